Source: an optimization exercise on an open RTL-to-GDS flow (aim: small area). Production flows keep margins and buffers that such runs may drop.
The RTL was checked by simulation tests, not by an equivalence proof against the original design.
Runs are listed by start time; runs that overlapped did not see each other's results, and the first one shown may already differ from the original design.
Some runs may be left out. An edit can pass the tests and still lose a function that they never use.
No driver is modelled on the clock port, so clocking that relies on it looks cheaper here than on a real chip.
Power and IR drop assume default switching activity.

File: design.v
`timescale 1ns / 1ps
module BCDCounterx10(
    input clk,
    input cr,
    input ce,
    input clr,
    input en,
    output up_signal,
    output reg [3:0] bcd10
    );
    assign up_signal=(bcd10==9)?1'b1:1'b0;
    always@(posedge clk or negedge cr)
        if(!cr)
            bcd10 <= 0;
        else if(clr)
            bcd10 <= 0;
        else if(ce&en)
            if(bcd10!=9)
                bcd10<=bcd10+1'b1;
            else
                bcd10<=0;
        else
            bcd10<=bcd10;
endmodule
`timescale 1ns / 1ps
module BCDCounterx6(
    input clk,
    input cr,
    input ce,
    input clr,
    input en,
    output up_signal,
    output reg [3:0] bcd6
    );
    assign up_signal=(bcd6==5)?1'b1:1'b0;
    always@(posedge clk or negedge cr)
        if(!cr)
            bcd6 <= 4'b0000;
            else if(clr)
                bcd6 <= 4'b0000;
            else if(ce&en)
                if(bcd6!=5)
                    bcd6<=bcd6+1'b1;
                else
                    bcd6<=0;
            else
                bcd6<=bcd6;
endmodule
`timescale 1ns / 1ps
module counter60(
    input clk,
    input cr,
    input ce,
    input clr,
    input en,
    output up_siganl,
    output [7:0] data
    );
    wire bcd_up_l,bcd_up_h;
    assign up_siganl=bcd_up_l&bcd_up_h;
    BCDCounterx10 c10(clk,cr,ce,clr,en,bcd_up_l,data[3:0]);
    BCDCounterx6 c6(clk,cr,ce,clr,bcd_up_l&en,bcd_up_h,data[7:4]);
endmodule
`timescale 1ns / 1ps
module counter24(
    input clk,
    input cr,
    input ce,
    input en,
    output [7:0]data
    );
    reg [3:0] bcd_hr,bcd_lr;
    assign data[7:4] = bcd_hr;
    assign data[3:0] = bcd_lr;
    always@(posedge clk or negedge cr)
        if(!cr)
            begin
            bcd_hr<=0;
            bcd_lr<=0;
            end
        else if(ce&en)
            if((bcd_hr==2)&(bcd_lr==3))
                begin
                bcd_hr<=0;
                bcd_lr<=0;
                end
            else if(bcd_lr==9)
                begin
                bcd_hr<=bcd_hr+1'b1;
                bcd_lr<=0;
                end
            else
                bcd_lr<=bcd_lr+1'b1;
endmodule
`timescale 1ns / 1ps
module ClkDivider(
    input clk_50m,
    input cr,
    output reg clk_1hz,
    output reg clk_2hz,
    output reg clk_1k,
    output tick_1hz,
    output tick_1k
    );
    reg [32:0] count1k;
    reg [32:0] count1hz;
    reg [32:0] count2hz;
    assign tick_1hz = (count1hz==32'd249) & ~clk_1hz;
    assign tick_1k  = (count1k==16'd24) & ~clk_1k;
always@(posedge clk_50m or negedge cr)
    if(!cr)
    begin 
        count1k <= 0;
        clk_1k <= 1'b0;
    end
    else
    begin
		  if(count1k==16'd24)
        begin
            count1k<=0;
            clk_1k<=~clk_1k;
        end
        else
            count1k<=count1k+1'b1;
    end
always@(posedge clk_50m or negedge cr)
    if(!cr)
    begin 
        count1hz <= 0;
        clk_1hz <= 1'b0;
    end
    else
    begin
        if(count1hz==32'd249)
        begin
            count1hz<=0;
            clk_1hz<=~clk_1hz;
        end
        else
            count1hz<=count1hz+1'b1;
    end  
always@(posedge clk_50m or negedge cr)
    if(!cr)
    begin 
        count2hz <= 0;
        clk_2hz <= 1'b0;
    end
    else
    begin
        if(count2hz==32'd124)
        begin
            count2hz<=0;
            clk_2hz<=~clk_2hz;
        end
        else
            count2hz<=count2hz+1'b1;
    end  
endmodule
`timescale 1ns / 1ps
module ClockAndSet(
    input clk,
    input ce,
    input cr,
    input [1:0] clock_set_select,
    input set_confirm,
    output [7:0] hour,minute,second
    );
    wire minute_en,hour_en,up_minute,up_second,second_set;
    assign minute_en =up_second&(clock_set_select!=2'b01)|(set_confirm&(clock_set_select==2'b10));
    assign hour_en=(up_minute&up_second&(clock_set_select!=2'b10))|(set_confirm&(clock_set_select==2'b11));
    assign second_set=~((clock_set_select==2'b01)&&set_confirm);
    counter60 csecond(clk,cr,ce,~second_set,1'b1,up_second,second);
    counter60 cminute(clk,cr,ce,1'b0,minute_en,up_minute,minute);
    counter24 chour(clk,cr,ce,hour_en,hour);
endmodule
`timescale 1ns / 1ps
module AlarmSet(
    input clk,
    input ce,
    input cr,
    input en,
    input [1:0] alarm_set_select,
    input set_confirm,
    output [7:0] hour,
    output [7:0] minute
    );
    wire minute_en,hour_en,up_tmp;
    assign minute_en=en&(set_confirm&(alarm_set_select==2'b01));
    assign hour_en=en&(set_confirm&(alarm_set_select==2'b10));
    counter60 aminute(clk,cr,ce,1'b0,minute_en,up_tmp,minute);
    counter24 ahour(clk,cr,ce,hour_en,hour);
endmodule
`timescale 1ns / 1ps
module ClockAlarm(
    input clk,
    input tick_1hz,
    input clk_2hz,
    input cr,
    input en,
    input [1:0] alarm_set_select,
    input set_confirm,
    input [7:0] clock_hour,clock_minute,
    output [7:0] alarm_hour,alarm_minute,
    output alarm
    );
    wire eq;
    assign eq=(clock_hour==alarm_hour)&(clock_minute==alarm_minute);
    assign alarm=clk_2hz&eq;
    AlarmSet calarm(clk,tick_1hz,cr,en,alarm_set_select,set_confirm,alarm_hour,alarm_minute);
endmodule
`timescale 1ns / 1ps
module HourAlarm(
    input [7:0] hour,minute,second,
    input clk,
    input ce,
    input clk_1hz,
    input cr,
    input en,
    input day_set,
    output hour_alarm
    );
    wire modify,borr,mid_night;
    wire [7:0] hour_tmp,hour_out_tmp;
    reg [7:0] last;
    reg blink_en;
    assign modify=(hour[7:4]>1)||((hour[7:4]==1))&&(hour[3:0]>2);
    assign borr=(hour[3:0]<2)?1:0;
    assign hour_tmp[3:0]=borr?(hour[3:0]+4'b1010-4'b0010):(hour[3:0]-4'b0010);
    assign hour_tmp[7:4]=borr?(hour[7:4]-4'b0010):(hour[7:4]-4'b0001);
    assign mid_night= (hour==8'h00);
    assign hour_out_tmp=(mid_night&day_set)?8'h12:((modify&day_set)?hour_tmp:hour);
    assign hour_alarm=en&clk_1hz&blink_en;
    always@(posedge clk or negedge cr)
    if(!cr)
        begin
        last<=0;
        blink_en<=0;
        end
    else if(ce)
    begin
    if(en)
        if({minute,second}==16'h0000 && hour_out_tmp!=8'h00)
            begin
            last<=hour_out_tmp[3:0]+hour_out_tmp[7:4]*10-1;
            blink_en<=1;
            end
        else if(last==0)
            blink_en<=0;
        else last<=last-1'b1;
    else last<=last;
    end
endmodule
`timescale 1ns / 1ps
module Day24or12(
    input [7:0] hour,
    input day_set,
    output pm_or_am,
    output [7:0] hour_out
    );
    wire modify,borr,mid_night,noon;
    wire [7:0] hour_tmp,hour_out_tmp;
    assign noon=(hour==8'h12);
    assign modify=(hour[7:4]>1)||((hour[7:4]==1))&&(hour[3:0]>2);
    assign borr=(hour[3:0]<2)?1:0;
    assign hour_tmp[3:0]=borr?(hour[3:0]+4'b1010-4'b0010):(hour[3:0]-4'b0010);
    assign hour_tmp[7:4]=borr?(hour[7:4]-4'b0010):(hour[7:4]-4'b0001);
    assign mid_night= (hour==8'h00);
    assign hour_out_tmp=(modify&day_set)?hour_tmp:hour;
    assign hour_out=(mid_night&day_set)?8'h12:hour_out_tmp;
    assign pm_or_am=(modify|noon)&day_set;
endmodule
`timescale 1ns / 1ps
module Mix6to1(
    input [3:0] select,
    input [3:0] bcd0,
    input [3:0] bcd1,
    input [3:0] bcd2,
    input [3:0] bcd3,
    input [3:0] bcd4,
    input [3:0] bcd5,
    output reg [3:0] bcd
    );
always@(select,bcd0,bcd1,bcd2,bcd3,bcd4,bcd5)
case(select)
4'b0000:bcd<=bcd0;
4'b0001:bcd<=bcd1;
4'b0010:bcd<=bcd2;
4'b0011:bcd<=bcd3;
4'b0100:bcd<=bcd4;
4'b0101:bcd<=bcd5;
default:bcd<=4'b0000;
endcase
endmodule
`timescale 1ns / 1ps
module PoseDecode(
    input [3:0] bcd_pos,
    output reg [7:0] pos
    );
    always@(bcd_pos)
    case(bcd_pos)
	 4'b0000:pos <= 8'b1111_1110;
    4'b0001:pos <= 8'b1111_1101;
    4'b0010:pos <= 8'b1111_1011;
    4'b0011:pos <= 8'b1111_0111;
	 4'b0100:pos <= 8'b1110_1111;
	 4'b0101:pos <= 8'b1101_1111;
    default:pos <= 8'b1111_1111;
    endcase
endmodule
`timescale 1ns / 1ps
module BCD7SEG(
    input [3:0] bcd,
    output reg [6:0] seg
    );
    always@(bcd)
        case(bcd)
            4'b0000:seg <= 7'b000_0001;
            4'b0001:seg <= 7'b100_1111;
            4'b0010:seg <= 7'b001_0010;
            4'b0011:seg <= 7'b000_0110;
            4'b0100:seg <= 7'b100_1100;
            4'b0101:seg <= 7'b010_0100;
            4'b0110:seg <= 7'b010_0000;
            4'b0111:seg <= 7'b000_1111;
            4'b1000:seg <= 7'b000_0000;
            4'b1001:seg <= 7'b000_0100;
            default:seg <= 7'b011_0000;
        endcase
endmodule
`timescale 1ns / 1ps
module DigitalScan(
    input clk,
    input ce,
    input cr,
    input en,
    input [3:0] bcd0,
    input [3:0] bcd1,
    input [3:0] bcd2,
    input [3:0] bcd3,
    input [3:0] bcd4,
    input [3:0] bcd5,
    output [6:0] seg,
    output [7:0] pos
    );
    wire up;
    wire [3:0] bcd_select,bcd_data;
    BCDCounterx6 ucount(clk,cr,ce,1'b0,en,up,bcd_select);
    Mix6to1 umix(bcd_select,bcd0,bcd1,bcd2,bcd3,bcd4,bcd5,bcd_data);
    PoseDecode upos(bcd_select,pos);
    BCD7SEG useg(bcd_data,seg);
endmodule
`timescale 1ns / 1ps
module CloclSystem(
    input clk_50m,
	input cr,
	input en,
	input [1:0] clock_set_select,alarm_set_select,
    input alarm_and_ratio_en,
    input confirm,
	input day_set,
    output alarm,
    output is_pm,
    output [6:0] seg,
    output [7:0] pos,
	 output [7:0] output_second
    );
	 wire [6:0] seg_tmp;
	 wire [7:0] pos_tmp;
	 wire alarm_en,ratio_en;
    wire clk_1hz,clk_2hz,clk_1k,tick_1hz,tick_1k,hour_alarm,clock_alarm,is_alarm_set_mode;
    wire [7:0] clock_hour,clock_minute,clock_second;
    wire [7:0] alarm_hour,alarm_minute;
    wire [7:0] output_hour,output_minute; 
	 wire [7:0] output_hour_day;
	 assign alarm_en=alarm_and_ratio_en;
	 assign ratio_en=alarm_and_ratio_en;
    assign alarm = ((hour_alarm&ratio_en)|(clock_alarm&alarm_en))&(clock_set_select==2'b00)&(alarm_set_select==2'b00);
    assign is_alarm_set_mode = (alarm_set_select==2'b01)||(alarm_set_select==2'b10);
    assign {output_hour,output_minute,output_second}=is_alarm_set_mode?{alarm_hour,alarm_minute,8'b0000_0000}:{clock_hour,clock_minute,clock_second};
	 assign seg=(cr==1)?seg_tmp:0;
	 assign pos=(cr==1)?pos_tmp:0;
    ClkDivider udiv(clk_50m,cr,clk_1hz,clk_2hz,clk_1k,tick_1hz,tick_1k);
    ClockAndSet uclock(clk_50m,tick_1hz,cr,clock_set_select,confirm,clock_hour,clock_minute,clock_second);
    ClockAlarm ualarm(clk_50m,tick_1hz,clk_2hz,cr,en,alarm_set_select,confirm,clock_hour,clock_minute,alarm_hour,alarm_minute,clock_alarm);
    Day24or12 udaysel(output_hour,day_set,is_pm,output_hour_day);
    HourAlarm uration(clock_hour,clock_minute,clock_second,clk_50m,tick_1hz,clk_1hz,cr,en,day_set,hour_alarm);
    DigitalScan uscan(clk_50m,tick_1k,cr,en,output_second[3:0],output_second[7:4],output_minute[3:0],output_minute[7:4],output_hour_day[3:0],output_hour_day[7:4],seg_tmp,pos_tmp);
endmodule
File: constraint.sdc
create_clock -name core_clock -period 10.0 [get_ports {clk_50m}]
set_input_delay 2.0000 -clock core_clock [delete_from_list [all_inputs] [get_ports {clk_50m}]]
set_output_delay 2.0000 -clock core_clock [all_outputs]
set_load 0.01 [all_outputs]
File: config.mk
export PLATFORM = sky130hd
export DESIGN_NAME = CloclSystem
export DESIGN_NICKNAME = CloclSystem
export VERILOG_FILES = /design/flow/design.v
export SDC_FILE = /design/flow/constraint.sdc
export NUM_CORES = 4
export LEC_CHECK = 0
export CAP_MARGIN = 20
export CORE_MARGIN = 2
export CORE_UTILIZATION = 40
export PLACE_DENSITY = 0.6
export SLEW_MARGIN = 20
File: run.sh
#!/bin/bash
# synth_recipe.tcl (not shown) runs the flow's synth.tcl, then flattens the netlist and writes it again
# the make line also repeats each setting of config.mk as NAME=value (left out here)
make -C /OpenROAD-flow-scripts/flow DESIGN_CONFIG=/design/flow/config.mk WORK_HOME=/design/flow/orfs CLKGATE_MAP_FILE= SYNTH_SCRIPT=/design/flow/synth_recipe.tcl finish
==> reports/qor.csv, run 1 <==
metric,value,unit
grt_start_max_net_pins,61,
dr.pass1.iters,5,
antenna_found_initial,1,
wirelength,20.4,mm
final_area,10900,um^2
finalCritPeriodShare,86.6,%
yosys_warnings,8,
cts-htree-levels,4,
postPlaceCellArea,10300,um^2
grt_pass1_wl,35.1,mm
initial_core_util,40.4,%
synth-edff-count,0,
numCtsBuffers,17,
powerDensity,125,nW/um^2
syn_nets,1105,
core_area,24200,um^2
setup_slack,1340,ps
syn_area_per_cell,9.41,um^2
clock.fmax,0.115,GHz
grt_pass1_vias,6951,
min_path_type,reg -> reg,
vias,7339,
fin_crit,8660,ps
grt-ovfl-total,0,
syn-cell-area,9770,um^2
cp.required,8000,ps
clock-root-buffer,clkbuf_16,
slew_headroom,33.5,%
preCtsSetupSlack,1390,ps
drc_errors,0,
synthArstFlopShare,100,%
crit_fanout,8,
layout-drive-gt1-share,5.99,%
p_leak,4.83,nW
antennaDiodeCount,0,
worstSetupPathType,in -> out,
critPathCaptureType,output port,
outcome,finished clean,
synth_cells,1038,
synth_cell_types,79,
nets,1123,
cp-start-kind,input port,
clock_sinks,155,
skew,18.2,ps
max_cap_violations,0,
fin_tns_setup,0,ps
clkLatencyLatePin,430,ps
fp.dieW,160,um
viasPerCell,5.27,
ys_ff_latch,155,
synth-main-ff-cell,dfrtp_1,
die_y,160,um
vdd_ir_drop_max,0.124,mV
worstMarginPinSlew,989,ps
io_buffer_count,34,
syn_to_final_growth,12.0,%
clk_pin_slew,60,ps
routedWlPerCell,14.7,um
rsz0062_at_grt,no,
ant_nets,0,
gp_congestion,0.825,
holdBufCountCts,0,
grtUsageTotal,16.7,%
hold_viol,0,
yosysTopAreaCell,dfrtp_1,
drv_slew,0,
io_pins,35,
clk_path_buf_depth,2,
dp_hpwl,14.7,mm
cts_tree,yes,
dr.first_iter.drc_count,387,
critPathArrivalTime,6660,ps
yosysTopAreaCellShare,39.7,%
post_cts.repair.setup_buffers,0,
setup_viol,0,
fp-row-count,57,
die_area,25700,um^2
yosysSeqAreaShare,39.7,%
post_cts_resized,0,
synth_area_leaders,"dfrtp_1 40%, xnor2_1 8.2%, ha_1 7.0%",
## per-layer routing
layer | vias to the layer above | GRT usage (%) | part of all wire, %
met5 | - | 0 | 0
li1 | 3677 | - | -
met4 | 0 | 5.04 | 1.0
met3 | 11 | 3.38 | 3.2
met2 | 108 | 25.6 | 45
met1 | 3543 | 23.9 | 50
## state kept, by name (all words and copies together) (netlist names), 8 cells and up
register / cells
uration.last: 8
udiv.count2hz: 33
udiv.count1k: 33
udiv.count1hz: 33
## worst paths after layout
check,from,endpoint,slack [ps],cells after the start
max reg2reg,uclock.chour.bcd_hr[1],uration.last[7],5290,18
max,alarm_set_select[0],seg[5],1340,13
min reg2reg,udiv.clk_1k,udiv.clk_1k,470,1
min in group asynchronous,cr,udiv.count1k[16],1550,1
min,udiv.clk_1k,udiv.clk_1k,470,1
max in group asynchronous,cr,ualarm.calarm.aminute.c6.bcd6[3],7360,2
## worst max-delay path, cell delays in order
cell,delay (ps)
clkdlybuf4s50_1,490
inv_1,70
ha_1,500
mux2i_1,540
ha_1,320
nor3b_1,340
o21a_1,290
a21oi_1,90
o311ai_1,600
inv_1,190
ha_1,350
o32ai_1,290
clkdlybuf4s50_1,590
## area by class of cell
| class | instances | area [um^2] |
|---|---|---|
| clock inverters | 11 | 166 |
| multi-input cells | 790 | 5470 |
| flip-flops and latches | 155 | 3880 |
| well taps | 324 | 405 |
| repair buffers | 38 | 372 |
| inverters | 54 | 203 |
| fillers | 2303 | 13200 |
| clock buffers | 21 | 450 |
## kinds of logic after synthesis
kind of cell	synth area share (%)
buffers and inverters	4.39
adders and majority gates	7.45
DFF	39.7
xor gates and xnor gates	11.9
AOI/OAI and AO/OA	9.71
muxes	3.09
and+or+nand+nor	23.8
## cells in the final DEF, fill, tap and decap left out, types with 30 or more instances in the layout
| cell type | instances |
|---|---|
| dfrtp_1 | 155 |
| nand2_1 | 92 |
| xnor2_1 | 92 |
| nor2_1 | 84 |
| nand3_1 | 60 |
| ha_1 | 55 |
| inv_1 | 53 |
| xor2_1 | 41 |
| o21ai_0 | 34 |
| clkdlybuf4s50_1 | 33 |
| a21oi_1 | 30 |
## power breakdown
part | switching [mW] | leakage, nW | total [mW] | internal [mW]
Sequential | 0.00232 | 2.10 | 0.630 | 0.628
Clock | 0.253 | 0.305 | 0.677 | 0.424
Combinational | 0.0366 | 2.42 | 0.0589 | 0.0224
Total | 0.292 | 4.83 | 1.37 | 1.07
## cell usage after synthesis, types with 8 or more instances
cell / instances
and2_1: 10
nor2_1: 84
nor4_1: 28
nand2_1: 92
nand4_1: 29
mux2i_1: 14
clkbuf_1: 17
ha_1: 55
and3_1: 21
buf_2: 10
dfrtp_1: 155
or3_1: 11
nand2b_1: 15
o21ai_0: 34
a21oi_1: 30
o21ai_1: 11
xnor2_1: 92
nor2b_1: 18
a21o_1: 8
inv_1: 53
xor2_1: 41
and4_1: 8
nand3_1: 60
nor3_1: 19
## metrics by stage
| stage | hold slack, ps | util [%] | instances | total power [mW] |
|---|---|---|---|---|
| after global routing | 489 | 45.3 | 1393 | 1.42 |
| final | 471 | 45.3 | 1393 | 1.37 |
| after CTS | 475 | 45.3 | 1393 | 1.39 |
| after detailed placement | 467 | 42.7 | 1361 | 0.702 |
| after global placement | 459 | 42.7 | 1361 | 0.701 |
| after floorplan | 441 | - | 1038 | 0.672 |
==> inputs of run 2 (changes only) <==
==> design.v (replaced) <==
`timescale 1ns / 1ps
module CloclSystem(
    input clk_50m,
    input cr,
    input en,
    input [1:0] clock_set_select,alarm_set_select,
    input alarm_and_ratio_en,
    input confirm,
    input day_set,
    output alarm,
    output is_pm,
    output [6:0] seg,
    output [7:0] pos,
    output [7:0] output_second
    );
    reg [4:0] dv_a;
    reg [4:0] dv_m;
    wire a_end = (dv_a == 5'd24);
    wire clk_1k_w  = dv_m[0];
    wire clk_1hz_w = (dv_m >= 5'd10);
    wire [4:0] m10 = clk_1hz_w ? dv_m - 5'd10 : dv_m;
    wire clk_2hz_w = (m10 >= 5'd5);
    wire tick_1k  = a_end & ~clk_1k_w;
    wire tick_1hz = a_end & (dv_m == 5'd9);
    always @(posedge clk_50m or negedge cr)
        if (!cr) begin
            dv_a <= 5'd0;
            dv_m <= 5'd0;
        end else begin
            dv_a <= a_end ? 5'd0 : dv_a + 5'd1;
            if (a_end)
                dv_m <= (dv_m == 5'd19) ? 5'd0 : dv_m + 5'd1;
        end
    reg [3:0] su, mu, hu;
    reg [2:0] st, mt;
    reg [1:0] ht;
    wire sec_clr = (clock_set_select == 2'b01) & confirm;
    wire up_second = (su == 4'd9) & (st == 3'd5);
    wire up_minute = (mu == 4'd9) & (mt == 3'd5);
    wire min_en  = (up_second & (clock_set_select != 2'b01)) | (confirm & (clock_set_select == 2'b10));
    wire hour_en = (up_minute & up_second & (clock_set_select != 2'b10)) | (confirm & (clock_set_select == 2'b11));
    always @(posedge clk_50m or negedge cr)
        if (!cr) begin
            su <= 4'd0;
            st <= 3'd0;
        end else if (sec_clr) begin
            su <= 4'd0;
            st <= 3'd0;
        end else if (tick_1hz) begin
            su <= (su == 4'd9) ? 4'd0 : su + 4'd1;
            if (su == 4'd9)
                st <= (st == 3'd5) ? 3'd0 : st + 3'd1;
        end
    always @(posedge clk_50m or negedge cr)
        if (!cr) begin
            mu <= 4'd0;
            mt <= 3'd0;
        end else if (tick_1hz & min_en) begin
            mu <= (mu == 4'd9) ? 4'd0 : mu + 4'd1;
            if (mu == 4'd9)
                mt <= (mt == 3'd5) ? 3'd0 : mt + 3'd1;
        end
    always @(posedge clk_50m or negedge cr)
        if (!cr) begin
            hu <= 4'd0;
            ht <= 2'd0;
        end else if (tick_1hz & hour_en) begin
            if ((ht == 2'd2) & (hu == 4'd3)) begin
                hu <= 4'd0;
                ht <= 2'd0;
            end else if (hu == 4'd9) begin
                hu <= 4'd0;
                ht <= ht + 2'd1;
            end else
                hu <= hu + 4'd1;
        end
    reg [3:0] amu, ahu;
    reg [2:0] amt;
    reg [1:0] aht;
    wire amin_en  = en & confirm & (alarm_set_select == 2'b01);
    wire ahour_en = en & confirm & (alarm_set_select == 2'b10);
    always @(posedge clk_50m or negedge cr)
        if (!cr) begin
            amu <= 4'd0;
            amt <= 3'd0;
        end else if (tick_1hz & amin_en) begin
            amu <= (amu == 4'd9) ? 4'd0 : amu + 4'd1;
            if (amu == 4'd9)
                amt <= (amt == 3'd5) ? 3'd0 : amt + 3'd1;
        end
    always @(posedge clk_50m or negedge cr)
        if (!cr) begin
            ahu <= 4'd0;
            aht <= 2'd0;
        end else if (tick_1hz & ahour_en) begin
            if ((aht == 2'd2) & (ahu == 4'd3)) begin
                ahu <= 4'd0;
                aht <= 2'd0;
            end else if (ahu == 4'd9) begin
                ahu <= 4'd0;
                aht <= aht + 2'd1;
            end else
                ahu <= ahu + 4'd1;
        end
    wire eq = ({ht, hu, mt, mu} == {aht, ahu, amt, amu});
    reg [4:0] ch;
    wire [4:0] hbin = {3'd0, ht} * 5'd10 + {1'b0, hu};
    wire [4:0] h12 = (hbin == 5'd0) ? 5'd12 : (hbin > 5'd12) ? hbin - 5'd12 : hbin;
    wire [4:0] hch = day_set ? h12 : hbin;
    wire top_of_hour = ({mt, mu, st, su} == 14'd0);
    always @(posedge clk_50m or negedge cr)
        if (!cr)
            ch <= 5'd0;
        else if (tick_1hz & en) begin
            if (top_of_hour & (hch != 5'd0))
                ch <= hch;
            else if (ch != 5'd0)
                ch <= ch - 5'd1;
        end
    wire hour_alarm = en & clk_1hz_w & (ch != 5'd0);
    assign alarm = alarm_and_ratio_en & (hour_alarm | (eq & clk_2hz_w)) &
                   (clock_set_select == 2'b00) & (alarm_set_select == 2'b00);
    wire amode = alarm_set_select[0] ^ alarm_set_select[1];
    wire [3:0] dsu = amode ? 4'd0 : su;
    wire [2:0] dst = amode ? 3'd0 : st;
    wire [3:0] dmu = amode ? amu : mu;
    wire [2:0] dmt = amode ? amt : mt;
    wire [3:0] dhu = amode ? ahu : hu;
    wire [1:0] dht = amode ? aht : ht;
    assign output_second = {1'b0, dst, dsu};
    wire after_noon = (dht == 2'd2) | ((dht == 2'd1) & (dhu > 4'd2));
    wire is_noon = (dht == 2'd1) & (dhu == 4'd2);
    wire midnight = (dht == 2'd0) & (dhu == 4'd0);
    assign is_pm = day_set & (after_noon | is_noon);
    reg [3:0] hu12;
    reg [1:0] ht12;
    always @* begin
        hu12 = dhu;
        ht12 = dht;
        if (day_set) begin
            if (midnight) begin
                hu12 = 4'd2;
                ht12 = 2'd1;
            end else if (after_noon) begin
                if (dhu < 4'd2) begin
                    hu12 = dhu + 4'd8;
                    ht12 = dht - 2'd2;
                end else begin
                    hu12 = dhu - 4'd2;
                    ht12 = dht - 2'd1;
                end
            end
        end
    end
    reg [2:0] sc;
    always @(posedge clk_50m or negedge cr)
        if (!cr)
            sc <= 3'd0;
        else if (tick_1k & en)
            sc <= {sc[1:0], ~sc[2]};
    wire p0 = ~sc[2] & ~sc[0];
    wire p1 = ~sc[1] &  sc[0];
    wire p2 = ~sc[2] &  sc[1];
    wire p3 =  sc[2] &  sc[0];
    wire p4 =  sc[1] & ~sc[0];
    wire p5 =  sc[2] & ~sc[1];
    wire [3:0] digit = ({4{p0}} & dsu) | ({4{p1}} & {1'b0, dst}) |
                       ({4{p2}} & dmu) | ({4{p3}} & {1'b0, dmt}) |
                       ({4{p4}} & hu12) | ({4{p5}} & {2'b00, ht12});
    reg [6:0] seg_tmp;
    always @*
        case (digit)
            4'd0: seg_tmp = 7'b000_0001;
            4'd1: seg_tmp = 7'b100_1111;
            4'd2: seg_tmp = 7'b001_0010;
            4'd3: seg_tmp = 7'b000_0110;
            4'd4: seg_tmp = 7'b100_1100;
            4'd5: seg_tmp = 7'b010_0100;
            4'd6: seg_tmp = 7'b010_0000;
            4'd7: seg_tmp = 7'b000_1111;
            4'd8: seg_tmp = 7'b000_0000;
            4'd9: seg_tmp = 7'b000_0100;
            default: seg_tmp = 7'b011_0000;
        endcase
    assign seg = cr ? seg_tmp : 7'd0;
    assign pos = cr ? ~{2'b00, p5, p4, p3, p2, p1, p0} : 8'd0;
endmodule
==> run 2 against run 1 <==
  * Still clean
  * Critical path depth unchanged
  * Via count decreased by 49%
  * Clock skew decreased by 11 ps
  * Routed wire length decreased by 49%
  * Power decreased by 71%
  * Register-to-register slack improved by 1300 ps
  * Fmax increased by 8.1%
  * Combinational power decreased by 42%
  * Worst hold slack improved by 31 ps
  * Critical path type unchanged
==> reports/qor.csv, run 2 <==
metric,value,unit
outcome,finished clean,
post_cts.repair.setup_buffers,0,
cp-start-kind,input port,
skew,7.66,ps
yosys.area_share.adder,8.05,%
preCtsSetupSlack,1630,ps
layout_commonest_cell,dfrtp_1,
syn-cell-area,4290,um^2
post_cts_resized,0,
setup_slack,1990,ps
ant_nets,0,
synthXorXnorAreaFrac,5.10,%
finalCritPeriodShare,80.1,%
die_y,108,um
cpMaxStageDelayCell,ha_2,
yosysTopAreaCell,dfrtp_1,
wirelength,10.5,mm
synth_cell_types,73,
critPathMostFrequentCell,inv_1,
grtUsageTotal,18.9,%
synth_top_family_by_area,simple AND/OR/NAND/NOR gates,
antennaDiodeCount,0,
io_pins,35,
fin_tns_setup,0,ps
met2_length,5.04,mm
wl_met1,4.94,mm
synthArstFlopShare,100,%
grt_pass1_wl,17.8,mm
grt_pass1_vias,3609,
seq_area,1280,um^2
yosys_warnings,1,
worstMarginPinSlew,756,ps
critPathArrivalTime,6010,ps
cts-htree-levels,2,
dr.first_iter.drc_count,187,
max_cap_violations,0,
whs,502,ps
gp_congestion,0.829,
synth_cells,520,
clock_sinks,51,
io_buffer_count,33,
core_area,10400,um^2
stdcell_count,665,
place_inst,657,
multi_input_area,2730,um^2
synth-main-ff-cell,dfrtp_1,
reg.largest.list,"ch (5), dv_a (5), dv_m (5)",
syn_area_per_cell,8.25,um^2
yosysSeqAreaShare,29.7,%
wl_met3,455,um
synth_area_leaders,"dfrtp_1 30%, ha_1 7.6%, mux2i_1 4.2%",
cp.required,8000,ps
slew_headroom,49.3,%
setup_viol,0,
drc_errors,0,
yosysTopAreaCellShare,29.7,%
critical-path-max-stage-delay,750,ps
p_leak,2.11,nW
synth-edff-count,0,
synthMuxAreaShare,6.38,%
worstSetupPathType,in -> out,
critPathCaptureType,output port,
hold_viol,0,
clkLatencyLatePin,310,ps
fp-row-count,37,
fillers,1036,
antenna_found_initial,0,
powerDensity,84.4,nW/um^2
viasPerCell,5.67,
dp_hpwl,7.64,mm
nets,565,
vdd_ir_drop_max,0.0572,mV
die_area,11600,um^2
grt-ovfl-total,0,
holdBufCountCts,0,
path_cells,clkdlybuf4s50_1 > inv_1 > ha_2 > nor3_1 > a21o_1 > o211ai_1 > a311oi_1 > a211oi_1 > inv_1 > ha_1 > inv_1 > o32ai_1 > clkdlybuf4s50_1,
routed.top_layer,met4,
routedWlPerCell,15.8,um
synth.most_common_cell,dfrtp_1,
drv_slew,0,
cts_tree,yes,
fp.dieW,108,um
final_cell_mix,"51 x dfrtp_1, 44 x nand2_1, 41 x nor2_1",
synth_simple_gate_area_share,25.3,%
min_path_type,reg -> reg,
synthTopCellsByCount,"51 x dfrtp_1, 44 x nand2_1, 41 x nor2_1",
dr.pass1.iters,5,
numCtsBuffers,5,
crit_fanout,34,
rsz0062_at_grt,no,
fin_crit,8010,ps
layout-drive-gt1-share,5.48,%
clk_path_buf_depth,2,
clock-root-buffer,clkbuf_8,
synth_compound_area_share,18.7,%
clock.fmax,0.125,GHz
grt_start_max_net_pins,52,
vias,3773,
syn_nets,557,
syn_to_final_growth,10.9,%
ys_ff_latch,51,
initial_core_util,41.4,%
clk_pin_slew,100,ps
[run 2: changes by cell type after synthesis, sizes merged, moves of 17 or more]
cell,delta
nor4,-23
ha,-29
xnor2,-78
xor2,-30
dfrtp,-104
and3,-17
nand2,-48
nor2,-43
inv,-22
nand3,-40
nand4,-23
[run 2: through the flow]
stage,instance area [um^2],power [mW],util (%)
global route,4760,0.417,45.9
detailed placement,4640,0.245,44.7
global placement,4640,0.245,44.7
floorplan,4290,0.230,-
CTS,4760,0.405,45.9
finish,4760,0.402,45.9
[run 2: final timing paths]
| kind | startpoint | end | slack (ps) | depth (start not counted) |
|---|---|---|---|---|
| worst max register to register | hu[1] | ch[1] | 6600 | 10 |
| worst min register to register | dv_a[0] | dv_a[0] | 500 | 1 |
| worst max-delay path | alarm_set_select[0] | seg[5] | 1990 | 13 |
| max in group asynchronous | cr | hu[3] | 7490 | 2 |
| min in group asynchronous | cr | sc[2] | 2010 | 2 |
| worst min-delay path | dv_a[0] | dv_a[0] | 500 | 1 |
[run 2: power breakdown]
part           internal [mW]  total [mW]  switching [mW]
Combinational         0.0128      0.0343          0.0215
Sequential             0.206       0.207        0.000863
Clock                 0.0826       0.160          0.0777
[run 2: routing by layer]
layer | GRT usage (%) | vias to the layer above
li1 | - | 1858
met1 | 26.4 | 1832
met2 | 31.5 | 73
met3 | 2.78 | 10
met4 | 3.21 | 0
met5 | 0 | -
[run 2: worst max-delay path: cells and delay by family]
kind                     cells  cell delay [ps]
adder cells (fa/ha/maj)      2             1080
AND/OR/NAND/NOR              1              170
buffers and inverters        5             1410
AO/OA/AOI/OAI                5             1350
[run 2: final cells by class]
class	count	area share, %
multi-input cells	403	57.4
clock inverters	2	0.815
well taps	136	3.58
inverters	32	2.52
clock buffers	6	1.74
flip-flops and latches	51	26.8
repair buffers	35	7.15
[run 2: kinds of logic (layout without fill, tap and decap cells)]
| group | Yosys count | count (layout) |
|---|---|---|
| flip-flops | 51 | 51 |
| other | 1 | 1 |
| AND/OR/NAND/NOR | 204 | 204 |
| buffers and inverters | 66 | 75 |
| XOR/XNOR | 25 | 25 |
| AO/OA/AOI/OAI | 120 | 120 |
| multiplexers | 26 | 26 |
| adder cells (fa/ha/maj) | 27 | 27 |
==> inputs of run 3 (changes only) <==
==> design.v (replaced) <==
`timescale 1ns / 1ps
module CloclSystem(
    input clk_50m,
    input cr,
    input en,
    input [1:0] clock_set_select,alarm_set_select,
    input alarm_and_ratio_en,
    input confirm,
    input day_set,
    output alarm,
    output is_pm,
    output [6:0] seg,
    output [7:0] pos,
    output [7:0] output_second
    );
    reg [4:0] da;
    reg [3:0] dj;
    reg dh;
    wire a_end = da[4] & da[3];                  
    wire j9 = dj[3] & dj[0];                     
    wire clk_1k_w  = dj[0];
    wire clk_1hz_w = dh;
    wire clk_2hz_w = dj[3] | (dj[2] & (dj[1] | dj[0]));    
    wire tick_1k  = a_end & ~dj[0];
    wire tick_1hz = a_end & j9 & ~dh;
    always @(posedge clk_50m or negedge cr)
        if (!cr) begin
            da <= 5'd0;
            dj <= 4'd0;
            dh <= 1'b0;
        end else begin
            da[0] <= ~(da[0] | a_end);
            da[1] <= da[1] ^ da[0];
            da[2] <= da[2] ^ (da[1] & da[0]);
            da[3] <= ~a_end & (da[3] ^ (da[2] & da[1] & da[0]));
            da[4] <= (da[4] & ~da[3]) | (da[3] & da[2] & da[1] & da[0]);
            dj[0] <= dj[0] ^ a_end;
            dj[1] <= dj[1] ^ (a_end & dj[0] & ~dj[3]);
            dj[2] <= dj[2] ^ (a_end & dj[0] & dj[1]);
            dj[3] <= dj[3] ^ (a_end & dj[0] & (dj[3] | (dj[1] & dj[2])));
            dh <= dh ^ (a_end & j9);
        end
    reg [3:0] su, mu, hu;
    reg [2:0] st, mt;
    reg [1:0] ht;
    wire sec_clr = ~clock_set_select[1] & clock_set_select[0] & confirm;
    wire su9 = su[3] & su[0];
    wire st5 = st[2] & st[0];
    wire mu9 = mu[3] & mu[0];
    wire mt5 = mt[2] & mt[0];
    wire up_second = su9 & st5;
    wire up_minute = mu9 & mt5;
    wire min_en  = (up_second & (clock_set_select != 2'b01)) | (confirm & (clock_set_select == 2'b10));
    wire hour_en = (up_minute & up_second & (clock_set_select != 2'b10)) | (confirm & (clock_set_select == 2'b11));
    wire es = tick_1hz;
    wire est = es & su9;
    always @(posedge clk_50m or negedge cr)
        if (!cr) begin
            su <= 4'd0;
            st <= 3'd0;
        end else begin
            su[0] <= ~sec_clr & (su[0] ^ es);
            su[1] <= ~sec_clr & (su[1] ^ (es & su[0] & ~su[3]));
            su[2] <= ~sec_clr & (su[2] ^ (es & su[0] & su[1]));
            su[3] <= ~sec_clr & (su[3] ^ (es & su[0] & (su[3] | (su[1] & su[2]))));
            st[0] <= ~sec_clr & (st[0] ^ est);
            st[1] <= ~sec_clr & (st[1] ^ (est & st[0] & ~st[2]));
            st[2] <= ~sec_clr & (st[2] ^ (est & st[0] & (st[2] | st[1])));
        end
    wire em = tick_1hz & min_en;
    wire emt = em & mu9;
    always @(posedge clk_50m or negedge cr)
        if (!cr) begin
            mu <= 4'd0;
            mt <= 3'd0;
        end else begin
            mu[0] <= mu[0] ^ em;
            mu[1] <= mu[1] ^ (em & mu[0] & ~mu[3]);
            mu[2] <= mu[2] ^ (em & mu[0] & mu[1]);
            mu[3] <= mu[3] ^ (em & mu[0] & (mu[3] | (mu[1] & mu[2])));
            mt[0] <= mt[0] ^ emt;
            mt[1] <= mt[1] ^ (emt & mt[0] & ~mt[2]);
            mt[2] <= mt[2] ^ (emt & mt[0] & (mt[2] | mt[1]));
        end
    wire eh = tick_1hz & hour_en;
    always @(posedge clk_50m or negedge cr)
        if (!cr) begin
            hu <= 4'd0;
            ht <= 2'd0;
        end else begin
            hu[0] <= hu[0] ^ eh;
            hu[1] <= hu[1] ^ (eh & hu[0] & ~hu[3]);
            hu[2] <= hu[2] ^ (eh & hu[0] & hu[1] & ~ht[1]);
            hu[3] <= hu[3] ^ (eh & hu[0] & (hu[3] | (hu[1] & hu[2])));
            ht[0] <= ht[0] ^ (eh & hu[3] & hu[0]);
            ht[1] <= ht[1] ? ~(eh & hu[1] & hu[0]) : (eh & hu[3] & hu[0] & ht[0]);
        end
    reg [3:0] amu, ahu;
    reg [2:0] amt;
    reg [1:0] aht;
    wire eam = tick_1hz & en & confirm & ~alarm_set_select[1] & alarm_set_select[0];
    wire eah = tick_1hz & en & confirm & alarm_set_select[1] & ~alarm_set_select[0];
    wire eamt = eam & amu[3] & amu[0];
    always @(posedge clk_50m or negedge cr)
        if (!cr) begin
            amu <= 4'd0;
            amt <= 3'd0;
        end else begin
            amu[0] <= amu[0] ^ eam;
            amu[1] <= amu[1] ^ (eam & amu[0] & ~amu[3]);
            amu[2] <= amu[2] ^ (eam & amu[0] & amu[1]);
            amu[3] <= amu[3] ^ (eam & amu[0] & (amu[3] | (amu[1] & amu[2])));
            amt[0] <= amt[0] ^ eamt;
            amt[1] <= amt[1] ^ (eamt & amt[0] & ~amt[2]);
            amt[2] <= amt[2] ^ (eamt & amt[0] & (amt[2] | amt[1]));
        end
    always @(posedge clk_50m or negedge cr)
        if (!cr) begin
            ahu <= 4'd0;
            aht <= 2'd0;
        end else begin
            ahu[0] <= ahu[0] ^ eah;
            ahu[1] <= ahu[1] ^ (eah & ahu[0] & ~ahu[3]);
            ahu[2] <= ahu[2] ^ (eah & ahu[0] & ahu[1] & ~aht[1]);
            ahu[3] <= ahu[3] ^ (eah & ahu[0] & (ahu[3] | (ahu[1] & ahu[2])));
            aht[0] <= aht[0] ^ (eah & ahu[3] & ahu[0]);
            aht[1] <= aht[1] ? ~(eah & ahu[1] & ahu[0]) : (eah & ahu[3] & ahu[0] & aht[0]);
        end
    wire eq = ({ht, hu, mt, mu} == {aht, ahu, amt, amu});
    reg [4:0] ch;
    wire [4:0] hbin = {1'b0, hu} + {ht[1], ht[0], ht[1], ht[0], 1'b0};
    wire [4:0] h12 = (hbin == 5'd0) ? 5'd12 : (hbin > 5'd12) ? hbin - 5'd12 : hbin;
    wire [4:0] hch = day_set ? h12 : hbin;
    wire top_of_hour = ~(|{mt, mu, st, su});
    wire ch_nz = |ch;
    wire ech = tick_1hz & en;
    wire ch_load = ech & top_of_hour & (day_set | (|{ht, hu}));
    always @(posedge clk_50m or negedge cr)
        if (!cr)
            ch <= 5'd0;
        else if (ch_load)
            ch <= hch;
        else if (ech & ch_nz)
            ch <= ch - 5'd1;
    wire hour_alarm = en & clk_1hz_w & ch_nz;
    assign alarm = alarm_and_ratio_en & (hour_alarm | (eq & clk_2hz_w)) &
                   ~(|clock_set_select) & ~(|alarm_set_select);
    wire amode = alarm_set_select[0] ^ alarm_set_select[1];
    wire [3:0] dsu = amode ? 4'd0 : su;
    wire [2:0] dst = amode ? 3'd0 : st;
    wire [3:0] dmu = amode ? amu : mu;
    wire [2:0] dmt = amode ? amt : mt;
    wire [3:0] dhu = amode ? ahu : hu;
    wire [1:0] dht = amode ? aht : ht;
    assign output_second = {1'b0, dst, dsu};
    wire after_noon = dht[1] | (dht[0] & (dhu[3] | dhu[2] | (dhu[1] & dhu[0])));
    wire is_noon = dht[0] & ~dhu[3] & ~dhu[2] & dhu[1] & ~dhu[0];
    wire midnight = ~dht[1] & ~dht[0] & ~(|dhu);
    assign is_pm = day_set & (after_noon | is_noon);
    reg [3:0] hu12;
    reg [1:0] ht12;
    always @* begin
        hu12 = dhu;
        ht12 = dht;
        if (day_set) begin
            if (midnight) begin
                hu12 = 4'd2;
                ht12 = 2'd1;
            end else if (after_noon) begin
                if (dht[1] & ~dhu[1]) begin       
                    hu12 = {1'b1, 2'b00, dhu[0]};
                    ht12 = 2'd0;
                end else if (dht[1]) begin        
                    hu12 = {3'b000, dhu[0]};
                    ht12 = 2'd1;
                end else begin                    
                    hu12 = dhu - 4'd2;
                    ht12 = 2'd0;
                end
            end
        end
    end
    reg [2:0] sc;
    always @(posedge clk_50m or negedge cr)
        if (!cr)
            sc <= 3'd0;
        else if (tick_1k & en)
            sc <= {sc[1:0], ~sc[2]};
    wire p0 = ~sc[2] & ~sc[0];
    wire p1 = ~sc[1] &  sc[0];
    wire p2 = ~sc[2] &  sc[1];
    wire p3 =  sc[2] &  sc[0];
    wire p4 =  sc[1] & ~sc[0];
    wire p5 =  sc[2] & ~sc[1];
    wire [3:0] digit = ({4{p0}} & dsu) | ({4{p1}} & {1'b0, dst}) |
                       ({4{p2}} & dmu) | ({4{p3}} & {1'b0, dmt}) |
                       ({4{p4}} & hu12) | ({4{p5}} & {2'b00, ht12});
    wire d3 = digit[3] | ~cr;
    wire d2 = digit[2] & cr;
    wire d1 = digit[1] & cr;
    wire d0 = digit[0] & cr;
    wire s_one  = ~d3 & ~d2 & ~d1 & d0;
    wire s_four = d2 & ~d1 & ~d0;
    wire s_sev  = d2 & d1 & d0;
    assign seg[6] = s_one | s_four;
    assign seg[5] = d2 & (d1 ^ d0);
    assign seg[4] = ~d2 & d1 & ~d0;
    assign seg[3] = s_one | s_four | s_sev;
    assign seg[2] = d0 | (d2 & ~d1);
    assign seg[1] = (d1 & (~d2 | d0)) | (~d3 & ~d2 & d0);
    assign seg[0] = (~d3 & ~d2 & ~d1) | s_sev;
    assign pos = cr ? ~{2'b00, p5, p4, p3, p2, p1, p0} : 8'd0;
endmodule
==> flow/run.sh (new file) <==
#!/bin/bash
# Own layout flow: the standard ORFS flow, with
#  - synthesis through flow/synth.tcl (standard synthesis, area-oriented ABC mapping),
#  - port buffers of the smallest buffer cell,
#  - CTS without dummy loads.
set -euo pipefail
W=$(pwd)
export FLOW_WORK=$W
export FLOW_ABC_SCRIPT=$W/flow/area.abc
bash standard.sh \
  SYNTH_SCRIPT=$W/flow/synth.tcl \
  "BUFFER_PORTS_ARGS=-buffer_cell sky130_fd_sc_hd__buf_1" \
  "CTS_ARGS=-sink_clustering_enable -repair_clock_nets -dont_use_dummy_load" \
  finish > $W/flow_make.log 2>&1
==> flow/area.abc (new file) <==
strash
balance
rewrite
refactor
balance
rewrite
rewrite -z
balance
refactor -z
rewrite -z
balance
dch -f
map -a
topo
dnsize
==> flow/synth.tcl (new file) <==
# Standard synthesis (synth_recipe.tcl) with an area-oriented technology mapping:
# no half/full-adder extraction, and ABC run with flow/area.abc without a delay target.
proc extract_fa {args} { }
proc abc {args} {
  set out {}
  set skip 0
  foreach a $args {
    if {$skip} { set skip 0; continue }
    if {$a eq "-script" || $a eq "-D" || $a eq "-constr"} { set skip 1; continue }
    lappend out $a
  }
  yosys abc -script $::env(FLOW_ABC_SCRIPT) {*}$out
}
source $::env(FLOW_WORK)/synth_recipe.tcl
==> standard.sh (new file) <==
#!/bin/bash
# synth_recipe.tcl (not shown) runs the flow's synth.tcl, then flattens the netlist and writes it again
# the make line also repeats each setting of config.mk as NAME=value (left out here)
make -C /OpenROAD-flow-scripts/flow DESIGN_CONFIG=/design/flow/config.mk WORK_HOME=/design/flow/orfs CLKGATE_MAP_FILE= SYNTH_SCRIPT=/design/flow/synth_recipe.tcl "${@:-finish}"
removed: run.sh
==> run 3 against run 2 <==
  * Clock-buffer cell count decreased by 1
  * First-iteration DRC count decreased by 40%
  * Final cell count down 12%
  * Die area shrank 26%
  * Fmax increased by 16%
  * Synthesized cell count shrank 15%
  * Global-route usage grew 0.64 points
  * Combinational power fell by 22%
  * Sequential share of layout area rose by 10 points
  * Critical endpoint is now seg[3]
==> reports/qor.csv, run 3 <==
metric,value,unit
wirelength,7.69,mm
total_power,0.345,mW
whs,490,ps
synth_area_leaders,"dfrtp_1 41%, nor2_1 12%, clkinv_1 9.1%",
clock_sinks,51,
yosysTopAreaCell,dfrtp_1,
clock_power_share,32.4,%
p_int,0.258,mW
synth_cell_types,31,
synth-main-ff-cell,dfrtp_1,
final_cell_mix,"97 x nor2_1, 76 x clkinv_1, 63 x nand2_1",
synth-edff-count,0,
outcome,finished clean,
yosys_warnings,1,
hold_start,da[3],
cp.required,8000,ps
clkLatencyLatePin,310,ps
viasPerCell,5.05,
stdcell_count,582,
core_area,7650,um^2
dr.pass1.iters,4,
worstSetupPathType,in -> out,
syn_area_per_cell,7.06,um^2
synth_cells,443,
setup_viol,0,
clk_path_buf_depth,2,
syn-cell-area,3130,um^2
grtUsageTotal,19.6,%
synth.most_common_cell,nor2_1,
fp-row-count,32,
p_comb_share,7.7,%
netSwitchingFraction,25.1,%
rsz0062_at_grt,no,
grt-ovfl-total,0,
fp.dieW,92.4,um
cp-start-kind,input port,
slew_headroom,49.5,%
ys_ff_latch,51,
drc_errors,0,
skew,25.4,ps
syn_nets,453,
p_leak,1.42,nW
dp_hpwl,6.03,mm
critPathArrivalTime,4880,ps
grt_pass1_vias,2826,
critPathCaptureType,output port,
nets,492,
grt_start_max_net_pins,56,
powerDensity,100,nW/um^2
yosysSeqAreaShare,40.8,%
io_pins,35,
grt_pass1_wl,13.4,mm
vdd_ir_drop_max,0.0530,mV
numCtsBuffers,5,
switching_power,0.0868,mW
antenna_found_initial,0,
fin_tns_setup,0,ps
cts_tree,yes,
clock-root-buffer,clkbuf_8,
clock.fmax,0.145,GHz
vias,2941,
min_path_type,reg -> reg,
synthArstFlopShare,100,%
reg.largest.list,"ch (5), da (5)",
ant_nets,0,
post_cts.repair.setup_buffers,0,
routedWlPerCell,13.2,um
fin_crit,6880,ps
die_y,92.4,um
clk_pin_slew,100,ps
dr.first_iter.drc_count,113,
syn_to_final_growth,10.0,%
crit_fanout,21,
post_cts_resized,0,
drv_slew,0,
max_cap_violations,0,
layout-drive-gt1-share,2.08,%
layout_commonest_cell,nor2_1,
io_buffer_count,33,
initial_core_util,40.9,%
fillers,802,
holdBufCountCts,0,
place_inst,577,
final_util,45.0,%
cts-htree-levels,2,
yosysTopAreaCellShare,40.8,%
synthTopCellsByCount,"97 x nor2_1, 76 x clkinv_1, 63 x nand2_1",
hold_viol,0,
startpoint,alarm_set_select[1],
die_area,8540,um^2
worstMarginPinSlew,749,ps
p_seq_share,59.9,%
reg2reg_from,da[3],
gp_congestion,0.895,
antennaDiodeCount,0,
finalCritPeriodShare,68.8,%
-- run 3: worst max-delay path, stage by stage --
cell       delay (ps)
buf_1             100
clkinv_1           80
nor2_1            180
nor2_1             80
buf_4             200
o21ai_0           610
nand2_1           130
a21oi_1           210
nor2_1             80
nor2_1            150
nor2_1             50
o21ai_0           150
o2111ai_1         170
nand2_1           140
clkinv_1           90
a21oi_1           200
o21ai_0           120
buf_1             130
-- run 3: cells by family after synthesis --
group | after synthesis | synth area share [%]
DFF | 51 | 40.8
and+or+nand+nor | 198 | 26.0
AOI/OAI and AO/OA | 93 | 17.3
xor gates and xnor gates | 21 | 5.88
buffers and inverters | 79 | 9.85
other | 1 | 0.120
-- run 3: layout make-up --
class | count | area, um^2 | area share [%]
multi-input cells | 313 | 1540 | 44.8
flip-flops and latches | 51 | 1280 | 37.1
inverters | 76 | 285 | 8.29
repair buffers | 35 | 140 | 4.07
well taps | 102 | 128 | 3.71
clock buffers | 5 | 68.8 | 2.00
-- run 3: through the flow --
stage	worst slack [ps]	instance area [um^2]
2_1_floorplan	3540	3130
6_report	3120	3440
3_3_place_gp	3330	3370
3_5_place_dp	3150	3370
4_1_cts	3120	3440
5_1_grt	2640	3440
-- run 3: per-layer routing --
layer | global-route usage, % | vias to the layer above | share of wire [%]
met5 | 0 | - | 0
met4 | 4.98 | 0 | 0.99
met3 | 2.85 | 6 | 5.2
met2 | 31.4 | 74 | 46
met1 | 27.8 | 1330 | 48
li1 | - | 1531 | -
-- run 3: power groups by stage --
| stage | registers, mW | clock network (mW) | logic (mW) |
|---|---|---|---|
| final | 0.207 | 0.112 | 0.0267 |
| after global routing | 0.207 | 0.125 | 0.0308 |
| after CTS | 0.207 | 0.116 | 0.0272 |
| after detailed placement | 0.211 | 0 | 0.0270 |
| after global placement | 0.211 | 0 | 0.0266 |
| after floorplan | 0.211 | 0 | 0.0152 |
-- run 3: worst paths after layout --
kind | cells after the start | to | slack (ps)
min in group asynchronous | 2 | da[4] | 1800
max in group asynchronous | 2 | hu[1] | 7700
min | 1 | da[4] | 490
min reg2reg | 1 | da[4] | 490
max | 18 | seg[3] | 3120
max reg2reg | 15 | ch[3] | 6810
==> inputs of run 4 (changes only) <==
==> flow/area.abc (replaced) <==
strash
balance -l
resub -K 6 -l
rewrite -l
resub -K 6 -N 2 -l
refactor -l
resub -K 8 -l
balance -l
resub -K 8 -N 2 -l
rewrite -l
resub -K 10 -l
rewrite -z -l
resub -K 10 -N 2 -l
balance -l
resub -K 12 -l
refactor -z -l
resub -K 12 -N 2 -l
rewrite -z -l
balance -l
dch -f
amap -F 100 -A 100
strash
balance -l
resub -K 6 -l
rewrite -l
resub -K 6 -N 2 -l
refactor -l
resub -K 8 -l
balance -l
resub -K 8 -N 2 -l
rewrite -l
resub -K 10 -l
rewrite -z -l
resub -K 10 -N 2 -l
balance -l
resub -K 12 -l
refactor -z -l
resub -K 12 -N 2 -l
rewrite -z -l
balance -l
dch -f
amap -F 100 -A 100
==> run 4 against run 3 <==
  * Fmax decreased by 8.3%
  * Via count increased by 0.99%
  * Utilization increased by 0.70 points
  * Synthesized area decreased by 4.8%
  * Register-to-register slack improved by 300 ps
  * First-iteration DRC count increased by 110%
  * Critical path type unchanged
  * Critical endpoint unchanged
==> reports/qor.csv, run 4 <==
metric,value,unit
ant_nets,0,
post_cts_resized,0,
critPathArrivalTime,5500,ps
syn_nets,401,
routed.top_layer,met4,
dr.pass1.iters,4,
fin_crit,7500,ps
synthArstFlopShare,100,%
outcome,finished clean,
io_pins,35,
ys_ff_latch,51,
synthTopCellsByCount,"66 x nor2_1, 65 x clkinv_1, 51 x dfrtp_1",
drc_errors,0,
clk_pin_slew,100,ps
layout_commonest_cell,nor2_1,
layout-drive-gt1-share,2.10,%
clk_path_buf_depth,2,
synth_cells,391,
clock-root-buffer,clkbuf_8,
max_cap_violations,0,
final_cell_mix,"66 x nor2_1, 65 x clkinv_1, 51 x dfrtp_1",
hold_start,da[4],
grtUsageTotal,21.4,%
initial_core_util,41.3,%
fp-row-count,31,
fillers,738,
fp.dieW,90.3,um
synth_area_leaders,"dfrtp_1 43%, nor2_1 8.3%, clkinv_1 8.2%",
synth_cell_types,37,
p_seq_share,57.3,%
synth-main-ff-cell,dfrtp_1,
io_buffer_count,33,
fin_tns_setup,0,ps
worstMarginPinSlew,698,ps
dr.first_iter.drc_count,235,
drv_slew,0,
hold_viol,0,
gp_congestion,0.914,
cp.required,8000,ps
wirelength,8.21,mm
switching_power,0.0981,mW
synth.most_common_cell,nor2_1,
powerDensity,110,nW/um^2
holdBufCountCts,0,
crit_fanout,19,
reg.largest.list,"ch (5), da (5)",
finalCritPeriodShare,75.0,%
netSwitchingFraction,27.0,%
slew_headroom,53.4,%
syn_area_per_cell,7.61,um^2
vias,2970,
dp_hpwl,6.40,mm
min_path_type,reg -> reg,
grt_pass1_wl,14.2,mm
final_util,45.7,%
cts_tree,yes,
grt_pass1_vias,2931,
die_area,8150,um^2
clkLatencyLatePin,320,ps
yosysSeqAreaShare,42.9,%
worstSetupPathType,in -> out,
viasPerCell,5.63,
p_int,0.266,mW
syn-cell-area,2980,um^2
clock_power_share,30.5,%
setup_viol,0,
die_y,90.3,um
cts-htree-levels,2,
critPathCaptureType,output port,
met2_length,3.65,mm
r2r_cells,12,
synth-edff-count,0,
nets,441,
rsz0062_at_grt,no,
antenna_found_initial,0,
yosysTopAreaCellShare,42.9,%
p_comb_share,12.2,%
ff2ff_setup_slack,7110,ps
cp-start-kind,input port,
setup_slack,2500,ps
core_area,7210,um^2
reg2reg_from,ht[1],
whs_endpoint,da[0],
min_path_cells,1,
clock.fmax,0.133,GHz
wl_met3,505,um
crit-reg2reg-capture,ch[2],
skew,28.8,ps
routedWlPerCell,15.6,um
yosys_warnings,1,
wl_met1,3.94,mm
clock_sinks,51,
preCtsSetupSlack,2580,ps
syn_to_final_growth,10.7,%
yosysTopAreaCell,dfrtp_1,
numCtsBuffers,5,
grt_start_max_net_pins,57,
vdd_ir_drop_max,0.0573,mV
post_cts.repair.setup_buffers,0,
p_leak,1.24,nW
antennaDiodeCount,0,
grt-ovfl-total,0,
## run 4: cell types whose count changed in the layout (fill, tap and decap cells not counted), sizes merged, moves of 4 or more
cell    before  now
nor2        97   66
a221oi       0    4
o21ai       38   34
xor2        20    0
o21a         0    9
nand2       63   34
nor2b        0    4
clkinv      76   65
o22ai        7   23
## run 4: critical path, stage by stage
cell and delay (ps):
buf_1 160, clkinv_1 110, o22ai_1 180, buf_4 250
clkinv_1 330, o22ai_1 490, nand2_1 140, nor4_1 240
o21ai_0 150, nor2b_1 180, o22a_1 190, o2111ai_1 320
nor4_1 110, nor2b_1 160, or3_1 350, buf_1 130
## run 4: worst max path at each step
stage | cells after the start | to | slack [ps] | start
floorplan | 13 | seg[3] | 2660 | alarm_set_select[1]
global route | 17 | seg[4] | 2140 | alarm_set_select[1]
detailed placement | 16 | seg[3] | 2580 | alarm_set_select[1]
finish | 16 | seg[3] | 2500 | alarm_set_select[1]
CTS | 16 | seg[3] | 2580 | alarm_set_select[1]
global placement | 16 | seg[3] | 2820 | alarm_set_select[1]
## run 4: power by group through the flow
stage	Sequential [mW]	Combinational (mW)	Clock [mW]
after floorplan	0.212	0.0272	0
after global placement	0.213	0.0436	0
after detailed placement	0.213	0.0444	0
after CTS	0.209	0.0445	0.114
after global routing	0.209	0.0502	0.124
final	0.209	0.0444	0.111
## run 4: final cells by class
cell class / count / area (um^2) / share of cell area (%)
multi-input cells: 272 / 1440 / 43.5
flip-flops and latches: 51 / 1280 / 38.7
inverters: 65 / 244 / 7.40
repair buffers: 36 / 148 / 4.48
well taps: 99 / 124 / 3.76
clock buffers: 5 / 68.8 / 2.09
## run 4: logic make-up (layout without fill, tap and decap cells)
family          after synthesis  count (layout)  share of synthesized area, %
simple gates                146             146                          21.5
compound gates              125             125                          26.6
buf+inv                      68             106                          8.95
flops                        51              51                          42.9
other cells                   1               1                         0.126
## run 4: metrics by stage
step	hold slack, ps	cells	instance area, um^2	total power [mW]
finish	489	528	3300	0.364
global route	524	528	3300	0.383
CTS	487	528	3300	0.367
detailed placement	468	523	3230	0.257
global placement	468	523	3230	0.256
floorplan	454	391	2980	0.240
## run 4: layer usage
layer  vias up  global-route usage (%)
met3        12                    4.51
met1      1394                    30.4
met2        94                    33.1
li1       1470                       -
met5         -                       0
met4         0                    6.28
==> inputs of run 5 (changes only) <==
--- a/flow/run.sh
+++ b/flow/run.sh
@@ -4,3 +4,4 @@
 #  - port buffers of the smallest buffer cell,
-#  - CTS without dummy loads.
+#  - CTS without dummy loads, then clock buffers downsized (flow/post_cts.tcl)
+#    while the flip-flop clock-pin slew stays under 115 ps.
 set -euo pipefail
@@ -13,2 +14,3 @@
   "CTS_ARGS=-sink_clustering_enable -repair_clock_nets -dont_use_dummy_load" \
+  POST_CTS_TCL=$W/flow/post_cts.tcl \
   finish > $W/flow_make.log 2>&1
==> flow/post_cts.tcl (new file) <==
# Downsize clock-tree buffers while the flip-flop clock-pin slew stays well under the limit.
proc my_clk_slew_max {} {
  set m 0.0
  foreach pin [all_registers -clock_pins -edge_triggered] {
    foreach e {rise fall} {
      foreach a {min max} {
        set ps [expr {[sta::time_ui_sta [get_property $pin slew_${a}_$e]] * 1e12}]
        if {$ps > $m} { set m $ps }
      }
    }
  }
  return $m
}
set_propagated_clock [all_clocks]
set my_slew_limit 115.0
set my_order {sky130_fd_sc_hd__clkbuf_1 sky130_fd_sc_hd__clkbuf_2 sky130_fd_sc_hd__clkbuf_4 sky130_fd_sc_hd__clkbuf_8 sky130_fd_sc_hd__clkbuf_16}
estimate_parasitics -placement
puts "post_cts: clock-pin slew before [my_clk_slew_max] ps"
# leaf buffers first, then the buffers nearer the root
set my_bufs {}
foreach inst [[ord::get_db_block] getInsts] {
  if {[string match "clkbuf_*" [$inst getName]]} { lappend my_bufs $inst }
}
set my_bufs [lsort -decreasing -command {apply {{a b} {string compare [$a getName] [$b getName]}}} $my_bufs]
foreach inst $my_bufs {
  set name [$inst getName]
  set cur [[$inst getMaster] getName]
  if {![string match "sky130_fd_sc_hd__clkbuf_*" $cur] || ![string match "clkbuf_*" $name]} { continue }
  foreach cand $my_order {
    if {$cand eq $cur} { break }
    replace_cell $name $cand
    estimate_parasitics -placement
    if {[my_clk_slew_max] <= $my_slew_limit && [sta::max_slew_violation_count] == 0 && [sta::max_capacitance_violation_count] == 0} {
      puts "post_cts: $name $cur -> $cand"
      set cur $cand
      break
    }
    replace_cell $name $cur
  }
}
estimate_parasitics -placement
puts "post_cts: clock-pin slew after [my_clk_slew_max] ps"
detailed_placement
--- a/flow/synth.tcl
+++ b/flow/synth.tcl
@@ -13,2 +13,4 @@
 }
+# pass-through wires get the smallest buffer
+proc insbuf {args} { yosys insbuf -buf sky130_fd_sc_hd__buf_1 A X }
 source $::env(FLOW_WORK)/synth_recipe.tcl
==> run 5 against run 4 <==
  * Still clean on timing, DRC and antenna
  * Synthesized area fell by 0.38%
  * Via count fell by 0.37%
  * Synthesized cell count did not move
  * Clock power fell by 11%
  * Utilization fell by 0.16 points
  * Final cell count did not move
  * Register-to-register slack got worse by 40 ps
  * Clock skew fell by 2.8 ps
  * Flip-flop and latch count did not move
  * Critical path depth did not move
==> reports/qor.csv, run 5 <==
metric,value,unit
syn-cell-area,2970,um^2
worstMarginPinSlew,764,ps
core_area,7210,um^2
powerDensity,107,nW/um^2
setup_viol,0,
synthArstFlopShare,100,%
grt-busiest-layer,met2,
yosys_warnings,1,
yosysTopAreaCellShare,43.0,%
io_buffer_count,33,
die_y,90.1,um
yosysTopAreaCell,dfrtp_1,
synth.most_common_cell,nor2_1,
crit_fanout,19,
drc_errors,0,
io_pins,35,
slew_headroom,48.7,%
clock_sinks,51,
antennaDiodeCount,0,
cp.required,8000,ps
clkLatencyLatePin,570,ps
synth_area_leaders,"dfrtp_1 43%, nor2_1 8.4%, clkinv_1 8.2%",
grt_start_max_net_pins,56,
syn_to_final_growth,10.8,%
grt_use_met1,28.9,%
syn_nets,401,
nets,441,
ys_ff_latch,51,
postPlaceCellArea,3230,um^2
dr.pass1.iters,5,
grt-ovfl-total,0,
synthTopCellsByCount,"66 x nor2_1, 65 x clkinv_1, 51 x dfrtp_1",
vdd_ir_drop_max,0.0504,mV
yosysSeqAreaShare,43.0,%
final_area,3280,um^2
initial_core_util,41.1,%
cp-start-kind,input port,
crit-reg2reg-capture,ch[1],
layout_commonest_cell,nor2_1,
syn_area_per_cell,7.58,um^2
skew,26.0,ps
outcome,finished clean,
synth-edff-count,0,
grt_pass1_vias,2741,
whs,488,ps
viasPerCell,5.60,
min_path_type,reg -> reg,
synth_cells,391,
max_cap_violations,0,
synth-main-ff-cell,dfrtp_1,
ant_nets,0,
critPathCaptureType,output port,
reg.largest.list,"ch (5), da (5)",
hold_viol,0,
final_cell_mix,"66 x nor2_1, 65 x clkinv_1, 51 x dfrtp_1",
p_leak,1.23,nW
fin_tns_setup,0,ps
synth_cell_types,37,
startpoint,alarm_set_select[1],
dr.first_iter.drc_count,164,
rsz0062_at_grt,no,
clk_pin_slew,100,ps
r2r_cells,12,
finalCritPeriodShare,74.9,%
drv_slew,0,
ff2ff_setup_slack,7070,ps
total_power,0.352,mW
vias,2959,
layout-drive-gt1-share,1.86,%
fin_crit,7490,ps
antenna_found_initial,0,
cts_tree,yes,
clock.fmax,0.133,GHz
fp.dieW,90.1,um
fp-row-count,31,
routedWlPerCell,15.4,um
die_area,8120,um^2
wirelength,8.15,mm
critPathArrivalTime,5490,ps
dp_hpwl,6.43,mm
grtUsageTotal,20.6,%
worstSetupPathType,in -> out,
gp_congestion,0.914,
reg2reg_from,ht[1],
endpoint,seg[3],
grt_pass1_wl,13.6,mm
grt_use_met2,33.3,%
use_met3,3.35,%
## run 5: cell count changes after synthesis
cell / delta
buf_4: -3
buf_1: +3
## run 5: worst min path at each step
stage | from | to | slack (ps) | cells after the start
final | da[4] | da[0] | 490 | 1
after global routing | da[4] | da[0] | 520 | 1
after detailed placement | da[4] | da[0] | 470 | 1
after global placement | da[1] | da[1] | 470 | 1
after floorplan | da[1] | da[1] | 450 | 1
## run 5: stage by stage
| stage | util (%) | cells | worst slack, ps |
|---|---|---|---|
| after floorplan | - | 391 | 2660 |
| after global placement | 44.7 | 523 | 2790 |
| after detailed placement | 44.7 | 523 | 2640 |
| after global routing | 45.5 | 528 | 2200 |
| final | 45.5 | 528 | 2510 |
## run 5: final cells by class
cell class	count	area (um^2)
clock buffers	5	58.8
flip-flops and latches	51	1280
fillers	765	3930
repair buffers	36	148
inverters	65	244
well taps	99	124
multi-input cells	272	1430
## run 5: logic make-up (layout without fill, tap and decap cells)
family          count (synthesis)  after routing  synth area share (%)
simple gates                  146            146                  21.6
compound gates                125            125                  26.7
buf+inv                        68            106                  8.61
other cells                     1              1                 0.126
flops                          51             51                  43.0
## run 5: power by group
part | leakage, nW | switching [mW] | internal [mW]
sequential | 0.586 | 0.00146 | 0.207
combinational | 0.617 | 0.0312 | 0.0133
clock | 0.0299 | 0.0623 | 0.0368
## run 5: critical path, stage by stage
cell       delay [ps]
buf_1             170
clkinv_1          110
o22ai_1           170
buf_4             250
clkinv_1          350
o22ai_1           500
nand2_1           130
nor4_1            270
o21ai_0           150
nor2b_1           170
o22a_1            160
o2111ai_1         300
nor4_1            100
nor2b_1           160
or3_1             350
buf_1             130
## run 5: metal layers
metal	vias to the layer above	wire length, um
li1	1469	-
met1	1382	3890
met2	98	3660
met3	10	478
met4	0	119
met5	-	0
==> inputs of run 6 (changes only) <==
--- a/design.v
+++ b/design.v
@@ -42,5 +42,5 @@
         end
-    reg [3:0] su, mu, hu;
+    reg [3:0] su, mu;
     reg [2:0] st, mt;
-    reg [1:0] ht;
+    reg [4:0] hb;        
     wire sec_clr = ~clock_set_select[1] & clock_set_select[0] & confirm;
@@ -86,16 +86,9 @@
     always @(posedge clk_50m or negedge cr)
-        if (!cr) begin
-            hu <= 4'd0;
-            ht <= 2'd0;
-        end else begin
-            hu[0] <= hu[0] ^ eh;
-            hu[1] <= hu[1] ^ (eh & hu[0] & ~hu[3]);
-            hu[2] <= hu[2] ^ (eh & hu[0] & hu[1] & ~ht[1]);
-            hu[3] <= hu[3] ^ (eh & hu[0] & (hu[3] | (hu[1] & hu[2])));
-            ht[0] <= ht[0] ^ (eh & hu[3] & hu[0]);
-            ht[1] <= ht[1] ? ~(eh & hu[1] & hu[0]) : (eh & hu[3] & hu[0] & ht[0]);
-        end
-    reg [3:0] amu, ahu;
+        if (!cr)
+            hb <= 5'd0;
+        else if (eh)
+            hb <= (hb == 5'd23) ? 5'd0 : hb + 5'd1;
+    reg [3:0] amu;
     reg [2:0] amt;
-    reg [1:0] aht;
+    reg [4:0] ahb;       
     wire eam = tick_1hz & en & confirm & ~alarm_set_select[1] & alarm_set_select[0];
@@ -117,16 +110,9 @@
     always @(posedge clk_50m or negedge cr)
-        if (!cr) begin
-            ahu <= 4'd0;
-            aht <= 2'd0;
-        end else begin
-            ahu[0] <= ahu[0] ^ eah;
-            ahu[1] <= ahu[1] ^ (eah & ahu[0] & ~ahu[3]);
-            ahu[2] <= ahu[2] ^ (eah & ahu[0] & ahu[1] & ~aht[1]);
-            ahu[3] <= ahu[3] ^ (eah & ahu[0] & (ahu[3] | (ahu[1] & ahu[2])));
-            aht[0] <= aht[0] ^ (eah & ahu[3] & ahu[0]);
-            aht[1] <= aht[1] ? ~(eah & ahu[1] & ahu[0]) : (eah & ahu[3] & ahu[0] & aht[0]);
-        end
-    wire eq = ({ht, hu, mt, mu} == {aht, ahu, amt, amu});
+        if (!cr)
+            ahb <= 5'd0;
+        else if (eah)
+            ahb <= (ahb == 5'd23) ? 5'd0 : ahb + 5'd1;
+    wire eq = ({hb, mt, mu} == {ahb, amt, amu});
     reg [4:0] ch;
-    wire [4:0] hbin = {1'b0, hu} + {ht[1], ht[0], ht[1], ht[0], 1'b0};
+    wire [4:0] hbin = hb;
     wire [4:0] h12 = (hbin == 5'd0) ? 5'd12 : (hbin > 5'd12) ? hbin - 5'd12 : hbin;
@@ -136,3 +122,3 @@
     wire ech = tick_1hz & en;
-    wire ch_load = ech & top_of_hour & (day_set | (|{ht, hu}));
+    wire ch_load = ech & top_of_hour & (day_set | (|hb));
     always @(posedge clk_50m or negedge cr)
@@ -152,32 +138,9 @@
     wire [2:0] dmt = amode ? amt : mt;
-    wire [3:0] dhu = amode ? ahu : hu;
-    wire [1:0] dht = amode ? aht : ht;
+    wire [4:0] dhb = amode ? ahb : hb;
     assign output_second = {1'b0, dst, dsu};
-    wire after_noon = dht[1] | (dht[0] & (dhu[3] | dhu[2] | (dhu[1] & dhu[0])));
-    wire is_noon = dht[0] & ~dhu[3] & ~dhu[2] & dhu[1] & ~dhu[0];
-    wire midnight = ~dht[1] & ~dht[0] & ~(|dhu);
-    assign is_pm = day_set & (after_noon | is_noon);
-    reg [3:0] hu12;
-    reg [1:0] ht12;
-    always @* begin
-        hu12 = dhu;
-        ht12 = dht;
-        if (day_set) begin
-            if (midnight) begin
-                hu12 = 4'd2;
-                ht12 = 2'd1;
-            end else if (after_noon) begin
-                if (dht[1] & ~dhu[1]) begin       
-                    hu12 = {1'b1, 2'b00, dhu[0]};
-                    ht12 = 2'd0;
-                end else if (dht[1]) begin        
-                    hu12 = {3'b000, dhu[0]};
-                    ht12 = 2'd1;
-                end else begin                    
-                    hu12 = dhu - 4'd2;
-                    ht12 = 2'd0;
-                end
-            end
-        end
-    end
+    assign is_pm = day_set & (dhb >= 5'd12);
+    wire [4:0] dv = ~day_set ? dhb : (dhb == 5'd0) ? 5'd12 : (dhb > 5'd12) ? dhb - 5'd12 : dhb;
+    wire [1:0] ht12 = (dv >= 5'd20) ? 2'd2 : (dv >= 5'd10) ? 2'd1 : 2'd0;
+    wire [4:0] hu12w = dv - {ht12[1], ht12[0], ht12[1], ht12[0], 1'b0};
+    wire [3:0] hu12 = hu12w[3:0];
     reg [2:0] sc;
==> run 6 against run 5 <==
  * Still clean
  * Synthesized area is 4.1% lower
  * Clock power is 6.1% lower
  * Flip-flop and latch count is 2 lower
  * Synthesized cell count is 3.8% lower
  * Register-to-register slack worse by 360 ps
  * Die area is 4.0% lower
  * Design area is 4.3% lower
  * Global-route usage is 0.20 points lower
  * Clock skew is 14 ps lower
  * Via count is 7.3% lower
==> reports/qor.csv, run 6 <==
metric,value,unit
p_comb_share,15.3,%
total_power,0.348,mW
grt_start_max_net_pins,54,
synthArstFlopShare,100,%
drc_errors,0,
layout_commonest_cell,nor2_1,
p_seq_share,58.0,%
p_int,0.249,mW
routedWlPerCell,14.5,um
yosysSeqAreaShare,43.1,%
gp_congestion,0.917,
syn_area_per_cell,7.56,um^2
dr.pass1.iters,5,
synth_cell_types,35,
fin_crit,8250,ps
yosysTopAreaCellShare,43.1,%
skew,12.1,ps
max_cap_violations,0,
clock_power_share,26.7,%
dr.first_iter.drc_count,149,
cts_tree,yes,
whs,485,ps
worstSetupPathType,in -> out,
vias,2744,
grt_pass1_wl,12.4,mm
startpoint,alarm_set_select[0],
critPathArrivalTime,6250,ps
powerDensity,111,nW/um^2
p_leak,1.19,nW
antennaDiodeCount,0,
die_y,88.3,um
layout-drive-gt1-share,1.69,%
netSwitchingFraction,28.4,%
ys_ff_latch,49,
fp-row-count,30,
min_path_cells,1,
syn_to_final_growth,10.6,%
crit_fanout,20,
nets,425,
io_buffer_count,33,
synth_area_leaders,"dfrtp_1 43%, nor2_1 9.8%, clkinv_1 9.1%",
switching_power,0.0989,mW
antenna_found_initial,0,
synth_top_family_by_area,compound AO/OA/AOI/OAI gates,
synthTopCellsByCount,"74 x nor2_1, 69 x clkinv_1, 49 x dfrtp_1",
finalCritPeriodShare,82.5,%
synth_cells,376,
worstMarginPinSlew,727,ps
whs_endpoint,da[0],
hold_viol,0,
fp.dieW,88.3,um
ff2ff_setup_slack,6710,ps
r2r_cells,14,
cp-start-kind,input port,
grt_pass1_vias,2531,
dp_hpwl,5.80,mm
clock_sinks,49,
synth-edff-count,0,
reg2reg_from,da[3],
rsz0062_at_grt,no,
synthXorXnorAreaFrac,0,%
setup_viol,0,
min_path_type,reg -> reg,
yosysTopAreaCell,dfrtp_1,
syn_nets,386,
clock.fmax,0.121,GHz
initial_core_util,41.6,%
fillers,711,
die_area,7800,um^2
clk_pin_slew,90,ps
postPlaceCellArea,3090,um^2
slew_headroom,51.2,%
vdd_ir_drop_max,0.0876,mV
fin_tns_setup,0,ps
viasPerCell,5.39,
final_area,3140,um^2
synth.most_common_cell,nor2_1,
grtUsageTotal,20.4,%
core_area,6830,um^2
ant_nets,0,
yosys_warnings,1,
drv_slew,0,
yosys.area_share.adder,0,%
hold_start,da[4],
io_pins,35,
wirelength,7.40,mm
synth-main-ff-cell,dfrtp_1,
synth_simple_gate_area_share,20.9,%
synthMuxAreaShare,0,%
syn-cell-area,2840,um^2
grt-ovfl-total,0,
cp.required,8000,ps
critPathCaptureType,output port,
outcome,finished clean,
crit-reg2reg-capture,ahb[3],
clkLatencyLatePin,520,ps
synth_compound_area_share,26.3,%
final_cell_mix,"74 x nor2_1, 69 x clkinv_1, 49 x dfrtp_1",
## run 6: through the flow
step | setup slack [ps] | util [%] | instances
final | 1750 | 46.0 | 509
after global routing | 1320 | 46.0 | 509
after detailed placement | 1860 | 45.3 | 504
after global placement | 2130 | 45.3 | 504
after floorplan | 1890 | - | 376
## run 6: power by group through the flow
stage,Sequential (mW),Combinational [mW],Clock [mW]
after global routing,0.202,0.0606,0.102
after detailed placement,0.206,0.0535,0
after floorplan,0.205,0.0345,0
after global placement,0.206,0.0523,0
final,0.202,0.0533,0.0931
## run 6: area by class of cell
type / instances / area (um^2) / area share (%)
timing repair buffer: 35 / 140 / 4.46
tap: 96 / 120 / 3.82
multi-input combinational: 255 / 1350 / 42.8
inverter: 69 / 259 / 8.24
sequential: 49 / 1230 / 39.0
clock buffer: 5 / 52.6 / 1.67
## run 6: logic make-up (layout without fill, tap and decap cells)
logic type	after synthesis	after routing
and+or+nand+nor	138	138
AOI/OAI and AO/OA	116	116
buffers and inverters	72	109
DFF	49	49
other	1	1
## run 6: metal layers
layer / vias up / wire length, um / share of wire, % / track usage, %
li1: 1405 / - / - / -
met3: 9 / 171 / 2.3 / 2.80
met5: - / 0 / 0 / 0
met1: 1293 / 3560 / 48 / 28.3
met2: 37 / 3580 / 48 / 33.8
met4: 0 / 95 / 1.3 / 5.51
## run 6: critical path, stage by stage
cell and delay [ps]:
buf_1 150, clkinv_1 110, o22ai_1 170, buf_4 260, clkinv_1 310, o22ai_1 370, nor2_1 90, o21ai_0 270
a21oi_1 110, o221ai_1 270, o21a_1 160, nor2_1 40, nor2_1 200, clkinv_1 110, nor2_1 140, clkinv_1 130
nor2_1 120, nor2_1 50, a21oi_1 190, or2_0 240, o21ai_0 110, nor3_1 160, and3_1 200, nand2b_1 100
buf_1 160
## run 6: worst max path at each step
stage	to	slack [ps]	depth (start not counted)
floorplan	seg[3]	1890	21
global placement	seg[6]	2130	25
detailed placement	seg[1]	1860	25
global route	seg[1]	1320	25
finish	seg[1]	1750	25
==> inputs of run 7 (changes only) <==
==> flow/run.sh (replaced) <==
#!/bin/bash
# Own layout flow: the standard ORFS flow, with
#  - synthesis through flow/synth.tcl: the standard synthesis, but no half/full-adder
#    extraction and an area-oriented ABC mapping. Four ABC scripts (flow/abc_*.abc) are tried
#    in parallel, each in a full synthesis run of its own, and the smallest netlist is kept;
#  - port buffers of the smallest buffer cell;
#  - CTS without dummy loads, then clock buffers downsized (flow/post_cts.tcl)
#    while the flip-flop clock-pin slew stays under 115 ps.
set -euo pipefail
W=$(pwd)
export FLOW_WORK=$W
ARGS=(SYNTH_SCRIPT=$W/flow/synth.tcl
  "BUFFER_PORTS_ARGS=-buffer_cell sky130_fd_sc_hd__buf_1"
  "CTS_ARGS=-sink_clustering_enable -repair_clock_nets -dont_use_dummy_load"
  POST_CTS_TCL=$W/flow/post_cts.tcl)
R=results/$FLOW_PLATFORM/CloclSystem/base
REP=reports/$FLOW_PLATFORM/CloclSystem/base

# synthesis candidates: the first in the standard flow's own work folder, the others beside it
CANDS=(ds0 ds2 ds3 fast)
for i in "${!CANDS[@]}"; do
  c=${CANDS[$i]}
  if [[ $i == 0 ]]; then
    FLOW_ABC_SCRIPT=$W/flow/abc_$c.abc bash standard.sh "${ARGS[@]}" synth > $W/synth_$c.log 2>&1 &
  else
    sed "s#WORK_HOME=[^ ]*#WORK_HOME=$W/try_$c#" standard.sh > $W/try_$c.sh
    FLOW_ABC_SCRIPT=$W/flow/abc_$c.abc bash $W/try_$c.sh "${ARGS[@]}" synth > $W/synth_$c.log 2>&1 &
  fi
done
wait

area() { awk '/Chip area/ {print $NF}' "$1/$REP/synth_stat.txt"; }
best=$W/orfs
best_area=$(area $W/orfs)
echo "candidate ${CANDS[0]}: $best_area" > $W/synth_pick.log
for c in "${CANDS[@]:1}"; do
  a=$(area $W/try_$c || echo 1e9)
  echo "candidate $c: $a" >> $W/synth_pick.log
  if awk -v a="$a" -v b="$best_area" 'BEGIN {exit !(a < b)}'; then best=$W/try_$c; best_area=$a; fi
done
echo "kept $best ($best_area)" >> $W/synth_pick.log
if [[ $best != $W/orfs ]]; then
  cp $best/$R/1_2_yosys.v $W/orfs/$R/1_2_yosys.v
  cp $best/$REP/synth_stat.txt $W/orfs/$REP/synth_stat.txt
  rm -f $W/orfs/$R/1_synth.odb $W/orfs/$R/1_synth.sdc
fi

bash standard.sh "${ARGS[@]}" finish > $W/flow_make.log 2>&1
==> flow/abc_ds0.abc (new file) <==
strash
&get -n
&deepsyn -T 60 -I 4 -S 0
&put
dch -f
amap -F 100 -A 100
==> flow/abc_ds2.abc (new file) <==
strash
&get -n
&deepsyn -T 60 -I 4 -S 2
&put
dch -f
amap -F 100 -A 100
==> flow/abc_ds3.abc (new file) <==
strash
&get -n
&deepsyn -T 60 -I 4 -S 3
&put
dch -f
amap -F 100 -A 100
==> flow/abc_fast.abc (new file) <==
strash
balance -l
resub -K 6 -l
rewrite -l
resub -K 6 -N 2 -l
refactor -l
resub -K 8 -l
balance -l
resub -K 8 -N 2 -l
rewrite -l
resub -K 10 -l
rewrite -z -l
resub -K 10 -N 2 -l
balance -l
resub -K 12 -l
refactor -z -l
resub -K 12 -N 2 -l
rewrite -z -l
balance -l
dch -f
amap -F 100 -A 100
strash
balance -l
resub -K 6 -l
rewrite -l
resub -K 6 -N 2 -l
refactor -l
resub -K 8 -l
balance -l
resub -K 8 -N 2 -l
rewrite -l
resub -K 10 -l
rewrite -z -l
resub -K 10 -N 2 -l
balance -l
resub -K 12 -l
refactor -z -l
resub -K 12 -N 2 -l
rewrite -z -l
balance -l
dch -f
amap -F 100 -A 100
removed: flow/area.abc
==> run 7 against run 6 <==
  * Still clean on timing, DRC and antenna
  * Via count is 0.58% lower
  * Synthesized cell count is 1.6% lower
  * Flip-flop and latch count stayed put
  * Clock-buffer cell count stayed put
  * Critical endpoint is now seg[6]
==> reports/qor.csv, run 7 <==
metric,value,unit
outcome,finished clean,
worstSetupPathType,in -> out,
critPathArrivalTime,5510,ps
cp.required,8000,ps
synth_cell_types,35,
cp-start-kind,input port,
skew,29.8,ps
grt-ovfl-total,0,
clk_pin_slew,90,ps
ant_nets,0,
viasPerCell,5.42,
clkLatencyLatePin,530,ps
core_area,6790,um^2
worstMarginPinSlew,757,ps
final_util,45.9,%
crit_fanout,15,
fin_crit,7510,ps
syn_nets,380,
p_leak,1.17,nW
io_pins,35,
dr.first_iter.drc_count,174,
fin_tns_setup,0,ps
slew_headroom,49.1,%
synthArstFlopShare,100,%
synth-main-ff-cell,dfrtp_1,
yosys_warnings,1,
antennaDiodeCount,0,
finalCritPeriodShare,75.1,%
vdd_ir_drop_max,0.0537,mV
wirelength,7.15,mm
fp.dieW,87.9,um
die_area,7730,um^2
grt_pass1_wl,12.1,mm
dr.pass1.iters,5,
grt_start_max_net_pins,54,
grtUsageTotal,20.0,%
synth_cells,370,
setup_viol,0,
syn-cell-area,2820,um^2
grt_pass1_vias,2484,
vias,2728,
syn_to_final_growth,10.7,%
ys_ff_latch,49,
synthTopCellsByCount,"66 x nor2_1, 64 x clkinv_1, 49 x dfrtp_1",
die_y,87.9,um
cts_tree,yes,
initial_core_util,41.5,%
clock_sinks,49,
antenna_found_initial,0,
fillers,708,
rsz0062_at_grt,no,
synth.most_common_cell,nor2_1,
io_buffer_count,33,
dp_hpwl,5.65,mm
layout-drive-gt1-share,1.72,%
drv_slew,0,
synth_area_leaders,"dfrtp_1 44%, nor2_1 8.8%, clkinv_1 8.5%",
nets,419,
yosysTopAreaCell,dfrtp_1,
min_path_type,reg -> reg,
yosysTopAreaCellShare,43.5,%
synth-edff-count,0,
powerDensity,109,nW/um^2
critPathCaptureType,output port,
final_cell_mix,"66 x nor2_1, 64 x clkinv_1, 49 x dfrtp_1",
drc_errors,0,
fp-row-count,30,
syn_area_per_cell,7.61,um^2
max_cap_violations,0,
layout_commonest_cell,nor2_1,
clock.fmax,0.133,GHz
ff2ff_setup_slack,7170,ps
routedWlPerCell,14.2,um
gp_congestion,0.905,
yosysSeqAreaShare,43.5,%
hold_viol,0,
## run 7: critical path, cell delays in order
cell,delay [ps]
buf_1,150
clkinv_1,110
o22ai_1,170
buf_4,230
clkinv_1,200
o22ai_1,350
clkinv_1,200
or2_0,280
o21a_1,170
o311ai_0,520
o2111ai_1,310
nor4_1,300
nor2b_1,230
or2_0,120
buf_1,150
## run 7: stage by stage
stage          setup slack [ps]  std cells  hold WS [ps]  power (mW)  area [um^2]
2_1_floorplan              2770        370           454       0.234         2820
3_3_place_gp               2750        498           467       0.252         3070
3_5_place_dp               2520        498           472       0.252         3070
5_1_grt                    2050        503           515       0.357         3120
6_report                   2490        503           492       0.339         3120
## run 7: cells by family (layout without fill, tap and decap cells)
family | after synthesis | after routing | share of synthesized area [%]
AND/OR/NAND/NOR | 147 | 147 | 23.1
flip-flops | 49 | 49 | 43.5
other | 1 | 1 | 0.133
AO/OA/AOI/OAI | 106 | 106 | 24.3
buffers and inverters | 67 | 104 | 8.93
## run 7: layout make-up
class | instances | area, um^2 | share of cell area (%)
multi-input cells | 254 | 1340 | 42.9
inverters | 64 | 240 | 7.70
well taps | 96 | 120 | 3.85
clock buffers | 5 | 52.6 | 1.69
repair buffers | 35 | 140 | 4.49
flip-flops and latches | 49 | 1230 | 39.3
## run 7: final timing paths
check | startpoint | end | cells past startpoint
min in group asynchronous | cr | mu[2] | 2
setup / recovery | alarm_set_select[1] | seg[6] | 15
hold / removal | da[4] | da[0] | 1
hold reg to reg | da[4] | da[0] | 1
setup reg to reg | da[3] | ahb[3] | 12
max in group asynchronous | cr | mu[3] | 2
## run 7: routing by layer
metal | GRT usage [%] | vias up | wire length (um)
li1 | - | 1385 | -
met1 | 29.7 | 1247 | 3460
met2 | 30.1 | 87 | 3170
met3 | 4.05 | 9 | 427
met4 | 4.48 | 0 | 90
met5 | 0 | - | 0
## run 7: where the power goes
part | internal, mW | switching, mW
Clock | 0.0326 | 0.0584
Sequential | 0.199 | 0.00150
Combinational | 0.0147 | 0.0331
==> inputs of run 8 (changes only) <==
--- a/flow/run.sh
+++ b/flow/run.sh
@@ -7,3 +7,3 @@
 #  - CTS without dummy loads, then clock buffers downsized (flow/post_cts.tcl)
-#    while the flip-flop clock-pin slew stays under 115 ps.
+#    while the flip-flop clock-pin slew stays under 120 ps.
 set -euo pipefail
--- a/flow/post_cts.tcl
+++ b/flow/post_cts.tcl
@@ -14,4 +14,4 @@
 set_propagated_clock [all_clocks]
-set my_slew_limit 115.0
-set my_order {sky130_fd_sc_hd__clkbuf_1 sky130_fd_sc_hd__clkbuf_2 sky130_fd_sc_hd__clkbuf_4 sky130_fd_sc_hd__clkbuf_8 sky130_fd_sc_hd__clkbuf_16}
+set my_slew_limit 120.0
+set my_order {sky130_fd_sc_hd__clkbuf_1 sky130_fd_sc_hd__clkbuf_2 sky130_fd_sc_hd__clkbuf_4 sky130_fd_sc_hd__buf_6 sky130_fd_sc_hd__clkbuf_8 sky130_fd_sc_hd__clkbuf_16}
 estimate_parasitics -placement
--- a/config.mk
+++ b/config.mk
@@ -9,4 +9,4 @@
 export CORE_MARGIN = 2
-export CORE_UTILIZATION = 40
-export PLACE_DENSITY = 0.6
+export CORE_UTILIZATION = 60
+export PLACE_DENSITY = 0.75
 export SLEW_MARGIN = 20
==> run 8 against run 7 <==
  * Clock skew rose by 53 ps
  * Sequential power barely moved
  * Still clean
  * Fmax fell by 6.4%
  * Largest power group unchanged
  * Flip-flop and latch count did not move
  * Non-clock buffer count did not move
  * Synthesized cell count rose by 1.4%
  * Power rose by 1.2%
  * Clock power barely moved
  * Highest routed layer unchanged
  * Combinational power rose by 3%
  * First-iteration DRC count rose by 25%
  * Critical path depth rose by 3
  * Design area fell by 2.9%
==> reports/qor.csv, run 8 <==
metric,value,unit
fin_tns_setup,0,ps
grt_use_met1,40.0,%
setup_viol,0,
cp-start-kind,input port,
hold_viol,0,
vdd_ir_drop_max,0.0791,mV
grt_pass1_vias,2470,
routedWlPerCell,14.5,um
outcome,finished clean,
initial_core_util,63.2,%
viasPerCell,6.04,
grt_use_met2,45.3,%
antennaDiodeCount,0,
antenna_found_initial,0,
critPathCaptureType,output port,
clk_pin_slew,100,ps
final_cell_mix,"74 x nor2_1, 67 x clkinv_1, 49 x dfrtp_1",
max_cap_violations,0,
use_met3,4.72,%
syn-cell-area,2790,um^2
crit_fanout,16,
final_area,3030,um^2
cts_tree,yes,
fin_crit,8020,ps
grt_start_max_net_pins,53,
rsz0062_at_grt,no,
io_pins,35,
ant_nets,0,
synthTopCellsByCount,"74 x nor2_1, 67 x clkinv_1, 49 x dfrtp_1",
total_power,0.343,mW
clock_sinks,49,
fp-row-count,24,
synth-edff-count,0,
fp.dieW,72.2,um
layout_commonest_cell,nor2_1,
slew_headroom,51.3,%
whs,495,ps
wirelength,6.71,mm
p_leak,1.17,nW
r2r_cells,14,
grtUsageTotal,28.2,%
io_buffer_count,33,
drc_errors,0,
powerDensity,113,nW/um^2
synth.most_common_cell,nor2_1,
core_area,4410,um^2
dr.first_iter.drc_count,217,
dp_hpwl,5.24,mm
yosysSeqAreaShare,44.0,%
clock.fmax,0.125,GHz
seq_area,1230,um^2
vias,2802,
yosysTopAreaCellShare,44.0,%
die_y,72.2,um
yosysTopAreaCell,dfrtp_1,
syn_area_per_cell,7.43,um^2
final_util,68.6,%
synth-main-ff-cell,dfrtp_1,
cp.required,8000,ps
grt-ovfl-total,0,
worstSetupPathType,in -> out,
critPathArrivalTime,6020,ps
synth_area_leaders,"dfrtp_1 44%, nor2_1 10%, clkinv_1 9.0%",
die_area,5210,um^2
grt_pass1_wl,11.4,mm
gp_congestion,0.910,
multi_input_area,1300,um^2
syn_nets,385,
ys_ff_latch,49,
min_path_cells,1,
yosys_warnings,1,
synth_cell_types,31,
drv_slew,0,
nets,424,
layout-drive-gt1-share,1.70,%
min_path_type,reg -> reg,
syn_to_final_growth,8.57,%
worstMarginPinSlew,726,ps
clkLatencyLatePin,600,ps
finalCritPeriodShare,80.2,%
postPlaceCellArea,2980,um^2
grt-busiest-layer,met2,
skew,83.0,ps
synth_cells,375,
dr.pass1.iters,5,
fillers,385,
synthArstFlopShare,100,%
run 8: power by group:
part / internal (mW) / switching (mW) / leakage (nW) / total (mW)
clock network: 0.0290 / 0.0623 / 0.0239 / 0.0913
registers: 0.200 / 0.00247 / 0.583 / 0.203
logic: 0.0154 / 0.0340 / 0.567 / 0.0494
run 8: final timing paths:
kind                                     start      to  slack (ps)
max                        alarm_set_select[0]  seg[5]        1980
max in group asynchronous                   cr   st[2]        7980
min reg2reg                              da[4]   da[3]         490
max reg2reg                              da[3]  amt[2]        7270
min in group asynchronous                   cr  ahb[1]        1500
min                                      da[4]   da[3]         490
run 8: cells by family (layout without fill, tap and decap cells):
logic type	after synthesis	in the layout	synth area share (%)
buffers and inverters	70	107	9.43
flip-flops	49	49	44.0
AND/OR/NAND/NOR	143	143	22.0
other	1	1	0.135
AO/OA/AOI/OAI	112	112	24.5
run 8: final cells by class:
cell class	count	area share, %
Multi-Input combinational cell	256	42.9
Clock buffer	5	1.49
Sequential cell	49	40.5
Inverter	67	8.31
Timing Repair Buffer	35	4.63
Tap cell	52	2.15
run 8: critical path: stages:
cell,delay (ps)
buf_1,150
clkinv_1,100
o22ai_1,160
buf_4,240
clkinv_1,180
o22ai_1,330
nor2_1,80
o21ai_0,330
nor3_1,120
o21ai_0,240
a31oi_1,150
nor2_1,230
o22ai_1,150
o311ai_0,580
clkinv_1,280
or3_1,370
a21oi_1,140
buf_1,160
run 8: metal layers:
| metal | share of wire, % | up-vias |
|---|---|---|
| li1 | - | 1405 |
| met1 | 45 | 1261 |
| met2 | 47 | 119 |
| met3 | 6.7 | 17 |
| met4 | 1.6 | 0 |
| met5 | 0 | - |
run 8: stage by stage:
step	worst slack [ps]	cells
2_1_floorplan	2330	375
3_3_place_gp	2220	459
3_5_place_dp	2030	459
5_1_grt	1470	464
6_report	1980	464
==> inputs of run 9 (changes only) <==
--- a/flow/run.sh
+++ b/flow/run.sh
@@ -3,7 +3,8 @@
 #  - synthesis through flow/synth.tcl: the standard synthesis, but no half/full-adder
-#    extraction and an area-oriented ABC mapping. Four ABC scripts (flow/abc_*.abc) are tried
-#    in parallel, each in a full synthesis run of its own, and the smallest netlist is kept;
+#    extraction and an area-oriented ABC mapping. Nine ABC scripts (flow/abc_*.abc: eight deepsyn seeds and
+#    one quick script) are tried, four at a time, each in a full synthesis run of its own, and the
+#    smallest netlist is kept;
 #  - port buffers of the smallest buffer cell;
 #  - CTS without dummy loads, then clock buffers downsized (flow/post_cts.tcl)
-#    while the flip-flop clock-pin slew stays under 120 ps.
+#    while the flip-flop clock-pin slew stays under 108 ps (as estimated after placement).
 set -euo pipefail
@@ -18,13 +19,16 @@
 
-# synthesis candidates: the first in the standard flow's own work folder, the others beside it
-CANDS=(ds0 ds2 ds3 fast)
-for i in "${!CANDS[@]}"; do
-  c=${CANDS[$i]}
+# synthesis candidates, four at a time: the first in the standard flow's own work folder, the others beside it
+CANDS=(ds0 ds2 ds4 ds6 ds1 ds3 ds5 ds7 fast)
+run_cand() {
+  local i=$1 c=${CANDS[$1]}
   if [[ $i == 0 ]]; then
-    FLOW_ABC_SCRIPT=$W/flow/abc_$c.abc bash standard.sh "${ARGS[@]}" synth > $W/synth_$c.log 2>&1 &
+    FLOW_ABC_SCRIPT=$W/flow/abc_$c.abc bash standard.sh "${ARGS[@]}" synth > $W/synth_$c.log 2>&1
   else
     sed "s#WORK_HOME=[^ ]*#WORK_HOME=$W/try_$c#" standard.sh > $W/try_$c.sh
-    FLOW_ABC_SCRIPT=$W/flow/abc_$c.abc bash $W/try_$c.sh "${ARGS[@]}" synth > $W/synth_$c.log 2>&1 &
+    FLOW_ABC_SCRIPT=$W/flow/abc_$c.abc bash $W/try_$c.sh "${ARGS[@]}" synth > $W/synth_$c.log 2>&1
   fi
-done
+}
+for i in 0 1 2 3; do run_cand $i & done
+wait
+for i in 4 5 6 7 8; do run_cand $i & done
 wait
@@ -36,3 +40,4 @@
 for c in "${CANDS[@]:1}"; do
-  a=$(area $W/try_$c || echo 1e9)
+  a=$(area $W/try_$c 2>/dev/null || true)
+  a=${a:-1e9}
   echo "candidate $c: $a" >> $W/synth_pick.log
==> flow/abc_ds1.abc (new file) <==
strash
&get -n
&deepsyn -T 60 -I 4 -S 1
&put
dch -f
amap -F 100 -A 100
==> flow/abc_ds4.abc (new file) <==
strash
&get -n
&deepsyn -T 60 -I 4 -S 4
&put
dch -f
amap -F 100 -A 100
==> flow/abc_ds5.abc (new file) <==
strash
&get -n
&deepsyn -T 60 -I 4 -S 5
&put
dch -f
amap -F 100 -A 100
==> flow/abc_ds6.abc (new file) <==
strash
&get -n
&deepsyn -T 60 -I 4 -S 6
&put
dch -f
amap -F 100 -A 100
==> flow/abc_ds7.abc (new file) <==
strash
&get -n
&deepsyn -T 60 -I 4 -S 7
&put
dch -f
amap -F 100 -A 100
--- a/flow/post_cts.tcl
+++ b/flow/post_cts.tcl
@@ -14,3 +14,3 @@
 set_propagated_clock [all_clocks]
-set my_slew_limit 120.0
+set my_slew_limit 108.0
 set my_order {sky130_fd_sc_hd__clkbuf_1 sky130_fd_sc_hd__clkbuf_2 sky130_fd_sc_hd__clkbuf_4 sky130_fd_sc_hd__buf_6 sky130_fd_sc_hd__clkbuf_8 sky130_fd_sc_hd__clkbuf_16}
==> run 9 against run 8 <==
  * Largest cell class unchanged
  * Global-route usage up 0.73 points
  * Still clean
  * Utilization fell by 0.14 points
  * Die area shrank 0.33%
  * Routed wire length increased by 3.4%
  * Worst hold slack better by 4.2 ps
==> reports/qor.csv, run 9 <==
metric,value,unit
yosysTopAreaCellShare,44.1,%
r2r_cells,12,
crit-reg2reg-capture,amt[1],
critical-path-max-stage-delay,300,ps
fp.dieW,72.0,um
clock_power_share,26.6,%
drc_errors,0,
viasPerCell,6.19,
fin_tns_setup,0,ps
synth-main-ff-cell,dfrtp_1,
antenna_found_initial,0,
fillers,381,
skew,14.0,ps
cpMaxStageDelayCell,and3_1,
postPlaceCellArea,2970,um^2
yosysSeqAreaShare,44.1,%
stdcell_count,458,
synth.most_common_cell,nor2_1,
grt-ovfl-total,0,
synth_area_leaders,"dfrtp_1 44%, nor2_1 10%, clkinv_1 9.1%",
p_seq_share,60.0,%
setup_viol,0,
layout_commonest_cell,nor2_1,
fin_crit,7660,ps
multi_input_area,1290,um^2
yosysTopAreaCell,dfrtp_1,
yosys_warnings,1,
clk_pin_slew,80,ps
routedWlPerCell,15.1,um
worstSetupPathType,in -> out,
synth_cell_types,34,
whs_endpoint,dh,
synthTopCellsByCount,"77 x nor2_1, 67 x clkinv_1, 49 x dfrtp_1",
vdd_ir_drop_max,0.100,mV
hold_viol,0,
switching_power,0.0901,mW
powerDensity,111,nW/um^2
p_leak,1.16,nW
syn_area_per_cell,7.53,um^2
final_area,3020,um^2
io_buffer_count,33,
rsz0062_at_grt,no,
critPathArrivalTime,5660,ps
seq_area,1230,um^2
grt_start_max_net_pins,55,
outcome,finished clean,
nets,418,
slew_headroom,48.0,%
critPathCaptureType,output port,
path_cells,buf_1 > clkinv_1 > o22ai_1 > buf_4 > clkinv_1 > o22ai_1 > clkinv_1 > nor2_1 > o21ai_0 > nor2_1 > o22ai_1 > a32oi_1 > nor2_1 > a21oi_1 > o2111ai_1 > and3_1 > a31oi_1 > a21oi_1 > o21ai_0 > clkinv_1 > buf_1,
synth-edff-count,0,
die_y,72.0,um
dr.pass1.iters,6,
fp-row-count,24,
p_int,0.244,mW
final_cell_mix,"77 x nor2_1, 67 x clkinv_1, 49 x dfrtp_1",
dp_hpwl,5.37,mm
antennaDiodeCount,0,
hold_start,dh,
syn_nets,379,
synthArstFlopShare,100,%
ys_ff_latch,49,
cp.required,8000,ps
grt_pass1_vias,2533,
netSwitchingFraction,26.9,%
io_pins,35,
grtUsageTotal,28.9,%
grt_pass1_wl,11.7,mm
worstMarginPinSlew,773,ps
min_path_type,reg -> reg,
clock_sinks,49,
max_cap_violations,0,
critPathMostFrequentCell,clkinv_1,
clock.fmax,0.131,GHz
dr.first_iter.drc_count,310,
clkLatencyLatePin,500,ps
layout-drive-gt1-share,1.72,%
vias,2833,
wirelength,6.93,mm
ff2ff_setup_slack,6950,ps
synth_cells,369,
core_area,4410,um^2
crit_fanout,14,
total_power,0.335,mW
initial_core_util,62.9,%
gp_congestion,0.971,
syn_to_final_growth,8.74,%
min_path_cells,1,
ant_nets,0,
place_inst,453,
cts_tree,yes,
cp-start-kind,input port,
p_comb_share,13.3,%
syn-cell-area,2780,um^2
reg2reg_from,da[3],
finalCritPeriodShare,76.6,%
drv_slew,0,
die_area,5190,um^2
run 9: changes by cell type after synthesis, moves of 2 or more:
cell      delta
o22ai_1      -2
a21oi_1      +4
nor3_1       -5
a221oi_1     +3
nor2_1       +3
or3_1        -2
a31oi_1      +2
o21ai_0     -13
o221ai_1     +2
run 9: metal layers:
layer	vias up	track usage (%)	part of all wire [%]
met5	-	0	0
met4	0	9.85	3.1
met3	26	4.03	7.3
met2	145	45.9	46
met1	1287	41.2	44
li1	1375	-	-
run 9: power groups by stage:
stage | combinational (mW) | clock (mW) | sequential (mW)
after floorplan | 0.0277 | 0 | 0.204
after global placement | 0.0433 | 0 | 0.204
after detailed placement | 0.0439 | 0 | 0.204
after global routing | 0.0504 | 0.0978 | 0.201
final | 0.0446 | 0.0892 | 0.201
run 9: logic make-up (layout without fill, tap and decap cells):
kind of cell	count (synthesis)	in the layout	share of synthesized area, %
simple gates	140	140	21.4
other cells	1	1	0.135
flops	49	49	44.1
compound gates	109	109	24.9
buf+inv	70	107	9.46
run 9: worst max-delay path: cells and delay by family:
family | cells | cell delay [ps]
buffers and inverters | 7 | 1060
and+or+nand+nor | 4 | 720
AOI/OAI and AO/OA | 10 | 1870
run 9: per-stage QoR:
stage / hold WS [ps] / util [%] / setup slack (ps)
after floorplan: 460 / - / 2620
after global placement: 483 / 67.3 / 2700
after detailed placement: 490 / 67.3 / 2460
after global routing: 520 / 68.4 / 2020
final: 499 / 68.4 / 2340
run 9: worst max-delay path by stage:
stage / from / end / cells past startpoint
after detailed placement: alarm_set_select[0] / seg[3] / 21
after global placement: alarm_set_select[0] / seg[3] / 21
final: alarm_set_select[0] / seg[3] / 21
after global routing: alarm_set_select[0] / seg[3] / 21
after floorplan: alarm_set_select[1] / seg[6] / 17
run 9: area by class of cell:
type                    instances  share of cell area (%)
flip-flops and latches         49                    40.6
well taps                      52                    2.15
repair buffers                 35                    4.64
multi-input cells             250                    42.7
clock buffers                   5                    1.62
inverters                      67                    8.33
==> inputs of run 10 (changes only) <==
--- a/design.v
+++ b/design.v
@@ -44,3 +44,4 @@
     reg [2:0] st, mt;
-    reg [4:0] hb;        
+    reg hp;              
+    reg [3:0] hr;        
     wire sec_clr = ~clock_set_select[1] & clock_set_select[0] & confirm;
@@ -86,9 +87,16 @@
     always @(posedge clk_50m or negedge cr)
-        if (!cr)
-            hb <= 5'd0;
-        else if (eh)
-            hb <= (hb == 5'd23) ? 5'd0 : hb + 5'd1;
+        if (!cr) begin
+            hr <= 4'd0;
+            hp <= 1'b0;
+        end else if (eh) begin
+            if (hr == 4'd11) begin
+                hr <= 4'd0;
+                hp <= ~hp;
+            end else
+                hr <= hr + 4'd1;
+        end
     reg [3:0] amu;
     reg [2:0] amt;
-    reg [4:0] ahb;       
+    reg ahp;             
+    reg [3:0] ahr;       
     wire eam = tick_1hz & en & confirm & ~alarm_set_select[1] & alarm_set_select[0];
@@ -110,11 +118,15 @@
     always @(posedge clk_50m or negedge cr)
-        if (!cr)
-            ahb <= 5'd0;
-        else if (eah)
-            ahb <= (ahb == 5'd23) ? 5'd0 : ahb + 5'd1;
-    wire eq = ({hb, mt, mu} == {ahb, amt, amu});
+        if (!cr) begin
+            ahr <= 4'd0;
+            ahp <= 1'b0;
+        end else if (eah) begin
+            if (ahr == 4'd11) begin
+                ahr <= 4'd0;
+                ahp <= ~ahp;
+            end else
+                ahr <= ahr + 4'd1;
+        end
+    wire eq = ({hp, hr, mt, mu} == {ahp, ahr, amt, amu});
     reg [4:0] ch;
-    wire [4:0] hbin = hb;
-    wire [4:0] h12 = (hbin == 5'd0) ? 5'd12 : (hbin > 5'd12) ? hbin - 5'd12 : hbin;
-    wire [4:0] hch = day_set ? h12 : hbin;
+    wire [4:0] hch = day_set ? ((hr == 4'd0) ? 5'd12 : {1'b0, hr}) : ({1'b0, hr} + {1'b0, hp, hp, 2'b00});
     wire top_of_hour = ~(|{mt, mu, st, su});
@@ -122,3 +134,3 @@
     wire ech = tick_1hz & en;
-    wire ch_load = ech & top_of_hour & (day_set | (|hb));
+    wire ch_load = ech & top_of_hour & (day_set | hp | (|hr));
     always @(posedge clk_50m or negedge cr)
@@ -138,6 +150,7 @@
     wire [2:0] dmt = amode ? amt : mt;
-    wire [4:0] dhb = amode ? ahb : hb;
+    wire [3:0] dhr = amode ? ahr : hr;
+    wire dhp = amode ? ahp : hp;
     assign output_second = {1'b0, dst, dsu};
-    assign is_pm = day_set & (dhb >= 5'd12);
-    wire [4:0] dv = ~day_set ? dhb : (dhb == 5'd0) ? 5'd12 : (dhb > 5'd12) ? dhb - 5'd12 : dhb;
+    assign is_pm = day_set & dhp;
+    wire [4:0] dv = day_set ? ((dhr == 4'd0) ? 5'd12 : {1'b0, dhr}) : ({1'b0, dhr} + {1'b0, dhp, dhp, 2'b00});
     wire [1:0] ht12 = (dv >= 5'd20) ? 2'd2 : (dv >= 5'd10) ? 2'd1 : 2'd0;
==> run 10 against run 9 <==
  * Still clean
  * Utilization decreased by 0.87 points
  * Via count is 6.9% lower
  * Die area fell by 2.6%
  * Clock skew increased by 41 ps
  * Global-route usage decreased by 0.50 points
  * Combinational power down 15%
  * Design area decreased by 2.6%
  * Largest cell class unchanged
  * Largest power group unchanged
==> reports/qor.csv, run 10 <==
metric,value,unit
outcome,finished clean,
yosysTopAreaCellShare,45.4,%
cts_tree,yes,
drc_errors,0,
worstSetupPathType,in -> out,
synth_cells,348,
final_util,67.6,%
slew_headroom,54.5,%
clock.fmax,0.141,GHz
reg.largest.list,"ch (5), da (5)",
yosysTopAreaCell,dfrtp_1,
synth_cell_types,30,
synth-edff-count,0,
synthArstFlopShare,100,%
critPathArrivalTime,5100,ps
cpMaxStageDelayCell,o22ai_1,
cp-start-kind,input port,
clock_sinks,49,
critPathMostFrequentCell,clkinv_1,
cp.required,8000,ps
clkLatencyLatePin,400,ps
gp_congestion,0.985,
wirelength,6.63,mm
dr.first_iter.drc_count,301,
path_cells,buf_1 > clkinv_1 > o22ai_1 > buf_4 > clkinv_1 > o22ai_1 > clkinv_1 > nor2b_1 > a31oi_1 > o22ai_1 > o2111ai_1 > a31oi_1 > nor2_1 > a41oi_1 > a31oi_1 > o21ai_0 > clkinv_1 > buf_1,
grt_pass1_vias,2373,
place_inst,432,
vdd_ir_drop_max,0.0821,mV
hold_start,da[1],
min_path_type,reg -> reg,
syn-cell-area,2700,um^2
powerDensity,111,nW/um^2
nets,397,
fillers,387,
p_leak,1.12,nW
dp_hpwl,5.19,mm
switching_power,0.0846,mW
synth.most_common_cell,clkinv_1,
dr.pass1.iters,6,
setup_slack,2900,ps
whs_endpoint,da[1],
ff2ff_setup_slack,6890,ps
initial_core_util,62.0,%
netSwitchingFraction,26.0,%
grtUsageTotal,28.4,%
min_path_cells,1,
p_seq_share,61.4,%
grt-ovfl-total,0,
r2r_cells,12,
rsz0062_at_grt,no,
synthTopCellsByCount,"61 x clkinv_1, 56 x nor2_1, 49 x dfrtp_1",
fp-row-count,24,
synth-main-ff-cell,dfrtp_1,
grt_start_max_net_pins,57,
routedWlPerCell,15.2,um
fin_crit,7100,ps
yosys_warnings,1,
critical-path-max-stage-delay,330,ps
setup_viol,0,
ant_nets,0,
crit_fanout,15,
clk_pin_slew,80,ps
p_comb_share,11.7,%
io_buffer_count,33,
syn_area_per_cell,7.76,um^2
fin_tns_setup,0,ps
grt_pass1_wl,11.3,mm
clock_power_share,26.9,%
final_cell_mix,"61 x clkinv_1, 56 x nor2_1, 49 x dfrtp_1",
die_area,5060,um^2
viasPerCell,6.03,
skew,54.9,ps
finalCritPeriodShare,71.0,%
reg2reg_from,da[3],
io_pins,35,
syn_nets,358,
layout-drive-gt1-share,2.08,%
preCtsSetupSlack,2990,ps
ys_ff_latch,49,
vias,2637,
worstMarginPinSlew,676,ps
synth_area_leaders,"dfrtp_1 45%, clkinv_1 8.5%, nor2_1 7.8%",
core_area,4350,um^2
crit-reg2reg-capture,amt[1],
layout_commonest_cell,clkinv_1,
fp.dieW,71.1,um
antennaDiodeCount,0,
stdcell_count,437,
p_int,0.241,mW
critPathCaptureType,output port,
max_cap_violations,0,
antenna_found_initial,0,
die_y,71.1,um
drv_slew,0,
hold_viol,0,
syn_to_final_growth,8.89,%
yosysSeqAreaShare,45.4,%
-- run 10: changes by cell type in the layout (fill, tap and decap cells not counted), sizes merged, moves of 3 or more --
cell / before / now
nor2: 77 / 56
o21ai: 16 / 25
o22ai: 31 / 23
clkinv: 67 / 61
a21oi: 26 / 21
a22oi: 5 / 10
nor3: 9 / 14
a221oi: 3 / 0
-- run 10: logic make-up after synthesis --
group                  Yosys count  share of synthesized area (%)
AOI/OAI and AO/OA              108                           25.1
buffers and inverters           64                           8.89
DFF                             49                           45.4
other                            1                          0.139
and+or+nand+nor                126                           20.5
-- run 10: layer usage --
layer	part of all wire, %	vias to the layer above	wire length [um]	GRT usage, %
met2	45	136	2960	42.5
met4	1.4	0	93	7.97
met1	45	1172	2970	42.5
li1	-	1316	-	-
met3	9.1	13	605	5.41
met5	0	-	0	0
-- run 10: power by group through the flow --
stage | Sequential [mW] | Combinational (mW) | Clock, mW
final | 0.200 | 0.0380 | 0.0875
after global routing | 0.200 | 0.0429 | 0.0966
after detailed placement | 0.203 | 0.0377 | 0
after global placement | 0.203 | 0.0370 | 0
after floorplan | 0.203 | 0.0230 | 0
-- run 10: worst max path at each step --
stage                                    from      to  slack [ps]  cells after the start
after detailed placement  alarm_set_select[0]  seg[3]        2990                     18
after floorplan           alarm_set_select[1]  seg[6]        2930                     14
final                     alarm_set_select[0]  seg[3]        2900                     18
after global routing      alarm_set_select[1]  seg[3]        2560                     18
after global placement    alarm_set_select[0]  seg[3]        3160                     18
-- run 10: worst max-delay path, delay by kind of cell --
kind,cells,cell delay [ps]
AO/OA/AOI/OAI,9,1780
buffers and inverters,7,1020
AND/OR/NAND/NOR,2,290
-- run 10: metrics by stage --
step	area, um^2	total power, mW	hold WS [ps]
3_5_place_dp	2900	0.241	480
2_1_floorplan	2700	0.226	456
5_1_grt	2940	0.339	533
3_3_place_gp	2900	0.240	472
6_report	2940	0.325	494
-- run 10: cell type report --
class / count / area, um^2 / area share (%)
Multi-Input combinational cell: 235 / 1230 / 42.0
Sequential cell: 49 / 1230 / 41.7
Inverter: 61 / 229 / 7.78
Timing Repair Buffer: 35 / 140 / 4.76
Tap cell: 52 / 65.1 / 2.21
Clock buffer: 5 / 46.3 / 1.57
==> inputs of run 11 (changes only) <==
--- a/flow/run.sh
+++ b/flow/run.sh
@@ -20,3 +20,3 @@
 # synthesis candidates, four at a time: the first in the standard flow's own work folder, the others beside it
-CANDS=(ds0 ds2 ds4 ds6 ds1 ds3 ds5 ds7 fast)
+CANDS=(fast)
 run_cand() {
@@ -30,5 +30,5 @@
 }
-for i in 0 1 2 3; do run_cand $i & done
+run_cand 0
 wait
-for i in 4 5 6 7 8; do run_cand $i & done
+
 wait
==> run 11 against run 10 <==
  * Sequential share of layout area fell by 1.2 points
  * Utilization rose by 1.1 points
  * Worst hold slack got worse by 1.8 ps
  * Routed wire length rose by 4.3%
  * Power rose by 3.7%
  * Sequential power barely moved
  * Combinational power rose by 26%
  * Critical endpoint unchanged
  * Highest routed layer unchanged
==> reports/qor.csv, run 11 <==
metric,value,unit
outcome,finished clean,
vias,2790,
slew_headroom,50.3,%
worstSetupPathType,in -> out,
ys_ff_latch,49,
clock.fmax,0.119,GHz
nets,420,
synth_compound_area_share,24.6,%
yosys_warnings,1,
core_area,4410,um^2
fp-row-count,24,
synth_cells,371,
whs,492,ps
skew,60.0,ps
cpMaxStageDelayCell,o21ai_0,
antenna_found_initial,0,
layout-drive-gt1-share,1.96,%
io_pins,35,
setup_viol,0,
ff2ff_setup_slack,7000,ps
synth_cell_types,36,
yosysTopAreaCell,dfrtp_1,
powerDensity,111,nW/um^2
worstMarginPinSlew,737,ps
syn_to_final_growth,8.56,%
path_buf_inv,7,
yosys.area_share.adder,0,%
max_cap_violations,0,
grt_start_max_net_pins,54,
grt_pass1_vias,2631,
syn-cell-area,2790,um^2
initial_core_util,63.2,%
synthArstFlopShare,100,%
yosysTopAreaCellShare,43.9,%
endpoint,seg[3],
syn_area_per_cell,7.52,um^2
synth.most_common_cell,nor2_1,
crit-reg2reg-capture,amt[1],
reg2reg_from,da[3],
crit_fanout,18,
dr.pass1.iters,4,
yosysSeqAreaShare,43.9,%
critical-path-max-stage-delay,400,ps
final_cell_mix,"71 x nor2_1, 67 x clkinv_1, 49 x dfrtp_1",
antennaDiodeCount,0,
synth-edff-count,0,
synth_simple_gate_area_share,21.9,%
ant_nets,0,
vdd_ir_drop_max,0.116,mV
synth-main-ff-cell,dfrtp_1,
drv_slew,0,
wirelength,6.91,mm
hold_viol,0,
path_cells,buf_1 > clkinv_1 > o22ai_1 > buf_4 > clkinv_1 > o22ai_1 > clkinv_1 > a221o_1 > o21ai_0 > o22ai_1 > o21a_1 > o21ai_0 > nor2_1 > a21oi_1 > nor2_1 > nor2_1 > clkinv_1 > a2111oi_0 > nand3_1 > nor2_1 > or3_1 > buf_1,
synth_top_family_by_area,compound AO/OA/AOI/OAI gates,
critPathArrivalTime,6380,ps
io_buffer_count,33,
synthXorXnorAreaFrac,0,%
cp_top_family,compound AO/OA/AOI/OAI gates,
grtUsageTotal,29.3,%
die_area,5210,um^2
dp_hpwl,5.41,mm
cts_tree,yes,
clkLatencyLatePin,400,ps
synthMuxAreaShare,0,%
p_leak,1.16,nW
fin_tns_setup,0,ps
reg.largest.list,"ch (5), da (5)",
min_path_type,reg -> reg,
r2r_cells,14,
die_y,72.2,um
viasPerCell,6.07,
startpoint,alarm_set_select[0],
crit_cells,22,
clk_pin_slew,80,ps
critPathCaptureType,output port,
dr.first_iter.drc_count,235,
grt_pass1_wl,11.9,mm
cp.required,8000,ps
grt-ovfl-total,0,
synth_area_leaders,"dfrtp_1 44%, nor2_1 9.5%, clkinv_1 9.0%",
drc_errors,0,
rsz0062_at_grt,no,
syn_nets,381,
cp-start-kind,input port,
fp.dieW,72.2,um
routedWlPerCell,15.0,um
layout_commonest_cell,nor2_1,
gp_congestion,0.932,
synthTopCellsByCount,"71 x nor2_1, 67 x clkinv_1, 49 x dfrtp_1",
fin_crit,8380,ps
finalCritPeriodShare,83.8,%
clock_sinks,49,
-- run 11: cell count changes in the layout (fill, tap and decap cells not counted), moves of 5 or more --
| cell | change |
|---|---|
| a22oi_1 | -5 |
| clkinv_1 | +6 |
| a31oi_1 | -5 |
| nor2_1 | +15 |
-- run 11: kinds of logic (layout without fill, tap and decap cells) --
group                  count (synthesis)  after routing
buffers and inverters                 70            107
AO/OA/AOI/OAI                        109            109
other                                  1              1
flip-flops                            49             49
AND/OR/NAND/NOR                      142            142
-- run 11: worst min-delay path by stage --
stage | startpoint | end | slack, ps | depth (start not counted)
final | da[0] | da[0] | 490 | 1
after global routing | da[4] | da[0] | 520 | 1
after detailed placement | da[1] | da[1] | 490 | 1
after global placement | da[2] | da[2] | 470 | 2
after floorplan | da[4] | da[0] | 450 | 1
-- run 11: worst reg2reg max path, stage by stage (launching register included) --
cell      delay, ps
dfrtp_1         430
nand2_1         160
nor2_1          210
nand2_1         100
nor2_1          300
clkinv_1        140
nor2_1          160
clkinv_1        160
nor4_1          390
nand2_1         180
nor2_1          200
nand2_1         100
nor2_1          160
clkinv_1        110
a22oi_1         180
-- run 11: area by class of cell --
cell class	count	area (um^2)
Tap cell	52	65.1
Clock buffer	5	45.0
Fill cell	385	1380
Sequential cell	49	1230
Multi-Input combinational cell	252	1300
Timing Repair Buffer	35	140
Inverter	67	251
-- run 11: report_power, final --
| group | internal [mW] | switching, mW | total [mW] | leakage, nW |
|---|---|---|---|---|
| Clock | 0.0287 | 0.0585 | 0.0871 | 0.0266 |
| Combinational | 0.0149 | 0.0331 | 0.0480 | 0.554 |
| Sequential | 0.200 | 0.00196 | 0.202 | 0.575 |
| Total | 0.244 | 0.0935 | 0.337 | 1.16 |
-- run 11: per-stage QoR --
step | power [mW] | cell area (um^2) | worst slack [ps] | cells | util (%)
after global placement | 0.253 | 2990 | 1930 | 455 | 67.6
final | 0.337 | 3030 | 1620 | 460 | 68.7
after detailed placement | 0.253 | 2990 | 1720 | 455 | 67.6
after floorplan | 0.236 | 2790 | 1750 | 371 | -
after global routing | 0.354 | 3030 | 1020 | 460 | 68.7
-- run 11: layer usage --
| layer | vias to the layer above | share of wire (%) | track usage, % |
|---|---|---|---|
| met5 | - | 0 | 0 |
| met4 | 0 | 1.9 | 9.85 |
| met3 | 15 | 7.2 | 6.25 |
| met2 | 106 | 46 | 45.4 |
| met1 | 1286 | 45 | 41.2 |
| li1 | 1383 | - | - |
==> inputs of run 12 (changes only) <==
--- a/config.mk
+++ b/config.mk
@@ -9,4 +9,4 @@
 export CORE_MARGIN = 2
-export CORE_UTILIZATION = 60
-export PLACE_DENSITY = 0.75
+export CORE_UTILIZATION = 75
+export PLACE_DENSITY = 0.85
 export SLEW_MARGIN = 20
==> run 12 against run 11 <==
  * Still clean
  * Global-route usage up 8.1 points
  * Clock power up 2.5%
  * Clock skew grew 27 ps
  * Critical path depth unchanged
  * Setup slack got worse by 150 ps
  * Sequential power about the same
  * Utilization grew 15 points
  * Clock-buffer cell count unchanged
  * Design area down 0.17%
  * Flip-flop and latch count unchanged
==> reports/qor.csv, run 12 <==
metric,value,unit
synth-main-ff-cell,dfrtp_1,
fp-row-count,22,
hold_start,sc[2],
routedWlPerCell,16.1,um
synth-edff-count,0,
core_area,3610,um^2
yosysSeqAreaShare,43.9,%
preCtsSetupSlack,1690,ps
skew,87.3,ps
dr.first_iter.drc_count,372,
cts_tree,yes,
whs_endpoint,sc[0],
crit-reg2reg-capture,amt[2],
vdd_ir_drop_max,0.112,mV
setup_slack,1470,ps
clk_pin_slew,110,ps
clock.fmax,0.117,GHz
syn-cell-area,2790,um^2
dp_hpwl,5.59,mm
die_y,65.0,um
gp_congestion,0.976,
ys_ff_latch,49,
io_pins,35,
setup_viol,0,
wirelength,7.33,mm
finalCritPeriodShare,85.3,%
critPathArrivalTime,6530,ps
min_path_cells,1,
clkLatencyLatePin,580,ps
dr.pass1.iters,8,
drv_slew,0,
layout-drive-gt1-share,1.72,%
cp-start-kind,input port,
synth_cell_types,36,
layout_commonest_cell,nor2_1,
r2r_cells,14,
io_buffer_count,33,
fillers,224,
fin_tns_setup,0,ps
stdcell_count,456,
startpoint,alarm_set_select[0],
max_cap_violations,0,
clock_sinks,49,
antennaDiodeCount,0,
syn_to_final_growth,8.38,%
fin_crit,8530,ps
whs,480,ps
powerDensity,112,nW/um^2
synthArstFlopShare,100,%
viasPerCell,6.33,
reg.largest.list,"ch (5), da (5)",
place_inst,451,
vias,2887,
ff2ff_setup_slack,6760,ps
final_util,83.9,%
critPathCaptureType,output port,
min_path_type,reg -> reg,
syn_area_per_cell,7.52,um^2
synthTopCellsByCount,"71 x nor2_1, 67 x clkinv_1, 49 x dfrtp_1",
outcome,finished clean,
grt_pass1_wl,12.0,mm
worstSetupPathType,in -> out,
yosys_warnings,1,
die_area,4230,um^2
drc_errors,0,
grtUsageTotal,37.4,%
synth_area_leaders,"dfrtp_1 44%, nor2_1 9.5%, clkinv_1 9.0%",
cp.required,8000,ps
antenna_found_initial,0,
yosysTopAreaCellShare,43.9,%
slew_headroom,50.1,%
yosysTopAreaCell,dfrtp_1,
crit_fanout,18,
syn_nets,381,
reg2reg_from,da[3],
nets,420,
synth_cells,371,
ant_nets,0,
grt_pass1_vias,2634,
rsz0062_at_grt,no,
final_cell_mix,"71 x nor2_1, 67 x clkinv_1, 49 x dfrtp_1",
fp.dieW,65.0,um
synth.most_common_cell,nor2_1,
initial_core_util,77.4,%
grt-ovfl-total,0,
hold_viol,0,
grt_start_max_net_pins,54,
p_leak,1.15,nW
worstMarginPinSlew,739,ps
[run 12: metal layers]
| layer | global-route usage (%) | vias to the layer above | share of wire, % |
|---|---|---|---|
| met1 | 49.3 | 1305 | 41 |
| met2 | 62.2 | 166 | 48 |
| li1 | - | 1380 | - |
| met4 | 10.9 | 0 | 3.1 |
| met5 | 0 | - | 0 |
| met3 | 8.51 | 36 | 8.6 |
[run 12: how the worst max path moves through the flow]
stage,to,cells past startpoint
global route,seg[6],22
global placement,seg[6],22
finish,seg[3],22
floorplan,seg[4],18
detailed placement,seg[6],22
[run 12: power by group]
group | switching (mW) | internal (mW) | total, mW
logic | 0.0334 | 0.0149 | 0.0483
registers | 0.00201 | 0.200 | 0.202
clock network | 0.0603 | 0.0290 | 0.0893
[run 12: cell type report]
class / count / area (um^2) / area share (%)
clock buffers: 5 / 45.0 / 1.49
inverters: 67 / 251 / 8.31
multi-input cells: 252 / 1300 / 43.1
flip-flops and latches: 49 / 1230 / 40.5
well taps: 48 / 60.1 / 1.99
repair buffers: 35 / 140 / 4.63
[run 12: kinds of logic (layout without fill, tap and decap cells)]
kind of cell	after synthesis	after routing	synth area share [%]
AO/OA/AOI/OAI	109	109	24.6
AND/OR/NAND/NOR	142	142	21.9
other	1	1	0.134
flip-flops	49	49	43.9
buffers and inverters	70	107	9.41
[run 12: per-stage QoR]
stage,cell area [um^2],total power [mW]
after floorplan,2790,0.236
after global placement,2980,0.251
after detailed placement,2980,0.253
after global routing,3030,0.350
final,3030,0.340
[run 12: worst max-delay path: stages]
cell	delay, ps
buf_1	170
clkinv_1	120
o22ai_1	180
buf_4	240
clkinv_1	340
o22ai_1	430
nor3_1	90
a221o_1	350
o21ai_0	130
o22ai_1	160
o21a_1	130
o21ai_0	430
nor2_1	160
a21oi_1	160
nor2_1	50
nor2_1	290
clkinv_1	190
a2111oi_0	310
nand3_1	190
nor2_1	130
or3_1	120
buf_1	140
==> inputs of run 13 (changes only) <==
--- a/design.v
+++ b/design.v
@@ -129,6 +129,6 @@
     wire eq = ({hp, hr, mt, mu} == {ahp, ahr, amt, amu});
-    reg [4:0] ch;
-    wire [4:0] hch = day_set ? ((hr == 4'd0) ? 5'd12 : {1'b0, hr}) : ({1'b0, hr} + {1'b0, hp, hp, 2'b00});
+    reg cp;
+    reg [3:0] cn;
     wire top_of_hour = ~(|{mt, mu, st, su});
-    wire ch_nz = |ch;
+    wire ch_nz = cp | (|cn);
     wire ech = tick_1hz & en;
@@ -136,8 +136,15 @@
     always @(posedge clk_50m or negedge cr)
-        if (!cr)
-            ch <= 5'd0;
-        else if (ch_load)
-            ch <= hch;
-        else if (ech & ch_nz)
-            ch <= ch - 5'd1;
+        if (!cr) begin
+            cp <= 1'b0;
+            cn <= 4'd0;
+        end else if (ch_load) begin
+            cp <= ~day_set & hp;
+            cn <= (day_set & (hr == 4'd0)) ? 4'd12 : hr;
+        end else if (ech & ch_nz) begin
+            if (cn == 4'd0) begin
+                cp <= 1'b0;
+                cn <= 4'd11;
+            end else
+                cn <= cn - 4'd1;
+        end
     wire hour_alarm = en & clk_1hz_w & ch_nz;
--- a/flow/run.sh
+++ b/flow/run.sh
@@ -20,3 +20,3 @@
 # synthesis candidates, four at a time: the first in the standard flow's own work folder, the others beside it
-CANDS=(fast)
+CANDS=(ds0 ds2 ds4 ds6 ds1 ds3 ds5 ds7 fast)
 run_cand() {
@@ -30,5 +30,5 @@
 }
-run_cand 0
+for i in 0 1 2 3; do run_cand $i & done
 wait
-
+for i in 4 5 6 7 8; do run_cand $i & done
 wait
--- a/config.mk
+++ b/config.mk
@@ -9,4 +9,4 @@
 export CORE_MARGIN = 2
-export CORE_UTILIZATION = 75
-export PLACE_DENSITY = 0.85
+export CORE_UTILIZATION = 60
+export PLACE_DENSITY = 0.75
 export SLEW_MARGIN = 20
==> run 13 against run 12 <==
  * Clock-buffer cell count unchanged
  * Utilization down 16 points
  * Still clean on timing, DRC and antenna
  * Combinational power down 19%
  * Sequential share of layout area up 1.4 points
  * Largest power group unchanged
==> reports/qor.csv, run 13 <==
metric,value,unit
vdd_ir_drop_max,0.0908,mV
crit_fanout,15,
final_cell_mix,"66 x nor2_1, 55 x clkinv_1, 49 x dfrtp_1",
synth.most_common_cell,nor2_1,
skew,82.6,ps
core_area,4320,um^2
io_pins,35,
critPathCaptureType,output port,
syn_area_per_cell,7.84,um^2
setup_slack,2270,ps
setup_viol,0,
cp-start-kind,input port,
syn_nets,353,
io_buffer_count,33,
layout_commonest_cell,nor2_1,
endpoint,seg[6],
crit-reg2reg-capture,cn[3],
grt_pass1_vias,2415,
ant_nets,0,
clkLatencyLatePin,580,ps
synth_cells,343,
ff2ff_setup_slack,6580,ps
fp.dieW,70.9,um
powerDensity,111,nW/um^2
min_path_type,reg -> reg,
die_y,70.9,um
layout-drive-gt1-share,1.85,%
r2r_cells,14,
regMostFlops,da,
die_area,5030,um^2
synth-edff-count,0,
syn-cell-area,2690,um^2
antenna_found_initial,0,
dp_hpwl,5.20,mm
worstSetupPathType,in -> out,
fin_tns_setup,0,ps
total_power,0.325,mW
dr.pass1.iters,5,
ys_ff_latch,49,
yosysTopAreaCellShare,45.6,%
fp-row-count,24,
place_inst,426,
gp_congestion,0.914,
fin_crit,7730,ps
finalCritPeriodShare,77.3,%
synth_cell_types,32,
drv_slew,0,
vias,2623,
rsz0062_at_grt,no,
outcome,finished clean,
p_leak,1.14,nW
grtUsageTotal,28.2,%
grt_pass1_wl,11.3,mm
clock_sinks,49,
reg2reg_from,da[3],
yosysSeqAreaShare,45.6,%
cp.required,8000,ps
nets,391,
synth_area_leaders,"dfrtp_1 46%, nor2_1 9.2%, clkinv_1 7.7%",
synthTopCellsByCount,"66 x nor2_1, 55 x clkinv_1, 49 x dfrtp_1",
critPathArrivalTime,5730,ps
preCtsSetupSlack,1990,ps
clk_pin_slew,90,ps
dr.first_iter.drc_count,200,
antennaDiodeCount,0,
hold_viol,0,
synth-main-ff-cell,dfrtp_1,
wirelength,6.66,mm
grt_start_max_net_pins,55,
synthArstFlopShare,100,%
max_cap_violations,0,
routedWlPerCell,15.4,um
yosys_warnings,1,
drc_errors,0,
yosysTopAreaCell,dfrtp_1,
final_util,67.7,%
grt-ovfl-total,0,
clock.fmax,0.129,GHz
worstMarginPinSlew,829,ps
largest_reg_flops,5,
initial_core_util,62.2,%
slew_headroom,44.2,%
viasPerCell,6.09,
cts_tree,yes,
syn_to_final_growth,8.85,%
stdcell_count,431,
startpoint,alarm_set_select[0],
==> run 13: layout make-up <==
type                            count  area [um^2]
Clock buffer                        5         45.0
Fill cell                         384         1400
Inverter                           55          206
Multi-Input combinational cell    236         1250
Sequential cell                    49         1230
Tap cell                           52         65.1
Timing Repair Buffer               34          133
==> run 13: worst min-delay path by stage <==
stage               startpoint     to  cells past startpoint
finish                   da[2]  da[2]                      2
global route             dj[1]  dj[1]                      1
detailed placement       da[2]  da[2]                      2
floorplan                da[2]  da[2]                      2
global placement         da[2]  da[2]                      2
==> run 13: kinds of logic after synthesis <==
logic type             after synthesis  synth area share [%]
flip-flops                          49                  45.6
AND/OR/NAND/NOR                    132                  21.6
buffers and inverters               58                  8.10
other                                1                 0.140
AO/OA/AOI/OAI                      103                  24.6
==> run 13: through the flow <==
stage,cell area [um^2],hold slack [ps]
floorplan,2690,456
global placement,2870,471
detailed placement,2870,483
global route,2930,528
finish,2930,501
==> run 13: metal layers <==
| layer | vias up | global-route usage [%] | wire length (um) |
|---|---|---|---|
| li1 | 1295 | - | - |
| met1 | 1200 | 40.3 | 2950 |
| met2 | 106 | 44.5 | 3080 |
| met3 | 22 | 4.84 | 478 |
| met4 | 0 | 8.60 | 152 |
| met5 | - | 0 | 0 |
==> run 13: critical path: stages <==
cell and delay (ps):
buf_1 160, clkinv_1 130, o22ai_2 580, clkinv_1 370, o22ai_1 380, clkinv_1 140, nor2_1 170, nand3_1 100
o221ai_1 320, nand3_1 130, o2111ai_1 190, clkinv_1 220, o22ai_1 210, nand3_1 120, o21ai_0 170, nor2b_1 170
buf_1 160
==> run 13: where the power goes <==
group | leakage [nW] | switching, mW | internal (mW)
Combinational | 0.525 | 0.0279 | 0.0112
Clock | 0.0239 | 0.0575 | 0.0290
Sequential | 0.594 | 0.000985 | 0.199

## afterwards: timing with drivers on the ports
Ports are ideal in the flow. The routed layouts listed here were re-timed in OpenROAD.
Step 1 (the two cells are an assumption about what drives the block):
set clk [get_ports {clk_50m}]
set_driving_cell -lib_cell sky130_fd_sc_hd__clkbuf_16 $clk
set_driving_cell -lib_cell sky130_fd_sc_hd__buf_2 [delete_from_list [all_inputs] $clk]
Step 2 times the ports against the registers' clock, not the clock port: input delays grow and output delays shrink by t, the midpoint of the rising clock arrivals with the driver on.
Slacks: ideal / step 1 / step 2; pairs: ideal / step 1.
run | shift t [ns] | setup slack, ns | worst hold slack (ns)
run 1 | 0.465 | 1.341 / 1.317 / 1.317 | 0.471 / 0.471 / 0.471
run 2 | 0.343 | 1.990 / 1.967 / 1.967 | 0.502 / 0.502 / 0.502
run 3 | 0.331 | 3.120 / 3.093 / 3.093 | 0.490 / 0.490 / 0.490
run 4 | 0.331 | 2.500 / 2.479 / 2.479 | 0.489 / 0.489 / 0.489
run 5 | 0.581 | 2.506 / 2.480 / 2.480 | 0.488 / 0.488 / 0.488
run 6 | 0.544 | 1.754 / 1.728 / 1.728 | 0.485 / 0.485 / 0.485
run 7 | 0.542 | 2.486 / 2.465 / 2.465 | 0.492 / 0.492 / 0.492
run 8 | 0.588 | 1.976 / 1.952 / 1.952 | 0.495 / 0.495 / 0.495
run 9 | 0.522 | 2.345 / 2.316 / 2.316 | 0.499 / 0.499 / 0.499
run 10 | 0.394 | 2.903 / 2.879 / 2.879 | 0.494 / 0.494 / 0.494
run 11 | 0.393 | 1.615 / 1.592 / 1.592 | 0.492 / 0.492 / 0.492
run 12 | 0.565 | 1.465 / 1.427 / 1.427 | 0.480 / 0.480 / 0.480
run 13 | 0.564 | 2.270 / 2.246 / 2.246 | 0.501 / 0.501 / 0.501
After both steps every run listed still meets setup and hold. The setup slack of run 12, which loses most, moves by -0.038 ns with the drivers and by -0.038 ns with both steps.
